This is an optimization exercise on Yosys and OpenROAD, whose aim is small area, not a production implementation. Function was checked by simulation only, so behaviour that the tests miss may differ from the original. The runs stand in the order in which they began. Some may have run side by side, so a run need not build on the results above it, and the first need not be the original design. Some runs may be left out. An edit can pass the tests and still lose a function that they never use. The flow treats the clock pin as an ideal source, which a real chip does not have. Power is estimated from default activity; no workload was simulated.

$ cat flow/design.v
`timescale 1ns / 1ps
module fulladder( input logic a, b, cin, output logic s, cout );
    assign s = a ^ b ^ cin;
    assign cout = (a&b) | (a&cin) | (b&cin);
endmodule
`timescale 1ns / 1ps
module mux2( input logic s, input logic [3:0] in1, in0, output logic [3:0] y );
    assign y = s ? in1 : in0;
endmodule
`timescale 1ns / 1ps
module ALU( input logic [3:0] a, b, input logic [1:0] s, output logic [3:0] Res );
    logic [3:0] op1, op2, op3, op4, cout1, cout2, cout3;
    fulladder additionop1( a[0], b[0], 0, op2[0], cout2[0] );
    fulladder additionop2( a[1], b[1], cout2[0], op2[1], cout2[1] );
    fulladder additionop3( a[2], b[2], cout2[1], op2[2], cout2[2] );
    fulladder additionop4( a[3], b[3], cout2[2], op2[3], cout2[3] );
    fulladder subtraction1( a[0], ~b[0], 1, op3[0], cout3[0] );
    fulladder subtraction2( a[1], ~b[1], cout3[0], op3[1], cout3[1] );
    fulladder subtraction3( a[2], ~b[2], cout3[1], op3[2], cout3[2] );
    fulladder subtraction4( a[3], ~b[3], cout3[2], op3[3], cout3[3] );
    always_comb
        begin
            case( s )
            0: Res = 0;
            1: Res = op2;
            2: Res = op3;
            3: Res = 0;
            endcase
        end
endmodule
`timescale 1ns / 1ps
module RF(input logic clk, wr_en, rst, input logic [2:0] rda1, rda2, wra, input logic [3:0] wrd, output logic [3:0] rdd1 ,rdd2);
    logic [3:0] registerData [7:0];
    logic loadCounter;
    always_ff @( posedge clk or posedge rst )
    begin
        if ( rst )
        begin
          registerData[0]  <= 0;
          registerData[1]  <= 0;
          registerData[2]  <= 0;
          registerData[3]  <= 0;
          registerData[4]  <= 0;
          registerData[5]  <= 0;
          registerData[6]  <= 0;
          registerData[7]  <= 0;
          loadCounter <= 0;
          rdd1 <= 0;
          rdd2 <= 0;
        end
        else
        begin
            if ( wr_en )
                registerData[wra] <= wrd;
            rdd1 <= registerData[rda1];
            rdd2 <= registerData[rda2]; 
        end
    end
endmodule
`timescale 1ns / 1ps
module Data_memory(input logic D_rd, D_wr, clk, reset, input logic [3:0] D_addr, W_data, output logic [3:0] R_data); 
    logic [3:0] data [15:0];
    always_ff @( posedge clk or posedge reset )
    begin
        if ( reset )
        begin
          data[0]  <= 4'h0;
          data[1]  <= 4'h1;
          data[2]  <= 4'h2;
          data[3]  <= 4'h3;
          data[4]  <= 4'h4;
          data[5]  <= 4'h5;
          data[6]  <= 4'h6;
          data[7]  <= 4'h7;
          data[8]  <= 4'h8;
          data[9]  <= 4'h9;
          data[10] <= 4'hA;
          data[11] <= 4'hB;
          data[12] <= 4'hC;
          data[13] <= 4'hD;
          data[14] <= 4'hE;
          data[15] <= 4'hF;
          R_data <= 0;
        end
        else
        begin
            if ( D_wr )
                data[D_addr] <= W_data;
            else if ( D_rd )
                R_data <= data[D_addr];
        end
    end
endmodule
`timescale 1ns / 1ps
module PC(input logic clk, leftBtnDebounce, rst, output logic [2:0] q);
    always_ff @( posedge clk, posedge rst )
    if ( rst )
    begin
        q <= 0;
    end      
    else if ( leftBtnDebounce )
    begin
        q <= q + 1;
    end
endmodule
`timescale 1ns / 1ps
module IR(input logic clk, leftBtnBounce, rst, switchEn, input logic[11:0] d1, d0, output logic [11:0] q);
    always_ff @(posedge clk or posedge rst) 
      if (rst)
        begin
        q <= 0; 
        end
      else
         begin
         if (leftBtnBounce)
         begin
         case( switchEn )
            1: q <= d1;
            0: q <= d0;
        endcase
         end
      end
endmodule
`timescale 1ns / 1ps
module Instruction_Memory( input logic [2:0] rda, output logic [11:0] rdd);
        always_comb
        case ( rda )
        0: rdd = 12'b000_00_001_0010;  
        1: rdd = 12'b000_00_000_0110;  
        2: rdd = 12'b101_010_000_001;  
        3: rdd = 12'b101_011_001_010;  
        4: rdd = 12'b110_100_000_011;  
        5: rdd = 12'b001_00_001_0101;  
        6: rdd = 12'b000_00_110_0101;  
        7: rdd = 12'b101_111_001_110;  
        endcase
endmodule 
`timescale 1ns / 1ps
module Controller(input logic switchEn, clk, reset, leftBtnDebounce, rightBtnDebounce, input logic [11:0] instructions, 
output logic D_rd, D_wr, isExternal,
output logic [1:0] ALUSel, output logic wr_en, output logic [3:0] D_addr, 
output logic [2:0] RF_addr1, RF_addr2, 
RF_waddr ); 
    logic loadCounter;
    always_ff @( posedge clk, posedge reset )
    if ( reset )
    begin
        ALUSel <= 0;
        D_rd <= 0;
        D_wr <= 0;
        isExternal <= 0; 
        wr_en <= 0; 
        D_addr <= 0;
        RF_addr1 <= 0;
        RF_addr2 <= 0;
        RF_waddr <= 0;
        loadCounter <= 0;   
    end
    else 
    begin
        if( (leftBtnDebounce & ~switchEn) | (rightBtnDebounce & switchEn) )
        begin           
            case( instructions[11:9] )
            3'b000:
            begin               
                ALUSel <= 0;
                D_rd <= 1;
                D_wr <= 0;
                isExternal <= 1; 
                wr_en <= 1;
                D_addr <= instructions[3:0];
                RF_waddr <= instructions[6:4];
                case ( loadCounter )
                0:
                begin
                RF_addr1 <= instructions[6:4];
                loadCounter <= 1;
                end
                1:
                begin
                RF_addr2 <= instructions[6:4];
                loadCounter <= 0;
                end
                endcase                 
            end
            3'b001:
            begin                
                ALUSel <= 0;
                D_rd <= 0;
                D_wr <= 1;
                isExternal <= 0; 
                wr_en <= 0; 
                D_addr <= instructions[3:0];
                RF_addr1 <= instructions[6:4];
                loadCounter <= 1;
            end
            3'b101:
            begin
                ALUSel <= 2'b01;
                D_rd <= 0;
                D_wr <= 0;
                isExternal <= 0; 
                wr_en <= 1;
                RF_addr1 <= instructions[2:0];
                RF_addr2 <= instructions[5:3];
                RF_waddr <= instructions[8:6];
            end    
            3'b110:
            begin
                ALUSel <= 2'b10;
                D_rd <= 0;
                D_wr <= 0;
                isExternal <= 0; 
                wr_en <= 1;
                RF_addr1 <= instructions[2:0];
                RF_addr2 <= instructions[5:3];
                RF_waddr <= instructions[8:6]; 
            end
            endcase 
         end
    end
endmodule 
`timescale 1ns / 1ps
module Control_Unit( input logic clk, reset, leftBtnDebounce, rightBtnDebounce, switchEn, input logic [11:0] switch, output logic [3:0] D_addr, 
output logic D_rd, D_wr, output logic [2:0] RF_addr1, RF_addr2, 
RF_waddr, output logic [1:0] ALUSel, output logic isExternal, output logic wr_en);
    logic [2:0] PC_out;
    logic loadCounter, IR_ld;
    logic [11:0] IM_ins, instructions;
    logic [2:0] PC_index;  
    assign IR_ld = 1;
    PC pc( clk, leftBtnDebounce, reset, PC_index );        
    Instruction_Memory ROM( PC_index, IM_ins );
    IR ins_reg( clk, IR_ld , reset, switchEn, switch, IM_ins, instructions );
    Controller controller( switchEn, clk, reset, leftBtnDebounce, rightBtnDebounce, instructions,
    D_rd, D_wr, isExternal, ALUSel, wr_en, D_addr, RF_addr1, RF_addr2, RF_waddr );
endmodule
`timescale 1ns / 1ps
module SevenSegmentDisplay(
    input clk, rst,
    input [3:0] in3, in2, in1, in0,
    output [6:0]seg, output logic dp,
    output [3:0] an
    );
    localparam N = 6;
    logic [N-1:0] count;
    always@ (posedge clk or posedge rst)
        if (rst)
            count <= {N{1'b0}};
        else
            count <= count + 1;
    logic [4:0]digit_val;
    logic [3:0]digit_en;
    always@ (*)
     begin
     digit_en = 4'b1111;
     digit_val = in0;
      case(count[N-1:N-2])
       2'b00 :   
        begin
         digit_val = {1'b0, in0};
         digit_en = 4'b1110;
        end
       2'b01:   
        begin
         digit_val = {1'b0, in1};
         digit_en = 4'b1101;
        end
       2'b10:   
        begin
         digit_val = {1'b0, in2};
         digit_en = 4'b1011;
        end
       2'b11:   
        begin
         digit_val = {1'b0, in3};
         digit_en = 4'b0111;
        end
      endcase
     end
    logic [6:0] sseg_LEDs; 
    always @(*)
     begin 
      sseg_LEDs = 7'b1111111;  
      case( digit_val)
       5'd0 : sseg_LEDs = 7'b1000000;  
       5'd1 : sseg_LEDs = 7'b1111001;  
       5'd2 : sseg_LEDs = 7'b0100100;  
       5'd3 : sseg_LEDs = 7'b0110000;  
       5'd4 : sseg_LEDs = 7'b0011001;  
       5'd5 : sseg_LEDs = 7'b0010010;  
       5'd6 : sseg_LEDs = 7'b0000010;  
       5'd7 : sseg_LEDs = 7'b1111000;  
       5'd8 : sseg_LEDs = 7'b0000000;  
       5'd9 : sseg_LEDs = 7'b0010000;  
       5'd10: sseg_LEDs = 7'b0001000;  
       5'd11: sseg_LEDs = 7'b0000011;  
       5'd12: sseg_LEDs = 7'b1000110;  
       5'd13: sseg_LEDs = 7'b0100001;  
       5'd14: sseg_LEDs = 7'b0000110;  
       5'd15: sseg_LEDs = 7'b0001110;  
       5'd16: sseg_LEDs = 7'b0110111;  
       default : sseg_LEDs = 7'b0111111;  
      endcase
    end
    assign an = digit_en;
    assign seg = sseg_LEDs; 
    assign dp = 1'b1;  
endmodule
module debouncer(input logic clk, input logic rst, input logic btnL,output logic pulse);
    logic [7:0] timer;
    typedef enum logic [1:0]{S0,S1,S2,S3} states;
    states state, nextState;
    logic gotInput;
    always_ff@(posedge clk or posedge rst)
        if (rst)
            state <= S0;
        else
            state <= nextState;
    always_ff@(posedge clk)
        begin    
            if(gotInput)
                timer <= 8'd200;
            else
                timer <= timer - 1;
        end
    always_comb
        case(state)
            S0: if(btnL) 
                begin  
                    nextState = S1;    
                    gotInput = 1;
                end
                else begin nextState = S0; gotInput = 0; end
            S1: begin nextState = S2; gotInput = 0; end
            S2: begin nextState = S3; gotInput = 0; end
            S3: begin if(timer == 0) nextState = S0; else nextState = S3; gotInput = 0; end
            default: begin nextState = S0; gotInput = 0; end
            endcase
    assign pulse = ( state == S1 );
endmodule
module datapathmodule( input logic [3:0] EXTDATA, input logic [2:0] AddrSrc1, AddrSrc2, AddrDest, input logic isExternal, clk, pushButn, rst, input logic [1:0] ALUSel, output [6:0]seg, output logic dp,
    output [3:0] an, output logic [3:0] rdd1);
    logic [3:0] data, rdd2, Res;
    logic pulse; 
    mux2 writeDataSelect( isExternal, EXTDATA, Res, data );
    debouncer bounce( clk, rst, pushButn, pulse );
    RF registerfile( clk, pulse, rst, AddrSrc1, AddrSrc2, AddrDest, data, rdd1, rdd2 );
    ALU aluxd( rdd1, rdd2, ALUSel, Res ); 
    SevenSegmentDisplay display( clk, rst, rdd1, rdd2, 0, Res, seg, dp, an );    
endmodule
`timescale 1ns / 1ps
module Simple_Processor(input logic clk, reset, leftBtn, rightBtn, switchEn, input logic [11:0] switch, output logic [6:0] seg, output logic dp, output logic [3:0] an);
    logic [3:0] D_addr, DataMemRead, rdd1;
    logic [2:0] RF_addr1, RF_addr2, RF_waddr;
    logic [1:0] ALUSel; 
    logic D_rd, D_wr, isExternal, wr_en, leftBtnDebounce, rightBtnDebounce;
    debouncer intstruc_mem_bounce( clk, reset, leftBtn, leftBtnDebounce );
    debouncer switch_bounce( clk, reset, rightBtn, rightBtnDebounce );
    Control_Unit controlUnit( clk, reset, leftBtnDebounce, rightBtnDebounce, switchEn, switch, D_addr, D_rd,D_wr,RF_addr1, RF_addr2, RF_waddr, ALUSel, isExternal, wr_en );    
    Data_memory dataMemory( D_rd, D_wr, clk, reset, D_addr, rdd1 , DataMemRead );                                                                                            
    datapathmodule datapath( DataMemRead, RF_addr1, RF_addr2, RF_waddr, isExternal, clk, wr_en, reset, ALUSel, seg, dp, an, rdd1);
endmodule
$ cat flow/run.sh
#!/bin/bash
# synth_recipe.tcl (not shown) runs the flow's synth.tcl, then flattens the netlist and writes it again
# the make line also repeats each setting of config.mk as NAME=value (left out here)
make -C /OpenROAD-flow-scripts/flow DESIGN_CONFIG=/design/flow/config.mk WORK_HOME=/design/flow/orfs CLKGATE_MAP_FILE= SYNTH_SCRIPT=/design/flow/synth_recipe.tcl finish
$ cat flow/config.mk
export PLATFORM = sky130hd
export DESIGN_NAME = Simple_Processor
export DESIGN_NICKNAME = Simple_Processor
export VERILOG_FILES = /design/flow/design.v
export SDC_FILE = /design/flow/constraint.sdc
export NUM_CORES = 4
export LEC_CHECK = 0
export CAP_MARGIN = 20
export CORE_MARGIN = 2
export CORE_UTILIZATION = 40
export SLEW_MARGIN = 20
$ cat flow/constraint.sdc
create_clock -name core_clock -period 10.0 [get_ports {clk}]
set_input_delay 2.0000 -clock core_clock [delete_from_list [all_inputs] [get_ports {clk}]]
set_output_delay 2.0000 -clock core_clock [all_outputs]
set_load 0.01 [all_outputs]
==> results.py, run 1 <==
metrics = {
    "run_status": {
        "outcome": "complete, no violations",
    },
    "clock_network": {
        "cts-root-buf": "clkbuf_16",
        "path_clk_slew_ns": 0.07,
        "clk_path_buf_depth": 2,
        "hold_buffers": 0,
        "cts_sinks": 178,
        "cts-resized-gates": 0,
        "clkLatencyLatePin_ns": 0.44,
        "post_cts_buffers": 0,
        "cts_buffers": 17,
        "cts_max_level": 4,
        "cts_tree": "built",
    },
    "yosys": {
        "synth_cell_types": 67,
        "syn_inst": 854,
        "yosys.area.top_type": "dfrtp_1",
        "avgSynthCellArea_um2": 10.57,
        "synth_seq_cells": 178,
        "yosys-top-cells-count": "dfrtp_1, nand2_1, mux2_2",
        "yosys.cell_count.top_type": "dfrtp_1",
        "syn_area_mm2": 0.009030,
        "synth_nets": 896,
        "ys_seq_area_share_pct": 48.44,
        "yosys_warnings": 14,
        "synth_flop_cell": "dfrtp_1",
        "synth-edff-count": 0,
        "netlist.area_leader.share_pct": 33.81,
        "synthTopCellsByArea": "dfrtp_1, mux2_2, dfstp_2, dfxtp_1, nand2_1",
        "synthArstFlopShare_pct": 86.52,
    },
    "die": {
        "io_pins": 29,
        "die_w_um": 154.3,
        "initial_utilization_pct": 41.12,
        "dieArea_mm2": 0.02379,
        "rows": 54,
        "die_h_um": 154.3,
        "coreArea_mm2": 0.02196,
    },
    "global_route": {
        "grt_pass1_vias": 6140,
        "grt_max_degree": 79,
        "antenna_found_initial": 0,
        "overflow": 0,
        "grt_pass1_wl_um": 33150,
        "grt_usage_pct": 17.75,
    },
    "finish": {
        "num-nets-final": 906,
        "diodes": 0,
        "final_area_mm2": 0.01013,
        "layout-drive-gt1-share_pct": 19.73,
        "area_growth_pct": 12.14,
    },
    "sta": {
        "tns_ns": 0,
        "slew_headroom_pct": 33.11,
        "skew_ns": 0.008660,
        "rsz0062_at_grt": "no",
        "setup_viol": 0,
        "finalCritPeriodShare_pct": 61.43,
        "report.final.slew_viol_count": 0,
        "fin_crit_ns": 6.143,
        "tightest_slew_ns": 1.003,
        "fmaxAchievable_mhz": 162.8,
        "final_hold_viol_count": 0,
    },
    "place": {
        "place_area_mm2": 0.009504,
        "dp_hpwl_um": 13470,
        "gp_congestion": 0.8407,
        "port_buffers": 27,
    },
    "power": {
        "ir_drop_uv": 116.0,
        "powerDensity_mw_per_mm2": 169.4,
        "p_leak_nw": 4.277,
    },
    "route": {
        "first_iter_violations": 514,
        "route.detailed.drc": 0,
        "first_pass_iters": 5,
        "vias_per_cell": 5.397,
        "wl_per_cell_um": 17.04,
        "routed_wl_um": 19710,
        "drtAntennaViolNets": 0,
        "vias": 6244,
    },
    "job": {
        "maxCapViolations": 0,
    },
    "critical_path": {
        "critPathRequiredTime_ns": 8.00,
        "critPathLaunchType": "flop",
        "cp-end-kind": "output pin",
        "worst-path-max-fanout": 12,
        "crit_arrival_ns": 4.14,
        "path_class": "reg2out",
    },
    "hold_path": {
        "hp-class": "reg2reg",
    },
}
-- per-stage QoR --
step	power, mW	setup WS, ns	cells	util (%)	hold slack, ns
floorplan	0.9879	3.903	854	-	0.4128
global placement	1.059	4.138	1124	43.28	0.4310
detailed placement	1.063	4.039	1124	43.28	0.4378
CTS	1.728	3.580	1156	45.97	0.4544
global route	1.805	3.570	1157	46.11	0.4736
finish	1.715	3.857	1157	46.11	0.4456
-- cell families after synthesis --
group	Yosys count	synth area share [%]
xor gates and xnor gates	25	2.757
and+or+nand+nor	269	14.27
buffers and inverters	74	3.339
AOI/OAI and AO/OA	151	10.03
other	1	0.04153
adders and majority gates	25	3.797
muxes	131	17.32
DFF	178	48.44
-- final cells by class --
class,count,area (um^2)
Inverter,34,132.6
Multi-Input combinational cell,602,4359
Clock inverter,13,125.1
Tap cell,280,350.3
Sequential cell,178,4374
Clock buffer,19,464.2
Fill cell,2021,11830
Timing Repair Buffer,31,320.3
-- cell usage in the layout (no fill, tap or decap), types with 12 or more instances in the layout --
cell type        instances
a21oi_1                 42
clkbuf_16               18
clkdlybuf4s50_1         27
dfrtp_1                122
dfstp_2                 32
dfxtp_1                 24
ha_1                    21
inv_1                   32
mux2_2                  89
mux2i_1                 31
nand2_1                 93
nand2b_1                15
nand3_1                 20
nor2_1                  69
nor2b_1                 12
nor3_1                  12
o21ai_0                 56
xnor2_1                 18
-- metal layers --
layer	wire [um]	global-route usage, %	share of wire (%)	vias to the layer above
met3	761	3.362	3.9	19
met1	9520	25.17	48	3080
li1	-	-	-	3013
met4	196	4.762	0.99	0
met5	0	0	0	-
met2	9234	28.12	47	132
-- worst max-delay path, cell delays in order, from the launching register on --
cell	delay [ns]
dfrtp_1	0.58
inv_1	0.22
ha_1	0.26
fa_1	0.42
inv_1	0.09
fa_1	0.18
xor3_1	0.25
nor4b_1	0.41
o31ai_2	0.25
or3_1	0.39
o211ai_1	0.11
clkdlybuf4s50_1	0.56
-- state kept, by name, indices dropped and copies added, names as in the netlist --
signal and cells:
controlUnit.controller.ALUSel 2, controlUnit.controller.D_addr 4, controlUnit.controller.D_rd 1, controlUnit.controller.D_wr 1
controlUnit.controller.RF_addr1 3, controlUnit.controller.RF_addr2 3, controlUnit.controller.RF_waddr 3, controlUnit.controller.loadCounter 1
controlUnit.controller.wr_en 1, controlUnit.ins_reg.q 12, controlUnit.pc.q 3, dataMemory.R_data 4
dataMemory.data 64, datapath.bounce.state 2, datapath.bounce.timer 8, datapath.display.count 6
datapath.registerfile.rdd1 4, datapath.registerfile.rdd2 4, datapath.registerfile.registerData 32, intstruc_mem_bounce.state 2
intstruc_mem_bounce.timer 8, switch_bounce.state 2, switch_bounce.timer 8
-- worst paths after layout --
path	start	end	depth (start not counted)	slack (ns)
max	datapath.registerfile.rdd1[0]$_DFF_PP0_	seg[1]	11	3.86
min	datapath.bounce.timer[0]$_SDFF_PP0_	datapath.bounce.timer[0]$_SDFF_PP0_	1	0.45
max reg2reg	datapath.registerfile.rdd1[0]$_DFF_PP0_	datapath.registerfile.registerData[3][3]$_DFFE_PP0P_	9	6.97
min reg2reg	datapath.bounce.timer[0]$_SDFF_PP0_	datapath.bounce.timer[0]$_SDFF_PP0_	1	0.45
max in group asynchronous	reset	dataMemory.data[15][1]$_DFFE_PP1P_	4	6.78
min in group asynchronous	reset	dataMemory.data[4][3]$_DFFE_PP0P_	2	2.05
-- where the power goes --
part	switching, mW	internal, mW	leakage [nW]
logic	0.118	0.102	1.88
clock network	0.297	0.367	0.274
registers	0.0618	0.770	2.12
==> inputs of run 2 (changes only) <==
==> flow/design.v (replaced) <==
`timescale 1ns / 1ps
module debouncer(input logic clk, input logic rst, input logic btn, output logic pulse);
    logic b;
    logic [7:0] t;
    logic last;
    assign last = (t & 8'hf5) == 8'h00;
    assign pulse = b & ((t & 8'h7b) == 8'h00);
    always_ff @(posedge clk)
        b <= ~rst & (b ? ~last : btn);
    always_ff @(posedge clk)
        t <= b ? {t[6:0], t[7] ^ t[2]} : 8'h04;
endmodule
module Simple_Processor(input logic clk, reset, leftBtn, rightBtn, switchEn, input logic [11:0] switch, output logic [6:0] seg, output logic dp, output logic [3:0] an);
    logic pL, pR, pW;
    logic [2:0] PC;
    logic [11:0] IR, rom;
    logic w;
    logic [1:0] e;
    logic lc;
    logic [3:0] D_addr;
    logic [2:0] a1, a2, wa;
    logic [3:0] dm [15:0];
    logic [3:0] R_data;
    logic [3:0] rf [7:0];
    logic [3:0] rdd1, rdd2, Res, wd;
    logic [5:0] count;
    logic ld, st, exec;
    debouncer dbL(clk, reset, leftBtn, pL);
    debouncer dbR(clk, reset, rightBtn, pR);
    debouncer dbW(clk, reset, w, pW);
    localparam logic [95:0] ROMV = {12'hBCE, 12'h065, 12'h215, 12'hD03,
                                    12'hACA, 12'hA81, 12'h006, 12'h012};
    assign rom = ROMV[PC*12 +: 12];
    always_ff @(posedge clk)
        if (reset) PC <= 3'd0;
        else if (pL) PC <= PC + 3'd1;
    always_ff @(posedge clk)
        IR <= switchEn ? switch : rom;
    assign exec = switchEn ? pR : pL;
    assign ld = w & (e == 2'b00);
    assign st = (e == 2'b11);
    always_ff @(posedge clk)
        if (reset) begin
            w <= 1'b0; e <= 2'b00; lc <= 1'b0; a1 <= 3'd0; a2 <= 3'd0;
        end else if (exec)
            case (IR[11:9])
                3'b000: begin
                    w <= 1'b1; e <= 2'b00; lc <= ~lc;
                    if (lc) a2 <= IR[6:4]; else a1 <= IR[6:4];
                end
                3'b001: begin
                    w <= 1'b0; e <= 2'b11; lc <= 1'b1; a1 <= IR[6:4];
                end
                3'b101: begin
                    w <= 1'b1; e <= 2'b01; a1 <= IR[2:0]; a2 <= IR[5:3];
                end
                3'b110: begin
                    w <= 1'b1; e <= 2'b10; a1 <= IR[2:0]; a2 <= IR[5:3];
                end
                default: ;
            endcase
    always_ff @(posedge clk)
        if (exec && IR[11:10] == 2'b00) D_addr <= IR[3:0];
    always_ff @(posedge clk)
        if (exec)
            case (IR[11:9])
                3'b000: wa <= IR[6:4];
                3'b101, 3'b110: wa <= IR[8:6];
                default: ;
            endcase
    logic [3:0] rwd;
    assign wd = ld ? R_data : Res;
    assign rwd = wd & {4{~reset}};
    always_ff @(posedge clk)
        for (int i = 0; i < 16; i++)
            if (reset | (st & (D_addr == i)))
                dm[i] <= (rdd1 & {4{~reset}}) | (4'(i) & {4{reset}});
    always_ff @(posedge clk)
        for (int i = 0; i < 8; i++)
            if (reset | (pW & (wa == i)))
                rf[i] <= rwd;
    always_ff @(posedge clk)
        if (reset | ld) R_data <= dm[D_addr] & {4{~reset}};
    always_ff @(posedge clk) begin
        rdd1 <= rf[a1];
        rdd2 <= rf[a2];
    end
    always_comb
        case (e)
            2'b01: Res = rdd1 + rdd2;
            2'b10: Res = rdd1 - rdd2;
            default: Res = 4'd0;
        endcase
    always_ff @(posedge clk)
        if (reset) count <= 6'd0;
        else count <= count + 6'd1;
    logic [3:0] dv;
    always_comb
        case (count[5:4])
            2'b00: begin dv = Res;  an = 4'b1110; end
            2'b01: begin dv = 4'd0; an = 4'b1101; end
            2'b10: begin dv = rdd2; an = 4'b1011; end
            default: begin dv = rdd1; an = 4'b0111; end
        endcase
    always_comb
        case (dv)
            4'd0 : seg = 7'b1000000;
            4'd1 : seg = 7'b1111001;
            4'd2 : seg = 7'b0100100;
            4'd3 : seg = 7'b0110000;
            4'd4 : seg = 7'b0011001;
            4'd5 : seg = 7'b0010010;
            4'd6 : seg = 7'b0000010;
            4'd7 : seg = 7'b1111000;
            4'd8 : seg = 7'b0000000;
            4'd9 : seg = 7'b0010000;
            4'd10: seg = 7'b0001000;
            4'd11: seg = 7'b0000011;
            4'd12: seg = 7'b1000110;
            4'd13: seg = 7'b0100001;
            4'd14: seg = 7'b0000110;
            default: seg = 7'b0001110;
        endcase
    assign dp = 1'b1;
endmodule
--- a/flow/config.mk
+++ b/flow/config.mk
@@ -5,6 +5,7 @@
 export SDC_FILE = /design/flow/constraint.sdc
 export NUM_CORES = 4
 export LEC_CHECK = 0
+export ABC_AREA = 1
 export CAP_MARGIN = 20
 export CORE_MARGIN = 2
 export CORE_UTILIZATION = 40
==> run 2 against run 1 <==
  * Non-clock buffer count down 2
  * Combinational power decreased by 21%
  * Die area decreased by 15%
  * Sequential power rose by 1%
  * Register-to-register slack improved by 0.28 ns
  * Critical path depth rose by 3
  * Fmax rose by 12%
  * Core utilization rose by 0.58 points
  * Worst hold slack worse by 0.019 ns
  * Power decreased by 2.3%
  * Sequential cell count is 5 lower
  * Clock power down 0.6%
==> results.py, run 2 <==
metrics = {
    "yosys": {
        "synth_nets": 864,
        "synth_cell_types": 43,
        "synth_seq_cells": 173,
        "yosys_warnings": 4,
        "syn_inst": 826,
        "yosys.area.top_type": "edfxtp_1",
        "syn_area_mm2": 0.007669,
        "synth_flop_cell": "edfxtp_1",
        "synthTopCellsByArea": "edfxtp_1, dfxtp_1, nand2_1, inv_1, nor2_1",
        "netlist.area_leader.share_pct": 41.90,
        "yosys-top-cells-count": "nand2_1, inv_1, edfxtp_1",
        "ys_seq_area_share_pct": 59.13,
        "synth-edff-count": 107,
        "synthArstFlopShare_pct": 0,
        "yosys.cell_count.top_type": "nand2_1",
        "avgSynthCellArea_um2": 9.284,
    },
    "critical_path": {
        "cpPeakStageDelay_ns": 0.52,
        "slowest_stage": "clkdlybuf4s50_1",
        "worstPathCellList": "inv_1 > ha_1 > inv_1 > o21ai_0 > fa_1 > nor3_1 > nor3_2 > inv_1 > ha_1 > inv_1 > o21ai_0 > nand3_1 > nand2_1 > clkdlybuf4s50_1",
        "crit_path_frequent_cell": "inv_1",
        "reg2reg_from": "rdd2[0]$_DFF_P_",
        "cp-end-kind": "output pin",
        "reg2reg_slack_ns": 7.25,
        "rr_worst_depth": 12,
        "path_class": "reg2out",
        "critPathRequiredTime_ns": 8.00,
        "critPathBufInv": 5,
        "cp_top_family": "adder cells",
        "crit_arrival_ns": 3.48,
        "worst-path-max-fanout": 5,
        "critPathLaunchType": "flop",
        "timing.rr.end": "rf[5][3]$_DFFE_PP_",
    },
    "finish": {
        "largest_reg_flops": 64,
        "layout_common_cells": "nand2_1, inv_1, edfxtp_1",
        "final_area_mm2": 0.008763,
        "largestRegisters": "dm (64), rf (32), IR (12)",
        "regMostFlops": "dm",
        "diodes": 0,
        "area_growth_pct": 14.28,
        "layout-drive-gt1-share_pct": 5.747,
        "num-nets-final": 895,
        "final_common_cell": "nand2_1",
    },
    "sta": {
        "setup_viol": 0,
        "tightest_slew_ns": 1.066,
        "finalCritPeriodShare_pct": 54.82,
        "tns_ns": 0,
        "fmaxAchievable_mhz": 182.4,
        "slew_headroom_pct": 27.99,
        "rsz0062_at_grt": "no",
        "report.final.slew_viol_count": 0,
        "skew_ns": 0.008440,
        "fin_crit_ns": 5.482,
        "final_hold_viol_count": 0,
    },
    "global_route": {
        "overflow": 0,
        "grt_usage_pct": 16.51,
        "antenna_found_initial": 0,
        "grt_pass1_wl_um": 26110,
        "grt_pass1_vias": 5333,
        "grt_max_degree": 41,
    },
    "clock_network": {
        "cts_sinks": 173,
        "cts-resized-gates": 0,
        "cts_buffers": 17,
        "clk_path_buf_depth": 2,
        "cts-root-buf": "clkbuf_16",
        "hold_buffers": 0,
        "clkLatencyLatePin_ns": 0.43,
        "cts_max_level": 4,
        "post_cts_buffers": 0,
        "path_clk_slew_ns": 0.07,
        "cts_tree": "built",
    },
    "route": {
        "route.detailed.drc": 0,
        "vias_per_cell": 5.034,
        "routed_wl_um": 15790,
        "first_pass_iters": 5,
        "wl_per_cell_um": 14.31,
        "first_iter_violations": 375,
        "drtAntennaViolNets": 0,
        "vias": 5558,
    },
    "power": {
        "ir_drop_uv": 114.5,
        "p_leak_nw": 3.655,
        "powerDensity_mw_per_mm2": 191.3,
    },
    "die": {
        "die_h_um": 142.5,
        "dieArea_mm2": 0.02029,
        "io_pins": 29,
        "rows": 50,
        "coreArea_mm2": 0.01877,
        "initial_utilization_pct": 40.86,
        "die_w_um": 142.5,
    },
    "place": {
        "place_area_mm2": 0.008144,
        "dp_hpwl_um": 11570,
        "gp_congestion": 0.9077,
        "port_buffers": 27,
    },
    "hold_path": {
        "whs_path_depth": 2,
        "min_from": "dbR.t[5]$_SDFF_PN0_",
        "hp-class": "reg2reg",
        "hold_end": "dbR.t[6]$_SDFF_PN0_",
    },
    "run_status": {
        "outcome": "complete, no violations",
    },
    "job": {
        "maxCapViolations": 0,
    },
}
==> run 2: cells by family after synthesis <==
group	share of synthesized area [%]
simple gates	19.74
flops	59.13
buf+inv	7.603
compound gates	9.725
fa+ha+maj	3.524
xor+xnor	0.2285
other cells	0.04890
==> run 2: worst max-delay path by stage <==
stage / start / endpoint / slack (ns) / depth (start not counted)
2_1_floorplan: rdd2[0]$_DFF_P_ / seg[3] / 5.67 / 13
3_3_place_gp: rdd2[0]$_DFF_P_ / seg[3] / 5.00 / 12
3_5_place_dp: rdd2[0]$_DFF_P_ / seg[3] / 4.96 / 14
4_1_cts: rdd2[0]$_DFF_P_ / seg[3] / 4.49 / 14
5_1_grt: rdd2[0]$_DFF_P_ / seg[3] / 4.25 / 14
6_report: rdd2[0]$_DFF_P_ / seg[3] / 4.52 / 14
==> run 2: metal layers <==
metal	wire length (um)	share of wire, %	GRT usage, %
met1	7713	49	22.32
met2	7213	46	25.91
met3	587	3.7	3.735
met4	279	1.8	6.357
met5	0	0	0
==> run 2: layout make-up <==
class	count	area (um^2)
clock buffers	21	525.5
clock inverters	11	86.33
fillers	1792	10000
inverters	128	480.5
multi-input cells	508	2559
flip-flops and latches	173	4534
well taps	234	292.8
repair buffers	29	285.3
==> run 2: per-stage QoR <==
step / hold slack, ns / std cells / utilization, % / worst slack (ns) / power (mW)
3_3_place_gp: 0.4128 / 1072 / 43.39 / 5.004 / 1.029
4_1_cts: 0.4257 / 1104 / 46.65 / 4.495 / 1.689
5_1_grt: 0.4503 / 1104 / 46.69 / 4.247 / 1.751
2_1_floorplan: 0.4003 / 826 / - / 5.672 / 0.9723
3_5_place_dp: 0.4176 / 1072 / 43.39 / 4.957 / 1.032
6_report: 0.4264 / 1104 / 46.69 / 4.518 / 1.676
==> run 2: tightest hold or removal path, delay by kind of cell, from the launching register on <==
family	cells	cell delay (ns)
simple gates	1	0.05
buf+inv	1	0.03
flops	1	0.31
==> run 2: report_power, final <==
group / leakage, nW / internal, mW / switching [mW] / total [mW]
clock network: 0.308 / 0.383 / 0.277 / 0.660
registers: 1.60 / 0.819 / 0.0251 / 0.844
logic: 1.75 / 0.0589 / 0.113 / 0.172
==> inputs of run 3 (changes only) <==
--- a/flow/config.mk
+++ b/flow/config.mk
@@ -8,5 +8,6 @@
 export ABC_AREA = 1
 export CAP_MARGIN = 20
 export CORE_MARGIN = 2
-export CORE_UTILIZATION = 40
+export CORE_UTILIZATION = 60
+export CTS_BUF_LIST = sky130_fd_sc_hd__clkbuf_8
 export SLEW_MARGIN = 20
==> run 3 against run 2 <==
  * Clock power decreased by 25%
  * Critical path type unchanged
  * Global-route usage increased by 8.0 points
  * Power decreased by 9.8%
  * Design area down 3.0%
  * Area after synthesis stayed put
  * Sequential share of layout area up 1.6 points
  * Via count rose by 1.3%
  * Cell count down 5.6%
  * Critical path depth unchanged
  * Worst setup slack got worse by 0.043 ns
  * Count of clock-buffer cells in the layout down 2
  * Worst hold slack better by 0.0020 ns
==> results.py, run 3 <==
metrics = {
    "run_status": {
        "outcome": "complete, no violations",
    },
    "global_route": {
        "grt_max_degree": 33,
        "grt_usage_pct": 24.49,
        "grt_pass1_wl_um": 25260,
        "antenna_found_initial": 0,
        "overflow": 0,
        "grt_pass1_vias": 5285,
    },
    "critical_path": {
        "worstPathCellList": "inv_1 > ha_1 > inv_1 > o21ai_0 > fa_1 > nor3_1 > nor3_2 > inv_1 > ha_1 > nand2_1 > o21ai_0 > nand3_1 > nand2_1 > clkdlybuf4s50_1",
        "worst-path-max-fanout": 5,
        "rr_worst_depth": 11,
        "critPathLaunchType": "flop",
        "cp_top_family": "adder cells",
        "path_class": "reg2out",
        "timing.rr.end": "rf[1][3]$_DFFE_PP_",
        "crit_path_frequent_cell": "inv_1",
        "reg2reg_slack_ns": 7.44,
        "critPathBufInv": 4,
        "slowest_stage": "clkdlybuf4s50_1",
        "reg2reg_from": "rdd2[0]$_DFF_P_",
        "critPathRequiredTime_ns": 8.00,
        "crit_arrival_ns": 3.52,
        "cp-end-kind": "output pin",
        "cpPeakStageDelay_ns": 0.52,
    },
    "place": {
        "port_buffers": 27,
        "place_area_mm2": 0.008082,
        "dp.cells": 1010,
        "gp_congestion": 0.9341,
        "dp_hpwl_um": 11490,
        "pre_cts_slack_ns": 4.974,
    },
    "sta": {
        "report.final.slew_viol_count": 0,
        "rsz0062_at_grt": "no",
        "fmaxAchievable_mhz": 181.0,
        "setup_viol": 0,
        "fin_crit_ns": 5.525,
        "fin_ws_ns": 4.475,
        "tns_ns": 0,
        "timing.hold.ws_ns": 0.4285,
        "slew_headroom_pct": 28.06,
        "finalCritPeriodShare_pct": 55.25,
        "skew_ns": 0.01039,
        "final_hold_viol_count": 0,
        "tightest_slew_ns": 1.065,
    },
    "route": {
        "first_iter_violations": 405,
        "wl_per_cell_um": 14.97,
        "drtAntennaViolNets": 0,
        "route.detailed.drc": 0,
        "vias": 5629,
        "wl_met2_um": 7418,
        "vias_per_cell": 5.402,
        "routed_wl_um": 15600,
        "first_pass_iters": 5,
        "wl_met3_um": 758,
        "top_layer_used": "met4",
        "wl_met1_um": 7056,
    },
    "power": {
        "finalPower_mw": 1.511,
        "p_leak_nw": 3.561,
        "pwr-share-seq_pct": 55.8,
        "powerDensity_mw_per_mm2": 177.9,
        "switchingPower_mw": 0.3769,
        "pwr-share-clk_pct": 32.8,
        "p_int_mw": 1.134,
        "swShare_pct": 24.94,
        "power_frac_comb_pct": 11.4,
        "ir_drop_uv": 130.2,
    },
    "finish": {
        "largestRegisters": "dm (64), rf (32), IR (12)",
        "diodes": 0,
        "largest_reg_flops": 64,
        "nFillCells": 1004,
        "layout.cells.non_filler": 1042,
        "final_common_cell": "nand2_1",
        "regMostFlops": "dm",
        "num-nets-final": 895,
        "area_growth_pct": 10.80,
        "final_area_mm2": 0.008497,
        "utilization_pct": 67.61,
        "layout_common_cells": "nand2_1, inv_1, edfxtp_1",
        "layout-drive-gt1-share_pct": 5.402,
    },
    "hold_path": {
        "hp-class": "reg2reg",
        "whs_path_depth": 2,
        "min_from": "dbR.t[3]$_SDFF_PN0_",
        "hold_end": "dbR.t[4]$_SDFF_PN0_",
    },
    "die": {
        "io_pins": 29,
        "die_h_um": 117.1,
        "die_w_um": 117.1,
        "rows": 41,
        "dieArea_mm2": 0.01370,
        "coreArea_mm2": 0.01257,
        "initial_utilization_pct": 61.02,
    },
    "yosys": {
        "yosys-top-cells-count": "nand2_1, inv_1, edfxtp_1",
        "syn_inst": 826,
        "synth-edff-count": 107,
        "synth_nets": 864,
        "synth_seq_cells": 173,
        "synth_cell_types": 43,
        "ys_seq_area_share_pct": 59.13,
        "yosys_warnings": 4,
        "yosys.area.top_type": "edfxtp_1",
        "synth_flop_cell": "edfxtp_1",
        "syn_area_mm2": 0.007669,
        "avgSynthCellArea_um2": 9.284,
        "netlist.area_leader.share_pct": 41.90,
        "yosys.cell_count.top_type": "nand2_1",
        "synthTopCellsByArea": "edfxtp_1, dfxtp_1, nand2_1, inv_1, nor2_1",
        "synthArstFlopShare_pct": 0,
    },
    "job": {
        "maxCapViolations": 0,
    },
    "clock_network": {
        "clk_path_buf_depth": 2,
        "cts_tree": "built",
        "hold_buffers": 0,
        "cts_sinks": 173,
        "cts-resized-gates": 0,
        "post_cts_buffers": 0,
        "clkLatencyLatePin_ns": 0.45,
        "cts-root-buf": "clkbuf_8",
        "path_clk_slew_ns": 0.08,
        "cts_buffers": 17,
        "cts_max_level": 4,
    },
}
==> run 3: cell types whose count changed in the layout (fill, tap and decap cells not counted), moves of 3 or more <==
cell | previous run | this run
clkbuf_8 | 0 | 19
bufinv_16 | 0 | 3
clkbuf_16 | 21 | 0
clkinv_1 | 1 | 4
==> run 3: cell type report <==
cell class	instances	area, um^2	share of cell area (%)
Inverter	128	480.5	5.655
Tap cell	172	215.2	2.533
Timing Repair Buffer	29	285.3	3.357
Clock inverter	13	146.4	1.723
Sequential cell	173	4534	53.36
Clock buffer	19	261.5	3.078
Multi-Input combinational cell	508	2574	30.29
==> run 3: cell families (layout without fill, tap and decap cells) <==
family / after synthesis / count (layout) / synth area share (%)
and+or+nand+nor: 359 / 359 / 19.74
adders and majority gates: 21 / 21 / 3.524
xor gates and xnor gates: 2 / 2 / 0.2285
AOI/OAI and AO/OA: 125 / 125 / 9.725
other: 1 / 1 / 0.04890
DFF: 173 / 173 / 59.13
buffers and inverters: 145 / 189 / 7.603
==> run 3: worst max path at each step <==
stage | startpoint | to | slack (ns) | cells past startpoint
floorplan | rdd2[0]$_DFF_P_ | seg[3] | 5.67 | 13
finish | rdd2[0]$_DFF_P_ | seg[3] | 4.48 | 14
global route | rdd2[0]$_DFF_P_ | seg[3] | 4.20 | 14
global placement | rdd2[0]$_DFF_P_ | seg[3] | 5.03 | 14
detailed placement | rdd2[0]$_DFF_P_ | seg[3] | 4.97 | 14
CTS | rdd2[0]$_DFF_P_ | seg[3] | 4.47 | 14
==> run 3: power by group through the flow <==
stage / clock [mW] / combinational (mW) / sequential [mW]
after floorplan: 0 / 0.123 / 0.850
after global placement: 0 / 0.167 / 0.859
after detailed placement: 0 / 0.171 / 0.860
after CTS: 0.501 / 0.172 / 0.844
after global routing: 0.526 / 0.199 / 0.850
final: 0.495 / 0.172 / 0.844
==> run 3: worst reg2reg max path: stages, from the launching register on <==
cell      delay, ns
dfxtp_1        0.39
inv_1          0.06
ha_1           0.27
inv_1          0.04
o21ai_0        0.27
inv_1          0.08
ha_1           0.28
nand3b_1       0.08
nand2_1        0.07
nand3_1        0.11
nand3_1        0.09
a21oi_1        0.53
==> run 3: layer usage <==
metal,vias to the layer above,global-route usage [%]
met5,-,0
met4,0,10.98
met3,30,4.428
met2,179,40.73
met1,2604,31.59
li1,2816,-
==> inputs of run 4 (changes only) <==
--- a/flow/config.mk
+++ b/flow/config.mk
@@ -9,5 +9,5 @@
 export CAP_MARGIN = 20
 export CORE_MARGIN = 2
 export CORE_UTILIZATION = 60
-export CTS_BUF_LIST = sky130_fd_sc_hd__clkbuf_8
+export CTS_BUF_LIST = sky130_fd_sc_hd__clkbuf_4 sky130_fd_sc_hd__clkbuf_8
 export SLEW_MARGIN = 20
==> run 4 against run 3 <==
  * Still clean on timing, DRC and antenna
  * Global-route usage about the same
  * Fmax about the same
  * Core utilization increased by 0.060 points
  * Register-to-register slack about the same
  * Via count increased by 0.11%
  * Highest routed layer unchanged
==> results.py, run 4 <==
metrics = {
    "critical_path": {
        "critPathRequiredTime_ns": 8.00,
        "cp-end-kind": "output pin",
        "crit_path_start": "rdd2[0]$_DFF_P_",
        "path_class": "reg2out",
        "reg2reg_from": "rdd2[0]$_DFF_P_",
        "worst-path-max-fanout": 5,
        "critPathLaunchType": "flop",
        "rr_worst_depth": 11,
        "crit_arrival_ns": 3.52,
    },
    "route": {
        "first_iter_violations": 522,
        "route.detailed.drc": 0,
        "vias_per_cell": 5.408,
        "wl_per_cell_um": 15.01,
        "vias": 5635,
        "first_pass_iters": 5,
        "drtAntennaViolNets": 0,
        "routed_wl_um": 15650,
    },
    "clock_network": {
        "path_clk_slew_ns": 0.08,
        "cts_sinks": 173,
        "cts-resized-gates": 0,
        "cts_max_level": 4,
        "cts_buffers": 17,
        "cts-root-buf": "clkbuf_8",
        "hold_buffers": 0,
        "post_cts_buffers": 0,
        "clk_path_buf_depth": 2,
        "clkLatencyLatePin_ns": 0.45,
        "cts_tree": "built",
    },
    "place": {
        "pre_cts_slack_ns": 4.974,
        "dp_hpwl_um": 11490,
        "port_buffers": 27,
        "gp_congestion": 0.9341,
    },
    "hold_path": {
        "min_from": "dbR.t[3]$_SDFF_PN0_",
        "whs_path_depth": 2,
        "hp-class": "reg2reg",
    },
    "sta": {
        "report.final.slew_viol_count": 0,
        "tns_ns": 0,
        "slew_headroom_pct": 27.03,
        "final_hold_viol_count": 0,
        "rsz0062_at_grt": "no",
        "setup_viol": 0,
        "skew_ns": 0.01082,
        "tightest_slew_ns": 1.080,
        "finalCritPeriodShare_pct": 55.19,
        "fmaxAchievable_mhz": 181.2,
        "fin_ws_ns": 4.481,
        "fin_crit_ns": 5.519,
    },
    "power": {
        "ir_drop_uv": 130.3,
        "powerDensity_mw_per_mm2": 178.5,
        "p_leak_nw": 3.560,
    },
    "die": {
        "die_w_um": 117.1,
        "io_pins": 29,
        "dieArea_mm2": 0.01370,
        "die_h_um": 117.1,
        "coreArea_mm2": 0.01257,
        "initial_utilization_pct": 61.02,
        "rows": 41,
    },
    "yosys": {
        "syn_inst": 826,
        "synth_nets": 864,
        "netlist.area_leader.share_pct": 41.90,
        "synth_seq_cells": 173,
        "syn_area_mm2": 0.007669,
        "synth_cell_types": 43,
        "synth-edff-count": 107,
        "yosys_warnings": 4,
        "avgSynthCellArea_um2": 9.284,
        "yosys.area.top_type": "edfxtp_1",
        "ys_seq_area_share_pct": 59.13,
        "yosys-top-cells-count": "nand2_1, inv_1, edfxtp_1",
        "yosys.cell_count.top_type": "nand2_1",
        "synthTopCellsByArea": "edfxtp_1, dfxtp_1, nand2_1, inv_1, nor2_1",
        "synth_flop_cell": "edfxtp_1",
        "synthArstFlopShare_pct": 0,
    },
    "finish": {
        "layout-drive-gt1-share_pct": 5.632,
        "final_common_cell": "nand2_1",
        "largestRegisters": "dm (64), rf (32), IR (12)",
        "area_growth_pct": 10.90,
        "diodes": 0,
        "layout_common_cells": "nand2_1, inv_1, edfxtp_1",
        "nFillCells": 999,
        "regMostFlops": "dm",
        "largest_reg_flops": 64,
        "num-nets-final": 895,
    },
    "global_route": {
        "overflow": 0,
        "grt_pass1_wl_um": 25290,
        "grt_usage_pct": 24.51,
        "grt_max_degree": 33,
        "grt_pass1_vias": 5294,
        "antenna_found_initial": 0,
    },
    "job": {
        "maxCapViolations": 0,
    },
    "run_status": {
        "outcome": "complete, no violations",
    },
}
-- run 4: cell counts after synthesis --
No cell type changed its count.
-- run 4: final cells by class --
type / count / area [um^2] / area share (%)
clock inverter: 11 / 138.9 / 1.633
clock buffer: 21 / 276.5 / 3.251
timing repair buffer: 29 / 285.3 / 3.354
sequential: 173 / 4534 / 53.32
multi-input combinational: 508 / 2574 / 30.26
tap: 172 / 215.2 / 2.531
inverter: 128 / 480.5 / 5.650
-- run 4: through the flow --
| stage | area (um^2) | hold slack (ns) | util (%) | total power, mW | instances |
|---|---|---|---|---|---|
| floorplan | 7669 | 0.4003 | - | 0.9723 | 826 |
| global placement | 8066 | 0.4127 | 64.18 | 1.026 | 1010 |
| detailed placement | 8082 | 0.4153 | 64.30 | 1.031 | 1010 |
| CTS | 8497 | 0.4263 | 67.61 | 1.525 | 1042 |
| global route | 8504 | 0.4498 | 67.67 | 1.583 | 1042 |
| finish | 8504 | 0.4289 | 67.67 | 1.518 | 1042 |
-- run 4: logic make-up (layout without fill, tap and decap cells) --
| logic type | count (synthesis) | after routing | share of synthesized area (%) |
|---|---|---|---|
| simple gates | 359 | 359 | 19.74 |
| flops | 173 | 173 | 59.13 |
| other cells | 1 | 1 | 0.04890 |
| buf+inv | 145 | 189 | 7.603 |
| fa+ha+maj | 21 | 21 | 3.524 |
| compound gates | 125 | 125 | 9.725 |
| xor+xnor | 2 | 2 | 0.2285 |
-- run 4: metal layers --
layer,vias to the layer above,share of wire (%),global-route usage (%)
met5,-,0,0
met1,2597,45,31.61
met3,31,5.8,4.428
met4,0,2.4,10.98
li1,2819,-,-
met2,188,47,40.77
-- run 4: final timing paths --
path         slack, ns                  end
max reg2reg       7.43   rf[1][3]$_DFFE_PP_
min               0.43  dbR.t[4]$_SDFF_PN0_
max               4.48               seg[3]
min reg2reg       0.43  dbR.t[4]$_SDFF_PN0_
-- run 4: where the power goes --
group	internal (mW)	switching, mW	total [mW]
Combinational	0.0592	0.113	0.172
Sequential	0.818	0.0258	0.844
Clock	0.264	0.237	0.502
Total	1.14	0.376	1.52
-- run 4: critical path: stages (launching register included) --
cell	delay, ns
dfxtp_1	0.38
inv_1	0.06
ha_1	0.27
inv_1	0.04
o21ai_0	0.27
fa_1	0.49
nor3_1	0.26
nor3_2	0.12
inv_1	0.13
ha_1	0.20
nand2_1	0.09
o21ai_0	0.08
nand3_1	0.09
nand2_1	0.08
clkdlybuf4s50_1	0.52
==> inputs of run 5 (changes only) <==
==> flow/flow/run.sh (new file) <==
#!/bin/bash
# Own layout flow: the standard synthesis, then the combinational logic
# (not the registers, which keep their cells and names) is mapped again with
# an area-oriented ABC script, then the standard layout steps run on that
# netlist, with the smallest buffer on the ports. Each tool's output is kept
# in a log file of its own in the work folder.
set -euo pipefail
W=$PWD
F=$W/flow
R=$W/orfs/results/${FLOW_PLATFORM:-sky130hd}/Simple_Processor/base
LIB=$FLOW_HOME/platforms/sky130hd/lib/sky130_fd_sc_hd__tt_025C_1v80.lib
YOSYS=${YOSYS_EXE:-$(command -v yosys || echo /OpenROAD-flow-scripts/tools/install/yosys/bin/yosys)}

bash standard.sh synth > $W/flow_synth.log 2>&1

# cells the platform does not allow
DU=""
for c in $(sed -n '/DONT_USE_CELLS += /,/^$/p' $FLOW_HOME/platforms/sky130hd/config.mk | tr -d '\\' | grep -o 'sky130[a-z0-9_]*'); do
  DU="$DU -dont_use $c"
done

cp $R/1_2_yosys.v $W/standard_1_2_yosys.v
cat > $W/remap.ys <<Y
read_liberty -ignore_miss_func $LIB
delete sky130_fd_sc_hd__df* sky130_fd_sc_hd__edf* sky130_fd_sc_hd__sdf* sky130_fd_sc_hd__sedf* sky130_fd_sc_hd__dlx* sky130_fd_sc_hd__dlr* sky130_fd_sc_hd__lpflow_inputisolatch_1
read_liberty -lib -ignore_redef $LIB
read_verilog $W/standard_1_2_yosys.v
hierarchy -top $FLOW_TOP
flatten
opt -purge
read_liberty -lib -ignore_redef $LIB
abc -script $F/remap.abc -liberty $LIB $DU
opt_clean -purge
setundef -zero
splitnets
opt_clean -purge
hilomap -singleton -hicell sky130_fd_sc_hd__conb_1 HI -locell sky130_fd_sc_hd__conb_1 LO
insbuf -buf sky130_fd_sc_hd__buf_4 A X
check -assert -mapped
stat -liberty $LIB
write_verilog -noattr -nohex -nodec $W/remapped.v
Y
$YOSYS -s $W/remap.ys > $W/flow_remap.log 2>&1
cp $W/remapped.v $R/1_2_yosys.v
touch $R/1_2_yosys.v

bash standard.sh finish "BUFFER_PORTS_ARGS=-buffer_cell sky130_fd_sc_hd__buf_1" > $W/flow_finish.log 2>&1
==> flow/flow/remap.abc (new file) <==
strash; &get -n; &dch; &nf -R 1000 -p; &put; strash; &get -n; &dch; &nf -R 1000 -p; &put; strash; &get -n; &dch; &nf -R 1000 -p; &put
==> flow/standard.sh (new file) <==
#!/bin/bash
# synth_recipe.tcl (not shown) runs the flow's synth.tcl, then flattens the netlist and writes it again
# the make line also repeats each setting of config.mk as NAME=value (left out here)
make -C /OpenROAD-flow-scripts/flow DESIGN_CONFIG=/design/flow/config.mk WORK_HOME=/design/flow/orfs CLKGATE_MAP_FILE= SYNTH_SCRIPT=/design/flow/synth_recipe.tcl "${@:-finish}"
--- a/flow/config.mk
+++ b/flow/config.mk
@@ -9,5 +9,5 @@
 export CAP_MARGIN = 20
 export CORE_MARGIN = 2
 export CORE_UTILIZATION = 60
-export CTS_BUF_LIST = sky130_fd_sc_hd__clkbuf_4 sky130_fd_sc_hd__clkbuf_8
+export CTS_BUF_LIST = sky130_fd_sc_hd__clkbuf_8
 export SLEW_MARGIN = 20
removed: flow/run.sh
==> run 5 against run 4 <==
  * Global-route usage fell by 0.19 points
  * Worst hold slack improved by 0.025 ns
  * Clock skew barely moved
  * Critical path depth fell by 1
  * Sequential cell count did not move
  * Critical path type unchanged
  * Still clean on timing, DRC and antenna
  * Non-clock buffer count fell by 1
  * Sequential power rose by 4.1%
  * Routed wire length fell by 7.5%
  * Worst setup slack improved by 0.12 ns
  * Power rose by 0.63%
  * Design area fell by 11%
==> results.py, run 5 <==
metrics = {
    "global_route": {
        "grt_max_degree": 64,
        "grt_usage_pct": 24.33,
        "grt_pass1_wl_um": 23280,
        "antenna_found_initial": 0,
        "grt_pass1_vias": 4478,
        "overflow": 0,
    },
    "power": {
        "p_leak_nw": 2.696,
        "ir_drop_uv": 185.2,
        "powerDensity_mw_per_mm2": 202.0,
        "finalPower_mw": 1.527,
    },
    "die": {
        "initial_utilization_pct": 61.30,
        "die_h_um": 111.8,
        "die_w_um": 111.8,
        "coreArea_mm2": 0.01137,
        "dieArea_mm2": 0.01249,
        "io_pins": 29,
        "rows": 39,
    },
    "sta": {
        "slew_headroom_pct": 29.97,
        "tns_ns": 0,
        "setup_viol": 0,
        "fmaxAchievable_mhz": 185.2,
        "final_hold_viol_count": 0,
        "finalCritPeriodShare_pct": 54.00,
        "report.final.slew_viol_count": 0,
        "tightest_slew_ns": 1.050,
        "skew_ns": 0.01035,
        "timing.hold.ws_ns": 0.4538,
        "fin_crit_ns": 5.400,
        "rsz0062_at_grt": "no",
    },
    "clock_network": {
        "cts_tree": "built",
        "cts_max_level": 4,
        "cts_buffers": 17,
        "post_cts_buffers": 0,
        "clkLatencyLatePin_ns": 0.45,
        "hold_buffers": 0,
        "cts-root-buf": "clkbuf_8",
        "clk_path_buf_depth": 2,
        "path_clk_slew_ns": 0.08,
        "cts_sinks": 173,
        "cts-resized-gates": 0,
    },
    "place": {
        "gp_congestion": 0.9289,
        "dp_hpwl_um": 10380,
        "place_area_mm2": 0.007168,
        "dp.cells": 725,
        "port_buffers": 27,
    },
    "critical_path": {
        "reg2reg_slack_ns": 6.50,
        "critPathRequiredTime_ns": 8.00,
        "path_class": "reg2out",
        "cpPeakStageDelay_ns": 0.40,
        "worstPathCellList": "nand2b_1 > nand2_1 > xor2_1 > maj3_1 > maj3_1 > xnor2_1 > nand2_1 > o21ai_0 > o21ai_0 > o221ai_1 > o21ai_0 > nand2_1 > buf_1",
        "cp_top_family": "compound AO/OA/AOI/OAI gates",
        "critPathLaunchType": "flop",
        "critPathBufInv": 1,
        "cp-end-kind": "output pin",
        "worst-path-max-fanout": 8,
        "slowest_stage": "dfxtp_1",
        "crit_arrival_ns": 3.40,
    },
    "route": {
        "first_pass_iters": 5,
        "first_iter_violations": 491,
        "vias": 4694,
        "route.detailed.drc": 0,
        "routed_wl_um": 14470,
        "wl_per_cell_um": 19.11,
        "vias_per_cell": 6.201,
        "drtAntennaViolNets": 0,
    },
    "yosys": {
        "syn_inst": 566,
        "syn_area_mm2": 0.006969,
        "avgSynthCellArea_um2": 12.31,
        "yosys_warnings": 4,
        "synth_nets": 583,
    },
    "hold_path": {
        "hp-class": "reg2reg",
    },
    "finish": {
        "largest_reg_flops": 64,
        "regMostFlops": "dm",
        "layout.cells.non_filler": 757,
        "final_area_mm2": 0.007561,
        "layout_common_cells": "edfxtp_1, dfxtp_1, nor2_1",
        "nFillCells": 882,
        "num-nets-final": 618,
        "layout-drive-gt1-share_pct": 5.049,
        "area_growth_pct": 8.492,
        "multi_input_area_mm2": 0.002307,
        "diodes": 0,
        "final_common_cell": "edfxtp_1",
        "largestRegisters": "dm (64), rf (32), IR (12)",
        "regArea_mm2": 0.004534,
    },
    "run_status": {
        "outcome": "complete, no violations",
    },
    "job": {
        "maxCapViolations": 0,
    },
}
[run 5: power by group]
part	internal [mW]	switching, mW
clock	0.240	0.230
sequential	0.835	0.0437
combinational	0.0687	0.110
[run 5: area by class of cell]
cell class / instances / area share, %
tap: 143 / 2.366
multi-input combinational: 371 / 30.51
clock buffer: 20 / 3.641
timing repair buffer: 28 / 1.456
clock inverter: 12 / 1.556
inverter: 10 / 0.4964
sequential: 173 / 59.97
[run 5: final timing paths]
kind | from | endpoint | cells after the start
setup / recovery | e[0]$_SDFFE_PP0P_ | seg[3] | 13
hold / removal | dbL.t[6]$_SDFF_PN0_ | dbL.t[7]$_SDFF_PN0_ | 1
setup reg to reg | dbL.t[6]$_SDFF_PN0_ | a1[1]$_SDFFE_PP0P_ | 8
hold reg to reg | dbL.t[6]$_SDFF_PN0_ | dbL.t[7]$_SDFF_PN0_ | 1
[run 5: through the flow]
step,setup WS [ns],utilization [%]
floorplan,5.400,-
global placement,5.172,63.05
detailed placement,5.067,63.05
CTS,4.567,66.50
global route,4.359,66.50
finish,4.600,66.50
[run 5: per-layer routing]
layer  wire length (um)  global-route usage (%)
met4                388                   9.877
met5                  0                       0
met1               6371                   32.47
met3                792                   5.171
met2               6916                   39.23
==> inputs of run 6 (changes only) <==
--- a/flow/flow/run.sh
+++ b/flow/flow/run.sh
@@ -44,4 +44,6 @@
 cp $W/remapped.v $R/1_2_yosys.v
 touch $R/1_2_yosys.v
 
-bash standard.sh finish "BUFFER_PORTS_ARGS=-buffer_cell sky130_fd_sc_hd__buf_1" > $W/flow_finish.log 2>&1
+# layout settings for the standard steps (make variables)
+source $F/params.sh
+bash standard.sh finish "${FINISH_ARGS[@]}" > $W/flow_finish.log 2>&1
==> flow/flow/params.sh (new file) <==
FINISH_ARGS=(
  "BUFFER_PORTS_ARGS=-buffer_cell sky130_fd_sc_hd__buf_1"
  "CTS_ARGS=-sink_clustering_enable -repair_clock_nets -dont_use_dummy_load -buf_list sky130_fd_sc_hd__clkbuf_8"
)
==> run 6 against run 5 <==
  * Clock power is 27% lower
  * Critical endpoint unchanged
  * Still clean on timing, DRC and antenna
  * Critical path depth stayed put
  * Design area is 2.1% lower
  * Largest cell class unchanged
  * Worst setup slack better by 0.0028 ns
  * Combinational power hardly changed
  * Sequential cell count stayed put
  * Cell count is 2.0% lower
  * Largest power group unchanged
  * Area after synthesis stayed put
  * Sequential power hardly changed
==> results.py, run 6 <==
metrics = {
    "route": {
        "wl_met2_um": 6887,
        "vias_per_cell": 6.292,
        "vias": 4669,
        "drtAntennaViolNets": 0,
        "wl_met3_um": 768,
        "wl_per_cell_um": 19.44,
        "first_pass_iters": 6,
        "routed_wl_um": 14420,
        "route.detailed.drc": 0,
        "first_iter_violations": 509,
        "wl_met1_um": 6408,
        "top_layer_used": "met4",
    },
    "finish": {
        "regMostFlops": "dm",
        "largest_reg_flops": 64,
        "layout-drive-gt1-share_pct": 3.172,
        "final_common_cell": "edfxtp_1",
        "layout.cells.non_filler": 742,
        "layout_common_cells": "edfxtp_1, dfxtp_1, nor2_1",
        "num-nets-final": 618,
        "largestRegisters": "dm (64), rf (32), IR (12)",
        "diodes": 0,
        "area_growth_pct": 6.212,
        "utilization_pct": 65.10,
        "nFillCells": 898,
        "final_area_mm2": 0.007402,
    },
    "die": {
        "io_pins": 29,
        "coreArea_mm2": 0.01137,
        "dieArea_mm2": 0.01249,
        "die_w_um": 111.8,
        "die_h_um": 111.8,
        "initial_utilization_pct": 61.30,
        "rows": 39,
    },
    "critical_path": {
        "cp_top_family": "compound AO/OA/AOI/OAI gates",
        "timing.rr.end": "a1[1]$_SDFFE_PP0P_",
        "slowest_stage": "dfxtp_1",
        "cpPeakStageDelay_ns": 0.40,
        "worst-path-max-fanout": 8,
        "cp-end-kind": "output pin",
        "worstPathCellList": "nand2b_1 > nand2_1 > xor2_1 > maj3_1 > maj3_1 > xnor2_1 > nand2_1 > o21ai_0 > o21ai_0 > o221ai_1 > o21ai_0 > nand2_1 > buf_1",
        "reg2reg_from": "dbL.t[6]$_SDFF_PN0_",
        "path_class": "reg2out",
        "reg2reg_slack_ns": 6.51,
        "critPathLaunchType": "flop",
        "rr_worst_depth": 8,
        "critPathBufInv": 1,
        "critPathRequiredTime_ns": 8.00,
        "crit_arrival_ns": 3.40,
    },
    "global_route": {
        "overflow": 0,
        "grt_max_degree": 64,
        "antenna_found_initial": 0,
        "grt_pass1_wl_um": 23070,
        "grt_usage_pct": 24.13,
        "grt_pass1_vias": 4478,
    },
    "power": {
        "ir_drop_uv": 150.9,
        "p_leak_nw": 2.600,
        "powerDensity_mw_per_mm2": 189.6,
        "finalPower_mw": 1.403,
    },
    "yosys": {
        "syn_inst": 566,
        "synth_nets": 583,
        "syn_area_mm2": 0.006969,
        "yosys_warnings": 4,
        "avgSynthCellArea_um2": 12.31,
    },
    "clock_network": {
        "cts_tree": "built",
        "cts-root-buf": "clkbuf_8",
        "post_cts_buffers": 0,
        "cts_buffers": 17,
        "path_clk_slew_ns": 0.07,
        "clk_path_buf_depth": 2,
        "cts_sinks": 173,
        "cts-resized-gates": 0,
        "clkLatencyLatePin_ns": 0.44,
        "hold_buffers": 0,
        "cts_max_level": 4,
    },
    "sta": {
        "fin_crit_ns": 5.397,
        "skew_ns": 0.02894,
        "fmaxAchievable_mhz": 185.3,
        "slew_headroom_pct": 28.85,
        "timing.hold.ws_ns": 0.4520,
        "finalCritPeriodShare_pct": 53.97,
        "tns_ns": 0,
        "final_hold_viol_count": 0,
        "fin_ws_ns": 4.603,
        "setup_viol": 0,
        "tightest_slew_ns": 1.067,
        "report.final.slew_viol_count": 0,
        "rsz0062_at_grt": "no",
    },
    "place": {
        "port_buffers": 27,
        "pre_cts_slack_ns": 5.067,
        "dp.cells": 725,
        "gp_congestion": 0.9289,
        "dp_hpwl_um": 10380,
        "place_area_mm2": 0.007168,
    },
    "hold_path": {
        "hold_end": "dbL.t[7]$_SDFF_PN0_",
        "hp-class": "reg2reg",
        "min_from": "dbL.t[6]$_SDFF_PN0_",
        "whs_path_depth": 1,
    },
    "run_status": {
        "outcome": "complete, no violations",
    },
    "job": {
        "maxCapViolations": 0,
    },
}
-- run 6: report_power, final --
| part | switching, mW | internal, mW |
|---|---|---|
| sequential | 0.0435 | 0.836 |
| combinational | 0.111 | 0.0687 |
| clock | 0.195 | 0.150 |
-- run 6: worst max-delay path by stage --
stage,slack (ns),start,cells past startpoint,endpoint
2_1_floorplan,5.40,e[0]$_SDFFE_PP0P_,12,seg[0]
3_3_place_gp,5.17,e[0]$_SDFFE_PP0P_,13,seg[3]
3_5_place_dp,5.07,e[0]$_SDFFE_PP0P_,13,seg[3]
4_1_cts,4.57,e[0]$_SDFFE_PP0P_,13,seg[3]
5_1_grt,4.37,e[0]$_SDFFE_PP0P_,12,seg[0]
6_report,4.60,e[0]$_SDFFE_PP0P_,13,seg[3]
-- run 6: metal layers --
metal / vias to the layer above / GRT usage, %
met5: - / 0
met3: 36 / 5.226
li1: 2243 / -
met4: 0 / 10.37
met1: 2220 / 32.04
met2: 170 / 38.75
-- run 6: final cells by class --
class                           instances  area [um^2]  area share (%)
Clock buffer                           17        234.0           3.161
Inverter                               10        37.54          0.5071
Multi-Input combinational cell        371         2307           31.17
Sequential cell                       173         4534           61.26
Tap cell                              143        178.9           2.417
Timing Repair Buffer                   28        110.1           1.487
==> inputs of run 7 (changes only) <==
--- a/flow/design.v
+++ b/flow/design.v
@@ -1,14 +1,16 @@
 `timescale 1ns / 1ps
 module debouncer(input logic clk, input logic rst, input logic btn, output logic pulse);
+    localparam logic [7:0] POL = 8'haa;
     logic b;
-    logic [7:0] t;
+    logic [7:0] u, t;
     logic last;
+    assign t = u ^ POL;
     assign last = (t & 8'hf5) == 8'h00;
     assign pulse = b & ((t & 8'h7b) == 8'h00);
     always_ff @(posedge clk)
         b <= ~rst & (b ? ~last : btn);
     always_ff @(posedge clk)
-        t <= b ? {t[6:0], t[7] ^ t[2]} : 8'h04;
+        u <= (b ? {t[6:0], t[7] ^ t[2]} : 8'h04) ^ POL;
 endmodule
 module Simple_Processor(input logic clk, reset, leftBtn, rightBtn, switchEn, input logic [11:0] switch, output logic [6:0] seg, output logic dp, output logic [3:0] an);
     logic pL, pR, pW;
@@ -69,7 +71,7 @@
                 default: ;
             endcase
     logic [3:0] rwd;
-    assign wd = ld ? R_data : Res;
+    assign wd = Res | (R_data & {4{ld}});
     assign rwd = wd & {4{~reset}};
     always_ff @(posedge clk)
         for (int i = 0; i < 16; i++)
@@ -85,12 +87,9 @@
         rdd1 <= rf[a1];
         rdd2 <= rf[a2];
     end
-    always_comb
-        case (e)
-            2'b01: Res = rdd1 + rdd2;
-            2'b10: Res = rdd1 - rdd2;
-            default: Res = 4'd0;
-        endcase
+    logic [3:0] sum;
+    assign sum = rdd1 + (rdd2 ^ {4{e[1]}}) + {3'b000, e[1]};
+    assign Res = sum & {4{e[0] ^ e[1]}};
     always_ff @(posedge clk)
         if (reset) count <= 6'd0;
         else count <= count + 6'd1;
==> run 7 against run 6 <==
  * Area after synthesis fell by 0.29%
  * Non-clock buffer count did not move
  * Clock skew fell by 0.0026 ns
  * Clock power rose by 1%
  * Fmax fell by 8.0%
  * Combinational power fell by 25%
  * Critical path depth fell by 6
  * Design area fell by 0.27%
  * Routed wire length rose by 0.93%
  * Power fell by 4.0%
  * Cell count rose by 0.40%
  * Worst hold slack got worse by 0.066 ns
==> results.py, run 7 <==
metrics = {
    "critical_path": {
        "path_class": "reg2out",
        "slowest_stage": "and2_0",
        "worstPathCellList": "and2_0 > nor3_1 > a222oi_1 > clkinv_1 > or3_1 > o221ai_1 > buf_1",
        "worst-path-max-fanout": 18,
        "crit_arrival_ns": 3.86,
        "cp-end-kind": "output pin",
        "critPathRequiredTime_ns": 8.00,
        "cp_top_family": "simple AND/OR/NAND/NOR gates",
        "critPathLaunchType": "flop",
        "cpPeakStageDelay_ns": 0.84,
        "critPathBufInv": 2,
    },
    "sta": {
        "slew_headroom_pct": 33.78,
        "tightest_slew_ns": 0.9927,
        "fin_ws_ns": 4.135,
        "fmaxAchievable_mhz": 170.5,
        "finalCritPeriodShare_pct": 58.65,
        "final_hold_viol_count": 0,
        "skew_ns": 0.02636,
        "fin_crit_ns": 5.865,
        "timing.hold.ws_ns": 0.3864,
        "setup_viol": 0,
        "report.final.slew_viol_count": 0,
        "tns_ns": 0,
        "rsz0062_at_grt": "no",
    },
    "clock_network": {
        "clk_path_buf_depth": 2,
        "path_clk_slew_ns": 0.07,
        "cts_buffers": 17,
        "cts-root-buf": "clkbuf_8",
        "cts_max_level": 4,
        "cts_tree": "built",
        "cts_sinks": 173,
        "cts-resized-gates": 0,
        "clkLatencyLatePin_ns": 0.45,
        "hold_buffers": 0,
        "post_cts_buffers": 0,
    },
    "yosys": {
        "syn_area_mm2": 0.006949,
        "synth_nets": 586,
        "avgSynthCellArea_um2": 12.21,
        "syn_inst": 569,
        "yosys_warnings": 4,
    },
    "power": {
        "powerDensity_mw_per_mm2": 182.4,
        "ir_drop_uv": 139.5,
        "p_leak_nw": 2.607,
        "finalPower_mw": 1.347,
    },
    "route": {
        "route.detailed.drc": 0,
        "drtAntennaViolNets": 0,
        "vias": 4710,
        "first_iter_violations": 468,
        "routed_wl_um": 14560,
        "wl_per_cell_um": 19.54,
        "vias_per_cell": 6.322,
        "first_pass_iters": 5,
    },
    "finish": {
        "layout.cells.non_filler": 745,
        "utilization_pct": 64.93,
        "layout-drive-gt1-share_pct": 3.156,
        "final_area_mm2": 0.007382,
        "num-nets-final": 621,
        "area_growth_pct": 6.230,
        "final_common_cell": "edfxtp_1",
        "layout_common_cells": "edfxtp_1, dfxtp_1, nand2_1",
        "regMostFlops": "dm",
        "diodes": 0,
        "largestRegisters": "dm (64), rf (32), IR (12)",
        "largest_reg_flops": 64,
    },
    "place": {
        "dp.cells": 728,
        "gp_congestion": 0.9336,
        "dp_hpwl_um": 10370,
        "place_area_mm2": 0.007148,
        "port_buffers": 27,
        "pre_cts_slack_ns": 4.675,
    },
    "global_route": {
        "grt_pass1_vias": 4557,
        "grt_max_degree": 64,
        "overflow": 0,
        "grt_pass1_wl_um": 23710,
        "grt_usage_pct": 24.69,
        "antenna_found_initial": 0,
    },
    "die": {
        "dieArea_mm2": 0.01246,
        "die_w_um": 111.6,
        "die_h_um": 111.6,
        "coreArea_mm2": 0.01137,
        "rows": 39,
        "io_pins": 29,
        "initial_utilization_pct": 61.12,
    },
    "job": {
        "maxCapViolations": 0,
    },
    "hold_path": {
        "hp-class": "reg2reg",
    },
    "run_status": {
        "outcome": "complete, no violations",
    },
}
## run 7: worst register-to-register path: stages (launching register included)
cell and delay (ns):
dfxtp_1 0.32, nor3_1 0.18, nand2_1 0.11, o32ai_1 0.68, nor3b_1 0.74, a31oi_1 0.21
a21oi_1 0.42, nor2_1 0.08, a211oi_1 0.23
## run 7: layout make-up
cell class | instances | area [um^2]
repair buffers | 28 | 110.1
flip-flops and latches | 173 | 4534
multi-input cells | 372 | 2280
fillers | 878 | 3988
clock buffers | 17 | 234.0
well taps | 143 | 178.9
inverters | 12 | 45.04
## run 7: layer usage
| metal | GRT usage [%] | vias to the layer above | wire [um] |
|---|---|---|---|
| li1 | - | 2252 | - |
| met1 | 34.55 | 2235 | 6567 |
| met2 | 38.46 | 198 | 6793 |
| met3 | 5.389 | 25 | 952 |
| met4 | 9.218 | 0 | 244 |
| met5 | 0 | - | 0 |
## run 7: final timing paths
check | slack [ns] | start | cells past startpoint | endpoint
max | 4.14 | e[1]$_SDFFE_PP0P_ | 7 | seg[3]
min | 0.39 | dbL.u[6]$_SDFF_PN0_ | 1 | dbL.u[7]$_DFF_P_
max reg2reg | 6.95 | dbR.u[4]$_SDFF_PN0_ | 8 | a1[2]$_SDFFE_PP0P_
min reg2reg | 0.39 | dbL.u[6]$_SDFF_PN0_ | 1 | dbL.u[7]$_DFF_P_
## run 7: report_power, final
group	switching (mW)	total (mW)	internal [mW]
combinational	0.0827	0.135	0.0518
clock	0.199	0.349	0.150
sequential	0.0395	0.863	0.824
==> inputs of run 8 (changes only) <==
==> flow/flow/params.sh (replaced) <==
FINISH_ARGS=(
  "BUFFER_PORTS_ARGS=-buffer_cell sky130_fd_sc_hd__buf_1"
  "CTS_ARGS=-sink_clustering_enable -repair_clock_nets -dont_use_dummy_load -buf_list sky130_fd_sc_hd__clkbuf_8"
  "POST_CTS_TCL=$F/post_cts.tcl"
)
==> flow/flow/post_cts.tcl (new file) <==
proc my_clk_worst_slew {} {
  set w 0
  foreach p [get_pins -hierarchical */CLK] {
    set s [get_property $p slew_max]
    if {$s > $w} { set w $s }
  }
  return $w
}
proc my_level_cmp {a b} {
  set la [lindex [split [get_name $a] _] 1]
  set lb [lindex [split [get_name $b] _] 1]
  return [expr {$la - $lb}]
}
set my_limit 0.115
set my_sizes {sky130_fd_sc_hd__clkbuf_2 sky130_fd_sc_hd__clkbuf_4 sky130_fd_sc_hd__clkbuf_8}
estimate_parasitics -placement
puts "post_cts: worst clock-pin slew before [my_clk_worst_slew]"
# leaf buffers first, then the buffers nearer the root
set my_insts [lsort -decreasing -command my_level_cmp [get_cells clkbuf_*]]
foreach inst $my_insts {
  set orig [get_property $inst ref_name]
  set oi [lsearch $my_sizes $orig]
  if {$oi < 0} { continue }
  for {set i 0} {$i < $oi} {incr i} {
    set cand [lindex $my_sizes $i]
    replace_cell $inst $cand
    estimate_parasitics -placement
    if {[my_clk_worst_slew] <= $my_limit} {
      puts "post_cts: [get_name $inst] $orig -> $cand"
      break
    }
    replace_cell $inst $orig
    estimate_parasitics -placement
  }
}
puts "post_cts: worst clock-pin slew after [my_clk_worst_slew]"
==> run 8 against run 7 <==
  * Fmax decreased by 1.9%
  * Power shrank 4.4%
  * First-iteration DRC count fell by 5.3%
  * Highest routed layer unchanged
==> results.py, run 8 <==
metrics = {
    "global_route": {
        "grt_max_degree": 64,
        "grt_pass1_vias": 4549,
        "grt_usage_pct": 24.73,
        "overflow": 0,
        "grt_pass1_wl_um": 23750,
        "antenna_found_initial": 0,
    },
    "finish": {
        "multi_input_area_mm2": 0.002280,
        "regMostFlops": "dm",
        "area_growth_pct": 5.149,
        "nFillCells": 889,
        "num-nets-final": 621,
        "largestRegisters": "dm (64), rf (32), IR (12)",
        "final_common_cell": "edfxtp_1",
        "regArea_mm2": 0.004534,
        "largest_reg_flops": 64,
        "layout-drive-gt1-share_pct": 3.156,
        "layout_common_cells": "edfxtp_1, dfxtp_1, nand2_1",
        "diodes": 0,
    },
    "run_status": {
        "outcome": "complete, no violations",
    },
    "critical_path": {
        "worstPathCellList": "and2_0 > nor3_1 > a222oi_1 > clkinv_1 > or3_1 > o221ai_1 > buf_1",
        "slowest_stage": "and2_0",
        "critPathRequiredTime_ns": 8.00,
        "cpPeakStageDelay_ns": 0.82,
        "cp-end-kind": "output pin",
        "path_class": "reg2out",
        "crit_arrival_ns": 3.98,
        "worst-path-max-fanout": 18,
        "critPathLaunchType": "flop",
    },
    "clock_network": {
        "clkLatencyLatePin_ns": 0.56,
        "cts_tree": "built",
        "path_clk_slew_ns": 0.09,
        "cts_sinks": 173,
    },
    "die": {
        "dieArea_mm2": 0.01246,
        "initial_utilization_pct": 61.12,
        "rows": 39,
        "io_pins": 29,
        "coreArea_mm2": 0.01137,
        "die_w_um": 111.6,
        "die_h_um": 111.6,
    },
    "yosys": {
        "avgSynthCellArea_um2": 12.21,
        "synth_nets": 586,
        "syn_inst": 569,
        "yosys_warnings": 4,
        "syn_area_mm2": 0.006949,
    },
    "route": {
        "vias_per_cell": 6.325,
        "vias": 4712,
        "route.detailed.drc": 0,
        "wl_per_cell_um": 19.61,
        "first_iter_violations": 443,
        "routed_wl_um": 14610,
        "first_pass_iters": 5,
        "drtAntennaViolNets": 0,
    },
    "sta": {
        "tightest_slew_ns": 0.9747,
        "report.final.slew_viol_count": 0,
        "slew_headroom_pct": 34.98,
        "fmaxAchievable_mhz": 167.2,
        "rsz0062_at_grt": "no",
        "setup_viol": 0,
        "skew_ns": 0.03648,
        "finalCritPeriodShare_pct": 59.81,
        "tns_ns": 0,
        "fin_crit_ns": 5.981,
        "timing.hold.ws_ns": 0.3831,
        "final_hold_viol_count": 0,
    },
    "place": {
        "dp_hpwl_um": 10370,
        "port_buffers": 27,
        "gp_congestion": 0.9336,
    },
    "job": {
        "maxCapViolations": 0,
    },
    "power": {
        "ir_drop_uv": 135.2,
        "powerDensity_mw_per_mm2": 176.2,
        "p_leak_nw": 2.576,
    },
    "hold_path": {
        "hp-class": "reg2reg",
    },
}
## run 8: report_power, final
group / total, mW / internal, mW / switching [mW] / leakage, nW
sequential: 0.863 / 0.823 / 0.0395 / 1.60
clock: 0.290 / 0.0986 / 0.192 / 0.0912
combinational: 0.135 / 0.0519 / 0.0830 / 0.880
## run 8: worst paths after layout
kind	start	to	slack, ns	cells past startpoint
worst max-delay path	e[1]$_SDFFE_PP0P_	seg[3]	4.02	7
worst max register to register	dbL.b$_DFF_P_	a1[2]$_SDFFE_PP0P_	6.84	8
worst min register to register	dbL.u[1]$_DFF_P_	dbL.u[2]$_SDFF_PN1_	0.38	1
worst min-delay path	dbL.u[1]$_DFF_P_	dbL.u[2]$_SDFF_PN1_	0.38	1
## run 8: worst max-delay path, delay by kind of cell, from the launching register on
kind | cells | cell delay, ns
AOI/OAI and AO/OA | 2 | 0.89
buffers and inverters | 2 | 0.53
and+or+nand+nor | 3 | 1.48
DFF | 1 | 0.53
## run 8: metrics by stage
step,worst slack [ns],utilization [%],cells,power (mW),instance area [um^2]
finish,4.019,64.27,745,1.288,7307
global route,3.763,64.27,745,1.343,7307
detailed placement,4.675,62.87,728,1.011,7148
global placement,4.781,62.87,728,1.007,7148
floorplan,5.086,-,569,0.9641,6949
## run 8: layer usage
metal / global-route usage, % / routed length [um] / vias to the layer above / part of all wire [%]
met5: 0 / 0 / - / 0
met4: 8.971 / 236 / 0 / 1.6
met3: 5.716 / 966 / 20 / 6.6
met2: 38.46 / 6782 / 216 / 46
met1: 34.55 / 6621 / 2223 / 45
li1: - / - / 2253 / -
## run 8: area by class of cell
cell class | count | share of cell area, %
Tap cell | 143 | 2.449
Sequential cell | 173 | 62.05
Multi-Input combinational cell | 372 | 31.20
Inverter | 12 | 0.6164
Clock buffer | 17 | 2.175
Timing Repair Buffer | 28 | 1.507
==> inputs of run 9 (changes only) <==
--- a/flow/design.v
+++ b/flow/design.v
@@ -5,8 +5,8 @@
     logic [7:0] u, t;
     logic last;
     assign t = u ^ POL;
-    assign last = (t & 8'hf5) == 8'h00;
-    assign pulse = b & ((t & 8'h7b) == 8'h00);
+    assign last = (t & 8'hf5) == 8'h00;    
+    assign pulse = b & ((t & 8'hf3) == 8'h00);
     always_ff @(posedge clk)
         b <= ~rst & (b ? ~last : btn);
     always_ff @(posedge clk)
--- a/flow/flow/run.sh
+++ b/flow/flow/run.sh
@@ -20,7 +20,11 @@
 done
 
 cp $R/1_2_yosys.v $W/standard_1_2_yosys.v
-cat > $W/remap.ys <<Y
+
+# remap_one SCRIPT TAG: map the standard netlist's logic again with one ABC
+# script; writes $W/remapped_TAG.v and its log.
+remap_one() {
+  cat > $W/remap_$2.ys <<Y
 read_liberty -ignore_miss_func $LIB
 delete sky130_fd_sc_hd__df* sky130_fd_sc_hd__edf* sky130_fd_sc_hd__sdf* sky130_fd_sc_hd__sedf* sky130_fd_sc_hd__dlx* sky130_fd_sc_hd__dlr* sky130_fd_sc_hd__lpflow_inputisolatch_1
 read_liberty -lib -ignore_redef $LIB
@@ -29,20 +33,41 @@
 flatten
 opt -purge
 read_liberty -lib -ignore_redef $LIB
-abc -script $F/remap.abc -liberty $LIB $DU
+abc -script $1 -liberty $LIB $DU
 opt_clean -purge
 setundef -zero
 splitnets
 opt_clean -purge
 hilomap -singleton -hicell sky130_fd_sc_hd__conb_1 HI -locell sky130_fd_sc_hd__conb_1 LO
-insbuf -buf sky130_fd_sc_hd__buf_4 A X
+insbuf -buf sky130_fd_sc_hd__buf_1 A X
 check -assert -mapped
 stat -liberty $LIB
-write_verilog -noattr -nohex -nodec $W/remapped.v
+write_verilog -noattr -nohex -nodec $W/remapped_$2.v
 Y
-$YOSYS -s $W/remap.ys > $W/flow_remap.log 2>&1
-cp $W/remapped.v $R/1_2_yosys.v
-touch $R/1_2_yosys.v
+  $YOSYS -s $W/remap_$2.ys > $W/flow_remap_$2.log 2>&1
+}
+
+# try each script, keep the smallest netlist (the standard one if none works)
+best=""
+best_area=""
+for scr in $F/remap*.abc; do
+  tag=$(basename $scr .abc)
+  if remap_one $scr $tag; then
+    area=$(grep "Chip area" $W/flow_remap_$tag.log | tail -1 | awk '{print $NF}' || true)
+    echo "$tag $area" >> $W/flow_remap_summary.log
+    if [[ -n "$area" ]] && { [[ -z "$best_area" ]] || awk "BEGIN{exit !($area < $best_area)}"; }; then
+      best=$tag
+      best_area=$area
+    fi
+  else
+    echo "$tag failed" >> $W/flow_remap_summary.log
+  fi
+done
+echo "chosen: ${best:-standard}" >> $W/flow_remap_summary.log
+if [[ -n "$best" ]]; then
+  cp $W/remapped_$best.v $R/1_2_yosys.v
+  touch $R/1_2_yosys.v
+fi
 
 # layout settings for the standard steps (make variables)
 source $F/params.sh
==> flow/flow/remap1.abc (new file) <==
strash; &get -n; &dch; &nf -R 1000 -p; &put; strash; &get -n; &dch; &nf -R 1000 -p; &put; strash; &get -n; &dch; &nf -R 1000 -p; &put
==> flow/flow/remap2.abc (new file) <==
strash; &get -n; &dch; &nf -R 1000 -p; &put; strash; &get -n; &dch; &nf -R 1000 -p; &put; strash; &get -n; &dch; &nf -R 1000 -p; &put; strash; &get -n; &dch; &nf -R 1000 -p; &put
==> flow/flow/remap3.abc (new file) <==
strash; &get -n; &dch -f; &nf -R 1000 -p -F 10 -A 10; &put; strash; &get -n; &dch -f; &nf -R 1000 -p -F 10 -A 10; &put; strash; &get -n; &dch -f; &nf -R 1000 -p -F 10 -A 10; &put
==> flow/flow/remap4.abc (new file) <==
strash; dch; if -K 4; mfs2 -W 10; strash; &get -n; &dch; &nf -R 1000 -p; &put; strash; &get -n; &dch; &nf -R 1000 -p; &put
==> flow/flow/remap5.abc (new file) <==
&get -n; &st; &dc2; &dch -f; &nf -R 1000 -p; &put
removed: flow/flow/remap.abc
==> run 9 against run 8 <==
  * Still clean
  * Routed wire length is 0.23% lower
  * Global-route usage is 0.68 points higher
  * Register-to-register slack better by 0.67 ns
==> results.py, run 9 <==
metrics = {
    "run_status": {
        "outcome": "complete, no violations",
    },
    "global_route": {
        "grt_usage_pct": 25.41,
        "overflow": 0,
        "antenna_found_initial": 0,
        "grt_pass1_vias": 4680,
        "grt_max_degree": 64,
        "grt_pass1_wl_um": 24120,
    },
    "sta": {
        "final_hold_viol_count": 0,
        "skew_ns": 0.03983,
        "tightest_slew_ns": 1.017,
        "tns_ns": 0,
        "fin_crit_ns": 5.701,
        "report.final.slew_viol_count": 0,
        "slew_headroom_pct": 32.17,
        "finalCritPeriodShare_pct": 57.01,
        "fmaxAchievable_mhz": 175.4,
        "rsz0062_at_grt": "no",
        "setup_viol": 0,
    },
    "finish": {
        "diodes": 0,
        "final_common_cell": "edfxtp_1",
        "largestRegisters": "dm (64), rf (32), IR (12)",
        "layout-drive-gt1-share_pct": 3.268,
        "layout_common_cells": "edfxtp_1, dfxtp_1, nand2_1",
        "largest_reg_flops": 64,
        "regMostFlops": "dm",
        "area_growth_pct": 5.851,
        "num-nets-final": 631,
    },
    "critical_path": {
        "timing.rr.end": "a2[2]$_SDFFE_PP0P_",
        "reg2reg_from": "dbR.b$_DFF_P_",
        "rr_worst_depth": 7,
        "cp-end-kind": "output pin",
        "reg2reg_slack_ns": 7.51,
        "critPathRequiredTime_ns": 8.00,
        "critPathLaunchType": "flop",
        "worst-path-max-fanout": 17,
        "crit_arrival_ns": 3.70,
        "path_class": "reg2out",
    },
    "route": {
        "vias_per_cell": 6.254,
        "vias": 4722,
        "wl_per_cell_um": 19.30,
        "route.detailed.drc": 0,
        "first_pass_iters": 7,
        "first_iter_violations": 485,
        "drtAntennaViolNets": 0,
        "routed_wl_um": 14570,
    },
    "place": {
        "port_buffers": 27,
        "gp_congestion": 0.9313,
        "dp_hpwl_um": 10540,
    },
    "power": {
        "finalPower_mw": 1.289,
        "p_leak_nw": 2.602,
        "ir_drop_uv": 135.9,
        "powerDensity_mw_per_mm2": 176.8,
    },
    "yosys": {
        "yosys_warnings": 4,
        "synth_nets": 596,
        "syn_inst": 579,
        "avgSynthCellArea_um2": 11.89,
        "syn_area_mm2": 0.006885,
    },
    "die": {
        "rows": 39,
        "die_h_um": 111.1,
        "dieArea_mm2": 0.01235,
        "coreArea_mm2": 0.01132,
        "io_pins": 29,
        "initial_utilization_pct": 60.82,
        "die_w_um": 111.1,
    },
    "clock_network": {
        "cts_tree": "built",
        "clkLatencyLatePin_ns": 0.58,
        "path_clk_slew_ns": 0.10,
        "cts_sinks": 173,
    },
    "hold_path": {
        "whs_path_depth": 1,
        "hold_end": "dbR.u[1]$_DFF_P_",
        "min_from": "dbR.u[0]$_SDFF_PN0_",
        "hp-class": "reg2reg",
    },
    "job": {
        "maxCapViolations": 0,
    },
}
==> run 9: power by group <==
| part | internal, mW | switching (mW) | total (mW) |
|---|---|---|---|
| logic | 0.0507 | 0.0863 | 0.137 |
| clock network | 0.0944 | 0.196 | 0.291 |
| registers | 0.823 | 0.0374 | 0.861 |
| total | 0.968 | 0.320 | 1.29 |
==> run 9: worst max path at each step <==
stage / startpoint / end / slack, ns
3_5_place_dp: e[1]$_SDFFE_PP0P_ / seg[3] / 4.91
2_1_floorplan: e[1]$_SDFFE_PP0P_ / seg[3] / 5.55
5_1_grt: e[1]$_SDFFE_PP0P_ / seg[3] / 3.79
6_report: e[1]$_SDFFE_PP0P_ / seg[3] / 4.30
3_3_place_gp: e[1]$_SDFFE_PP0P_ / seg[3] / 5.11
==> run 9: per-layer routing <==
metal	vias to the layer above	GRT usage, %	part of all wire, %
met2	183	41.06	48
met1	2239	32.33	43
met4	0	11.93	3.4
met3	45	6.616	6.0
met5	-	0	0
li1	2255	-	-
==> run 9: worst max-delay path, cell delays in order, from the launching register on <==
cell and delay (ns):
dfxtp_1 0.47, and2_0 0.84, nor2_1 0.22, nand2_1 0.14, nor2_1 0.05, a221oi_1 0.66, nand2_1 0.19, a21oi_1 0.18
nor2_1 0.07, o21ai_0 0.15, buf_1 0.16
==> run 9: cell type report <==
type	count	area, um^2
tap	143	178.9
timing repair buffer	28	110.1
inverter	10	37.54
sequential	173	4534
fill	872	4033
multi-input combinational	384	2275
clock buffer	17	152.6
==> run 9: through the flow <==
step	cell area (um^2)	hold WS [ns]	setup WS [ns]	util, %	cells
2_1_floorplan	6885	0.3660	5.550	-	579
3_3_place_gp	7129	0.3748	5.113	62.98	738
3_5_place_dp	7129	0.3728	4.913	62.98	738
5_1_grt	7288	0.3713	3.788	64.38	755
6_report	7288	0.3622	4.299	64.38	755
==> inputs of run 10 (changes only) <==
--- a/flow/config.mk
+++ b/flow/config.mk
@@ -8,6 +8,6 @@
 export ABC_AREA = 1
 export CAP_MARGIN = 20
 export CORE_MARGIN = 2
-export CORE_UTILIZATION = 60
+export CORE_UTILIZATION = 75
 export CTS_BUF_LIST = sky130_fd_sc_hd__clkbuf_8
 export SLEW_MARGIN = 20
==> run 10 against run 9 <==
  * Design area shrank 0.58%
  * Sequential power is essentially flat
  * Register-to-register slack lost 0.14 ns
  * Worst setup slack lost 0.15 ns
  * Fmax shrank 2.6%
  * Count of clock-buffer cells in the layout is the same
  * First-iteration DRC count grew 18%
  * Via count grew 4.4%
  * Critical path type unchanged
  * Largest cell class unchanged
==> results.py, run 10 <==
metrics = {
    "sta": {
        "fin_ws_ns": 4.149,
        "tns_ns": 0,
        "setup_viol": 0,
        "rsz0062_at_grt": "no",
        "tightest_slew_ns": 1.212,
        "report.final.slew_viol_count": 0,
        "fmaxAchievable_mhz": 170.9,
        "final_hold_viol_count": 0,
        "skew_ns": 0.04896,
        "fin_crit_ns": 5.851,
        "slew_headroom_pct": 18.47,
        "finalCritPeriodShare_pct": 58.51,
    },
    "place": {
        "pre_cts_slack_ns": 4.892,
        "gp_congestion": 0.9854,
        "dp_hpwl_um": 10290,
        "dp.cells": 703,
        "place_area_mm2": 0.007086,
        "port_buffers": 27,
    },
    "finish": {
        "utilization_pct": 82.28,
        "largestRegisters": "dm (64), rf (32), IR (12)",
        "area_growth_pct": 5.234,
        "num-nets-final": 631,
        "layout-drive-gt1-share_pct": 3.105,
        "layout.cells.non_filler": 720,
        "final_area_mm2": 0.007246,
        "layout_common_cells": "edfxtp_1, dfxtp_1, nand2_1",
        "final_common_cell": "edfxtp_1",
        "largest_reg_flops": 64,
        "diodes": 0,
        "regMostFlops": "dm",
    },
    "critical_path": {
        "path_class": "reg2out",
        "cp-end-kind": "output pin",
        "critPathLaunchType": "flop",
        "crit_arrival_ns": 3.85,
        "critPathRequiredTime_ns": 8.00,
        "rr_worst_depth": 6,
        "worst-path-max-fanout": 17,
    },
    "yosys": {
        "synth_nets": 596,
        "syn_area_mm2": 0.006885,
        "yosys_warnings": 4,
        "avgSynthCellArea_um2": 11.89,
        "syn_inst": 579,
    },
    "job": {
        "maxCapViolations": 0,
    },
    "power": {
        "powerDensity_mw_per_mm2": 178.9,
        "ir_drop_uv": 134.1,
        "p_leak_nw": 2.606,
    },
    "route": {
        "vias_per_cell": 6.849,
        "route.detailed.drc": 0,
        "first_iter_violations": 573,
        "drtAntennaViolNets": 0,
        "routed_wl_um": 14630,
        "first_pass_iters": 6,
        "wl_per_cell_um": 20.32,
        "vias": 4931,
    },
    "die": {
        "die_h_um": 99.82,
        "rows": 34,
        "coreArea_mm2": 0.008806,
        "io_pins": 29,
        "dieArea_mm2": 0.009963,
        "die_w_um": 99.82,
        "initial_utilization_pct": 78.19,
    },
    "clock_network": {
        "clkLatencyLatePin_ns": 0.56,
        "cts_tree": "built",
        "path_clk_slew_ns": 0.10,
        "cts_sinks": 173,
    },
    "global_route": {
        "grt_max_degree": 64,
        "grt_pass1_wl_um": 23730,
        "overflow": 0,
        "grt_usage_pct": 31.54,
        "grt_pass1_vias": 4686,
        "antenna_found_initial": 0,
    },
    "hold_path": {
        "hp-class": "reg2reg",
        "whs_path_depth": 1,
    },
    "run_status": {
        "outcome": "complete, no violations",
    },
}
-- run 10: per-layer routing --
| metal | share of wire, % | GRT usage (%) |
|---|---|---|
| met1 | 40 | 42.90 |
| met2 | 48 | 50.36 |
| met3 | 10 | 7.730 |
| met4 | 1.9 | 11.80 |
| met5 | 0 | 0 |
-- run 10: final timing paths --
kind / start / end / slack (ns)
worst min register to register: dbR.u[3]$_DFF_P_ / dbR.u[4]$_SDFF_PN0_ / 0.39
worst min-delay path: dbR.u[3]$_DFF_P_ / dbR.u[4]$_SDFF_PN0_ / 0.39
worst max register to register: D_addr[3]$_DFFE_PP_ / R_data[0]$_DFFE_PP_ / 7.37
worst max-delay path: e[1]$_SDFFE_PP0P_ / seg[3] / 4.15
-- run 10: power breakdown --
part	internal [mW]	switching (mW)	total, mW
Clock	0.0990	0.195	0.294
Combinational	0.0507	0.0887	0.139
Sequential	0.823	0.0391	0.863
Total	0.973	0.323	1.30
-- run 10: critical path, stage by stage (launching register included) --
cell and delay [ns]:
dfxtp_1 0.48, and2_0 0.88, nor2_1 0.25, nand2_1 0.16
nor2_1 0.05, a221oi_1 0.67, nand2_1 0.21, a21oi_1 0.19
nor2_1 0.07, o21ai_0 0.17, buf_1 0.17
-- run 10: layout make-up --
type	count	area (um^2)
inverter	10	37.54
multi-input combinational	384	2268
clock buffer	17	160.2
fill	505	1560
timing repair buffer	28	110.1
tap	108	135.1
sequential	173	4534
-- run 10: metrics by stage --
| stage | hold slack, ns | total power, mW |
|---|---|---|
| after floorplan | 0.3660 | 0.9621 |
| after global placement | 0.3713 | 1.003 |
| after detailed placement | 0.3792 | 1.013 |
| after global routing | 0.4099 | 1.341 |
| final | 0.3895 | 1.296 |
==> inputs of run 11 (changes only) <==
==> flow/flow/remap2.abc (replaced) <==
strash; &get -n; &dch -x; &nf -R 1000 -p -C 32; &put; strash; &get -n; &dch -x; &nf -R 1000 -p -C 32; &put; strash; &get -n; &dch -x; &nf -R 1000 -p -C 32; &put; strash; &get -n; &dch -x; &nf -R 1000 -p -C 32; &put; strash; &get -n; &dch -x; &nf -R 1000 -p -C 32; &put
==> flow/flow/remap3.abc (replaced) <==
strash; &get -n; &dch; &nf -R 1000 -p -C 32; &put; strash; &get -n; &dch; &nf -R 1000 -p -C 32; &put; strash; &get -n; &dch; &nf -R 1000 -p -C 32; &put; strash; &get -n; &dch; &nf -R 1000 -p -C 32; &put; strash; &get -n; &dch; &nf -R 1000 -p -C 32; &put
==> flow/flow/remap4.abc (replaced) <==
strash; &get -n; &dch -x; &nf -R 1000 -p -C 32; &put; strash; &get -n; &dch -x; &nf -R 1000 -p -C 32; &put; strash; &get -n; &dch -x; &nf -R 1000 -p -C 32; &put
==> flow/flow/remap5.abc (replaced) <==
strash; &get -n; &dch -x; &nf -R 1000 -p -C 32; &put; strash; &get -n; &dch -x; &nf -R 1000 -p -C 32; &put; strash; &get -n; &dc2; &put; strash; &get -n; &dch -x; &nf -R 1000 -p -C 32; &put; strash; &get -n; &dch -x; &nf -R 1000 -p -C 32; &put; strash; &get -n; &dch -x; &nf -R 1000 -p -C 32; &put
==> flow/flow/remap6.abc (new file) <==
strash; &get -n; &dc2; &put; strash; &get -n; &dch -x; &nf -R 1000 -p -C 32; &put; strash; &get -n; &dch -x; &nf -R 1000 -p -C 32; &put; strash; &get -n; &dch -x; &nf -R 1000 -p -C 32; &put; strash; &get -n; &dch -x; &nf -R 1000 -p -C 32; &put; strash; &get -n; &dch -x; &nf -R 1000 -p -C 32; &put
--- a/flow/config.mk
+++ b/flow/config.mk
@@ -8,6 +8,6 @@
 export ABC_AREA = 1
 export CAP_MARGIN = 20
 export CORE_MARGIN = 2
-export CORE_UTILIZATION = 75
+export CORE_UTILIZATION = 60
 export CTS_BUF_LIST = sky130_fd_sc_hd__clkbuf_8
 export SLEW_MARGIN = 20
==> run 11 against run 10 <==
  * Sequential share of layout area up 0.36 points
  * Non-clock buffer count up 1
  * Core utilization down 16 points
  * Sequential power up 0.6%
  * Largest cell class unchanged
==> results.py, run 11 <==
metrics = {
    "clock_network": {
        "cts_sinks": 173,
        "cts_tree": "built",
        "clkLatencyLatePin_ns": 0.43,
        "path_clk_slew_ns": 0.11,
    },
    "route": {
        "first_iter_violations": 650,
        "wl_per_cell_um": 19.43,
        "vias_per_cell": 6.431,
        "routed_wl_um": 14300,
        "drtAntennaViolNets": 0,
        "route.detailed.drc": 0,
        "first_pass_iters": 7,
        "vias": 4733,
    },
    "critical_path": {
        "slowest_stage": "and2_0",
        "reg2reg_slack_ns": 6.74,
        "worstSetupPathDepth": 10,
        "worstPathCellList": "and2_0 > nor2_1 > nand2_1 > nor2_1 > a221oi_1 > nand2b_1 > a21oi_1 > nor2b_1 > a21oi_1 > buf_1",
        "critPathLaunchType": "flop",
        "cp_top_family": "simple AND/OR/NAND/NOR gates",
        "path_class": "reg2out",
        "timing.rr.end": "a1[0]$_SDFFE_PP0P_",
        "worst-path-max-fanout": 17,
        "crit_arrival_ns": 3.80,
        "cp-endpoint": "seg[1]",
        "cp-end-kind": "output pin",
        "cpPeakStageDelay_ns": 0.81,
        "reg2reg_from": "dbL.u[6]$_SDFF_PN0_",
        "critPathRequiredTime_ns": 8.00,
        "rr_worst_depth": 9,
        "critPathBufInv": 1,
        "crit_path_start": "e[1]$_SDFFE_PP0P_",
    },
    "place": {
        "dp_hpwl_um": 10260,
        "port_buffers": 27,
        "gp_congestion": 0.9468,
    },
    "sta": {
        "final_hold_viol_count": 0,
        "slew_headroom_pct": 34.65,
        "report.final.slew_viol_count": 0,
        "fmaxAchievable_mhz": 172.5,
        "skew_ns": 0.03554,
        "finalCritPeriodShare_pct": 57.97,
        "fin_crit_ns": 5.797,
        "setup_viol": 0,
        "tns_ns": 0,
        "rsz0062_at_grt": "no",
        "tightest_slew_ns": 0.9700,
    },
    "power": {
        "pwr-share-seq_pct": 67.1,
        "power_frac_comb_pct": 10.6,
        "finalPower_mw": 1.294,
        "p_leak_nw": 2.554,
        "swShare_pct": 24.73,
        "switchingPower_mw": 0.3200,
        "pwr-share-clk_pct": 22.4,
        "ir_drop_uv": 126.8,
        "powerDensity_mw_per_mm2": 179.6,
        "p_int_mw": 0.9742,
    },
    "finish": {
        "largestRegisters": "dm (64), rf (32), IR (12)",
        "num-nets-final": 615,
        "diodes": 0,
        "regMostFlops": "dm",
        "largest_reg_flops": 64,
        "final_common_cell": "edfxtp_1",
        "layout-drive-gt1-share_pct": 3.356,
        "area_growth_pct": 5.885,
        "utilization_pct": 65.88,
        "layout_common_cells": "edfxtp_1, nand2_1, dfxtp_1",
        "nFillCells": 855,
    },
    "global_route": {
        "grt_usage_pct": 24.09,
        "antenna_found_initial": 0,
        "grt_pass1_wl_um": 22940,
        "grt_max_degree": 64,
        "overflow": 0,
        "grt_pass1_vias": 4365,
    },
    "yosys": {
        "syn_inst": 562,
        "avgSynthCellArea_um2": 12.11,
        "yosys_warnings": 4,
        "synth_nets": 579,
        "syn_area_mm2": 0.006804,
    },
    "die": {
        "die_w_um": 110.5,
        "coreArea_mm2": 0.01094,
        "io_pins": 29,
        "die_h_um": 110.5,
        "rows": 38,
        "dieArea_mm2": 0.01221,
        "initial_utilization_pct": 62.22,
    },
    "hold_path": {
        "whs_path_depth": 1,
        "hp-class": "reg2reg",
    },
    "run_status": {
        "outcome": "complete, no violations",
    },
    "job": {
        "maxCapViolations": 0,
    },
}
[run 11: through the flow]
stage / setup slack (ns) / hold WS [ns] / area [um^2] / std cells
2_1_floorplan: 5.471 / 0.3646 / 6804 / 562
3_3_place_gp: 4.990 / 0.3695 / 7052 / 719
3_5_place_dp: 4.732 / 0.3741 / 7052 / 719
5_1_grt: 3.826 / 0.4041 / 7204 / 736
6_report: 4.203 / 0.3896 / 7204 / 736
[run 11: area by class of cell]
type | instances | area [um^2] | area share, %
Clock buffer | 17 | 152.6 | 2.119
Inverter | 5 | 18.77 | 0.2605
Multi-Input combinational cell | 372 | 2206 | 30.62
Sequential cell | 173 | 4534 | 62.94
Tap cell | 140 | 175.2 | 2.431
Timing Repair Buffer | 29 | 117.6 | 1.633
[run 11: how the worst min path moves through the flow]
stage | slack [ns] | startpoint | to
floorplan | 0.36 | dbL.u[1]$_DFF_P_ | dbL.u[2]$_SDFF_PN1_
global placement | 0.37 | dbR.u[3]$_DFF_P_ | dbR.u[4]$_SDFF_PN0_
detailed placement | 0.37 | dbL.u[4]$_SDFF_PN0_ | dbL.u[5]$_DFF_P_
global route | 0.40 | dbL.u[4]$_SDFF_PN0_ | dbL.u[5]$_DFF_P_
finish | 0.39 | dbR.u[3]$_DFF_P_ | dbR.u[4]$_SDFF_PN0_
[run 11: power groups by stage]
stage | sequential (mW) | clock, mW | combinational [mW]
2_1_floorplan | 0.867 | 0 | 0.0996
3_3_place_gp | 0.882 | 0 | 0.132
3_5_place_dp | 0.884 | 0 | 0.136
5_1_grt | 0.875 | 0.325 | 0.153
6_report | 0.868 | 0.289 | 0.137
[run 11: worst reg2reg max path: stages (launching register included)]
cell      delay (ns)
dfxtp_1         0.32
nor3_1          0.18
nand3_1         0.12
or2_0           0.30
o22ai_1         0.44
nor3b_1         0.83
a21oi_1         0.22
a21oi_1         0.43
nor2_1          0.07
a311oi_1        0.26
[run 11: metal layers]
layer | global-route usage (%) | routed length (um) | vias up
li1 | - | - | 2225
met1 | 33.83 | 6484 | 2264
met2 | 36.77 | 6560 | 219
met3 | 5.982 | 899 | 25
met4 | 8.917 | 354 | 0
met5 | 0 | 0 | -
==> inputs of run 12 (changes only) <==
--- a/flow/flow/post_cts.tcl
+++ b/flow/flow/post_cts.tcl
@@ -11,7 +11,7 @@
   set lb [lindex [split [get_name $b] _] 1]
   return [expr {$la - $lb}]
 }
-set my_limit 0.115
+set my_limit 0.106
 set my_sizes {sky130_fd_sc_hd__clkbuf_2 sky130_fd_sc_hd__clkbuf_4 sky130_fd_sc_hd__clkbuf_8}
 estimate_parasitics -placement
 puts "post_cts: worst clock-pin slew before [my_clk_worst_slew]"
==> run 12 against run 11 <==
  * Still clean
  * Synthesized cell count did not move
  * Critical path depth did not move
  * Power rose by 1.3%
  * Clock skew fell by 0.0053 ns
  * Routed wire length fell by 0.34%
  * Die area did not move
  * Global-route usage barely moved
  * Count of clock-buffer cells in the layout did not move
  * Critical path type unchanged
  * Critical endpoint unchanged
==> results.py, run 12 <==
metrics = {
    "hold_path": {
        "hp-class": "reg2reg",
        "hold_end": "dbR.u[4]$_SDFF_PN0_",
        "whs_path_depth": 1,
        "min_from": "dbR.u[3]$_DFF_P_",
    },
    "critical_path": {
        "reg2reg_slack_ns": 6.73,
        "worst-path-max-fanout": 17,
        "timing.rr.end": "a1[2]$_SDFFE_PP0P_",
        "cp_top_family": "simple AND/OR/NAND/NOR gates",
        "critPathBufInv": 1,
        "cpPeakStageDelay_ns": 0.81,
        "critPathLaunchType": "flop",
        "reg2reg_from": "dbL.u[6]$_SDFF_PN0_",
        "rr_worst_depth": 9,
        "crit_arrival_ns": 3.85,
        "worstPathCellList": "and2_0 > nor2_1 > nand2_1 > nor2_1 > a221oi_1 > nand2b_1 > a21oi_1 > nor2b_1 > a21oi_1 > buf_1",
        "slowest_stage": "and2_0",
        "path_class": "reg2out",
        "critPathRequiredTime_ns": 8.00,
        "cp-end-kind": "output pin",
    },
    "yosys": {
        "synth_nets": 579,
        "syn_area_mm2": 0.006804,
        "syn_inst": 562,
        "avgSynthCellArea_um2": 12.11,
        "yosys_warnings": 4,
    },
    "sta": {
        "tns_ns": 0,
        "report.final.slew_viol_count": 0,
        "final_hold_viol_count": 0,
        "slew_headroom_pct": 34.36,
        "rsz0062_at_grt": "no",
        "fin_crit_ns": 5.850,
        "fmaxAchievable_mhz": 170.9,
        "skew_ns": 0.03028,
        "tightest_slew_ns": 0.9743,
        "setup_viol": 0,
        "finalCritPeriodShare_pct": 58.50,
    },
    "finish": {
        "layout-drive-gt1-share_pct": 3.356,
        "diodes": 0,
        "largestRegisters": "dm (64), rf (32), IR (12)",
        "final_common_cell": "edfxtp_1",
        "largest_reg_flops": 64,
        "area_growth_pct": 6.252,
        "layout.cells.non_filler": 736,
        "layout_common_cells": "edfxtp_1, nand2_1, dfxtp_1",
        "nFillCells": 854,
        "regMostFlops": "dm",
        "num-nets-final": 615,
    },
    "power": {
        "swShare_pct": 24.57,
        "p_int_mw": 0.9890,
        "switchingPower_mw": 0.3222,
        "pwr-share-seq_pct": 66.2,
        "powerDensity_mw_per_mm2": 181.4,
        "pwr-share-clk_pct": 23.4,
        "p_leak_nw": 2.564,
        "power_frac_comb_pct": 10.4,
        "ir_drop_uv": 128.8,
    },
    "route": {
        "first_pass_iters": 7,
        "first_iter_violations": 779,
        "routed_wl_um": 14250,
        "vias": 4719,
        "drtAntennaViolNets": 0,
        "route.detailed.drc": 0,
        "wl_per_cell_um": 19.36,
        "vias_per_cell": 6.412,
    },
    "run_status": {
        "outcome": "complete, no violations",
    },
    "place": {
        "port_buffers": 27,
        "gp_congestion": 0.9468,
        "dp_hpwl_um": 10260,
        "dp.cells": 719,
    },
    "die": {
        "initial_utilization_pct": 62.22,
        "dieArea_mm2": 0.01221,
        "io_pins": 29,
        "rows": 38,
        "coreArea_mm2": 0.01094,
        "die_h_um": 110.5,
        "die_w_um": 110.5,
    },
    "global_route": {
        "overflow": 0,
        "grt_max_degree": 64,
        "grt_usage_pct": 24.06,
        "antenna_found_initial": 0,
        "grt_pass1_vias": 4398,
        "grt_pass1_wl_um": 22890,
    },
    "clock_network": {
        "cts_sinks": 173,
        "cts_tree": "built",
        "clkLatencyLatePin_ns": 0.54,
        "path_clk_slew_ns": 0.09,
    },
    "job": {
        "maxCapViolations": 0,
    },
}
-- run 12: layout make-up --
type | instances | area [um^2] | share of cell area, %
sequential | 173 | 4534 | 62.72
inverter | 5 | 18.77 | 0.2596
tap | 140 | 175.2 | 2.423
clock buffer | 17 | 177.7 | 2.458
timing repair buffer | 29 | 117.6 | 1.627
multi-input combinational | 372 | 2206 | 30.51
-- run 12: power by group through the flow --
stage | Sequential (mW) | Clock, mW | Combinational, mW
global route | 0.875 | 0.343 | 0.153
detailed placement | 0.884 | 0 | 0.136
floorplan | 0.867 | 0 | 0.0996
global placement | 0.882 | 0 | 0.132
finish | 0.868 | 0.307 | 0.137
-- run 12: metal layers --
layer	vias up	track usage, %	share of wire, %
met5	-	0	0
met4	0	9.667	2.2
met3	28	6.422	7.3
met2	227	36.48	46
met1	2239	33.38	44
li1	2225	-	-
-- run 12: how the worst max path moves through the flow --
stage              to  slack (ns)         startpoint  depth (start not counted)
2_1_floorplan  seg[1]        5.47  e[1]$_SDFFE_PP0P_                         10
3_3_place_gp   seg[1]        4.99  e[1]$_SDFFE_PP0P_                         10
3_5_place_dp   seg[1]        4.73  e[1]$_SDFFE_PP0P_                         10
5_1_grt        seg[3]        3.73  e[1]$_SDFFE_PP0P_                         10
6_report       seg[1]        4.15  e[1]$_SDFFE_PP0P_                         10
-- run 12: metrics by stage --
stage | power, mW | setup slack [ns] | instance area, um^2 | hold WS, ns | utilization, %
finish | 1.311 | 4.150 | 7229 | 0.3898 | 66.11
global route | 1.371 | 3.725 | 7229 | 0.4045 | 66.11
detailed placement | 1.019 | 4.732 | 7052 | 0.3741 | 64.49
global placement | 1.014 | 4.990 | 7052 | 0.3695 | 64.49
floorplan | 0.9670 | 5.471 | 6804 | 0.3646 | -
==> inputs of run 13 (changes only) <==
--- a/flow/flow/post_cts.tcl
+++ b/flow/flow/post_cts.tcl
@@ -11,7 +11,7 @@
   set lb [lindex [split [get_name $b] _] 1]
   return [expr {$la - $lb}]
 }
-set my_limit 0.106
+set my_limit 0.110
 set my_sizes {sky130_fd_sc_hd__clkbuf_2 sky130_fd_sc_hd__clkbuf_4 sky130_fd_sc_hd__clkbuf_8}
 estimate_parasitics -placement
 puts "post_cts: worst clock-pin slew before [my_clk_worst_slew]"
==> run 13 against run 12 <==
  * Sequential power barely moved
  * Worst setup slack improved by 0.00070 ns
  * Non-clock buffer count did not move
  * Critical path depth did not move
  * Sequential share of layout area rose by 0.11 points
  * Worst hold slack barely moved
  * Area after synthesis did not move
  * Synthesized cell count did not move
  * Routed wire length rose by 0.37%
  * Critical endpoint unchanged
  * Highest routed layer unchanged
==> results.py, run 13 <==
metrics = {
    "run_status": {
        "outcome": "complete, no violations",
    },
    "critical_path": {
        "cp-end-kind": "output pin",
        "slowest_stage": "and2_0",
        "worstPathCellList": "and2_0 > nor2_1 > nand2_1 > nor2_1 > a221oi_1 > nand2b_1 > a21oi_1 > nor2b_1 > a21oi_1 > buf_1",
        "worst-path-max-fanout": 17,
        "path_class": "reg2out",
        "cpPeakStageDelay_ns": 0.82,
        "crit_arrival_ns": 3.85,
        "rr_worst_depth": 9,
        "critPathRequiredTime_ns": 8.00,
        "critPathLaunchType": "flop",
    },
    "route": {
        "wl_met3_um": 1024,
        "wl_per_cell_um": 19.43,
        "drtAntennaViolNets": 0,
        "wl_met2_um": 6582,
        "route.detailed.drc": 0,
        "top_layer_used": "met4",
        "vias_per_cell": 6.452,
        "first_pass_iters": 7,
        "wl_met1_um": 6349,
        "vias": 4749,
        "first_iter_violations": 743,
        "routed_wl_um": 14300,
    },
    "sta": {
        "fmaxAchievable_mhz": 171.0,
        "slew_headroom_pct": 34.47,
        "finalCritPeriodShare_pct": 58.49,
        "timing.hold.ws_ns": 0.3898,
        "final_hold_viol_count": 0,
        "rsz0062_at_grt": "no",
        "tns_ns": 0,
        "setup_viol": 0,
        "tightest_slew_ns": 0.9727,
        "report.final.slew_viol_count": 0,
        "skew_ns": 0.03879,
        "fin_crit_ns": 5.849,
    },
    "place": {
        "dp.cells": 719,
        "gp_congestion": 0.9468,
        "dp_hpwl_um": 10260,
        "port_buffers": 27,
    },
    "global_route": {
        "grt_usage_pct": 24.09,
        "grt_max_degree": 64,
        "overflow": 0,
        "antenna_found_initial": 0,
        "grt_pass1_vias": 4391,
        "grt_pass1_wl_um": 22920,
    },
    "power": {
        "p_leak_nw": 2.559,
        "ir_drop_uv": 128.7,
        "powerDensity_mw_per_mm2": 180.4,
    },
    "finish": {
        "regMostFlops": "dm",
        "largestRegisters": "dm (64), rf (32), IR (12)",
        "largest_reg_flops": 64,
        "layout.cells.non_filler": 736,
        "layout_common_cells": "edfxtp_1, nand2_1, dfxtp_1",
        "final_common_cell": "edfxtp_1",
        "area_growth_pct": 6.068,
        "layout-drive-gt1-share_pct": 3.356,
        "diodes": 0,
        "nFillCells": 856,
        "num-nets-final": 615,
    },
    "die": {
        "die_h_um": 110.5,
        "initial_utilization_pct": 62.22,
        "io_pins": 29,
        "coreArea_mm2": 0.01094,
        "rows": 38,
        "dieArea_mm2": 0.01221,
        "die_w_um": 110.5,
    },
    "clock_network": {
        "clkLatencyLatePin_ns": 0.54,
        "path_clk_slew_ns": 0.09,
        "cts_sinks": 173,
        "cts_tree": "built",
    },
    "yosys": {
        "syn_inst": 562,
        "synth_nets": 579,
        "avgSynthCellArea_um2": 12.11,
        "yosys_warnings": 4,
        "syn_area_mm2": 0.006804,
    },
    "hold_path": {
        "hp-class": "reg2reg",
        "whs_path_depth": 1,
    },
    "job": {
        "maxCapViolations": 0,
    },
}
==> run 13: area by class of cell <==
type	count	area [um^2]	area share (%)
flip-flops and latches	173	4534	62.83
multi-input cells	372	2206	30.57
well taps	140	175.2	2.427
clock buffers	17	165.2	2.288
repair buffers	29	117.6	1.630
inverters	5	18.77	0.2601
==> run 13: worst paths after layout <==
path / start / to / slack (ns)
max: e[1]$_SDFFE_PP0P_ / seg[1] / 4.15
min: dbR.u[3]$_DFF_P_ / dbR.u[4]$_SDFF_PN0_ / 0.39
max reg2reg: dbL.u[6]$_SDFF_PN0_ / a1[2]$_SDFFE_PP0P_ / 6.72
min reg2reg: dbR.u[3]$_DFF_P_ / dbR.u[4]$_SDFF_PN0_ / 0.39
==> run 13: through the flow <==
step	setup WS [ns]	util (%)	cell area [um^2]	power (mW)
3_5_place_dp	4.732	64.49	7052	1.019
3_3_place_gp	4.990	64.49	7052	1.014
5_1_grt	3.735	66.00	7217	1.362
6_report	4.151	66.00	7217	1.302
2_1_floorplan	5.471	-	6804	0.9670
==> run 13: power breakdown <==
part / switching, mW / internal (mW)
clock network: 0.194 / 0.103
logic: 0.0860 / 0.0509
registers: 0.0411 / 0.827
==> run 13: critical path: cells and delay by family (launching register included) <==
family,cells,cell delay (ns)
simple gates,6,1.63
buf+inv,1,0.18
flops,1,0.52
compound gates,3,1.01
==> run 13: routing by layer <==
metal	GRT usage [%]	up-vias
met4	9.667	0
met3	6.422	32
met5	0	-
li1	-	2220
met2	36.40	232
met1	33.53	2265
==> inputs of run 14 (changes only) <==
==> flow/flow/remap7.abc (new file) <==
strash; &get -n; &deepsyn -T 60; &put; strash; &get -n; &dch -x; &nf -R 1000 -p -C 32; &put; strash; &get -n; &dch -x; &nf -R 1000 -p -C 32; &put; strash; &get -n; &dch -x; &nf -R 1000 -p -C 32; &put; strash; &get -n; &dch -x; &nf -R 1000 -p -C 32; &put; strash; &get -n; &dch -x; &nf -R 1000 -p -C 32; &put
==> run 14 against run 13 <==
  * Count of clock-buffer cells in the layout is the same
  * Via count shrank 2.5%
  * Global-route usage up 1.3 points
  * Largest cell class unchanged
  * Highest routed layer unchanged
  * Power increased by 6.0%
  * Sequential power up 2.3%
  * Still clean on timing, DRC and antenna
  * First-iteration DRC count is 19% higher
  * Core utilization decreased by 0.19 points
==> results.py, run 14 <==
metrics = {
    "die": {
        "coreArea_mm2": 0.01094,
        "die_h_um": 110.2,
        "initial_utilization_pct": 61.91,
        "dieArea_mm2": 0.01215,
        "io_pins": 29,
        "rows": 38,
        "die_w_um": 110.2,
    },
    "route": {
        "wl_per_cell_um": 19.94,
        "vias_per_cell": 6.398,
        "first_iter_violations": 885,
        "drtAntennaViolNets": 0,
        "first_pass_iters": 6,
        "route.detailed.drc": 0,
        "routed_wl_um": 14440,
        "vias": 4632,
    },
    "place": {
        "port_buffers": 27,
        "place_area_mm2": 0.007018,
        "pre_cts_slack_ns": 4.481,
        "gp_congestion": 0.9504,
        "dp_hpwl_um": 10200,
    },
    "sta": {
        "report.final.slew_viol_count": 0,
        "skew_ns": 0.03627,
        "fin_ws_ns": 3.905,
        "final_hold_viol_count": 0,
        "slew_headroom_pct": 35.27,
        "fin_crit_ns": 6.095,
        "tightest_slew_ns": 0.9704,
        "finalCritPeriodShare_pct": 60.95,
        "setup_viol": 0,
        "fmaxAchievable_mhz": 164.1,
        "tns_ns": 0,
        "rsz0062_at_grt": "no",
    },
    "critical_path": {
        "reg2reg_from": "dbL.b$_DFF_P_",
        "crit_path_start": "e[1]$_SDFFE_PP0P_",
        "slowest_stage": "and2_0",
        "path_class": "reg2out",
        "critPathRequiredTime_ns": 8.00,
        "worst-path-max-fanout": 17,
        "cpPeakStageDelay_ns": 0.81,
        "crit_path_frequent_cell": "nor2_1",
        "crit_arrival_ns": 4.09,
        "cp-end-kind": "output pin",
        "critPathLaunchType": "flop",
        "worstPathCellList": "and2_0 > nor2_1 > nand2_1 > nor2_1 > a221oi_1 > xnor2_1 > o21a_1 > nand2b_1 > o21ai_0 > nor3_1 > o2bb2ai_1 > buf_1",
    },
    "finish": {
        "layout_common_cells": "edfxtp_1, dfxtp_1, nand2_1",
        "largestRegisters": "dm (64), rf (32), IR (12)",
        "num-nets-final": 603,
        "largest_reg_flops": 64,
        "final_common_cell": "edfxtp_1",
        "final_area_mm2": 0.007196,
        "area_growth_pct": 6.283,
        "regMostFlops": "dm",
        "nFillCells": 841,
        "layout-drive-gt1-share_pct": 3.425,
        "diodes": 0,
    },
    "hold_path": {
        "hp-class": "reg2reg",
        "min_from": "dbL.u[3]$_DFF_P_",
    },
    "power": {
        "power_frac_comb_pct": 13.2,
        "ir_drop_uv": 115.9,
        "swShare_pct": 25.96,
        "pwr-share-seq_pct": 64.3,
        "pwr-share-clk_pct": 22.5,
        "powerDensity_mw_per_mm2": 191.8,
        "p_int_mw": 1.022,
        "p_leak_nw": 2.537,
        "switchingPower_mw": 0.3582,
    },
    "yosys": {
        "yosys_warnings": 4,
        "avgSynthCellArea_um2": 12.31,
        "synth_nets": 567,
        "syn_area_mm2": 0.006770,
        "syn_inst": 550,
    },
    "global_route": {
        "antenna_found_initial": 0,
        "grt_pass1_wl_um": 22420,
        "grt_usage_pct": 25.43,
        "overflow": 0,
        "grt_pass1_vias": 4257,
        "grt_max_degree": 64,
    },
    "job": {
        "maxCapViolations": 0,
    },
    "clock_network": {
        "clkLatencyLatePin_ns": 0.45,
        "path_clk_slew_ns": 0.09,
        "cts_sinks": 173,
        "cts_tree": "built",
    },
    "run_status": {
        "outcome": "complete, no violations",
    },
}
[run 14: cell types whose count changed in the layout (fill, tap and decap cells not counted), sizes merged, moves of 4 or more]
| cell | change |
|---|---|
| clkinv | +8 |
| nor2b | -4 |
| nand2 | -11 |
| a31o | +4 |
| nand4 | -5 |
| nor2 | -6 |
| o21ai | -7 |
[run 14: layout make-up]
| type | count | area (um^2) | area share, % |
|---|---|---|---|
| clock buffers | 17 | 177.7 | 2.469 |
| inverters | 13 | 48.80 | 0.6781 |
| multi-input cells | 352 | 2142 | 29.77 |
| flip-flops and latches | 173 | 4534 | 63.02 |
| well taps | 140 | 175.2 | 2.434 |
| repair buffers | 29 | 117.6 | 1.635 |
[run 14: critical path: cells and delay by family (launching register included)]
| family | cells | cell delay [ns] |
|---|---|---|
| buf+inv | 1 | 0.17 |
| compound gates | 4 | 1.20 |
| flops | 1 | 0.49 |
| xor+xnor | 1 | 0.18 |
| simple gates | 6 | 1.63 |
[run 14: per-layer routing]
| metal | GRT usage, % | routed length [um] |
|---|---|---|
| met2 | 39.96 | 6816 |
| met3 | 6.408 | 1002 |
| met5 | 0 | 0 |
| met1 | 34.37 | 6344 |
| met4 | 9.732 | 274 |
[run 14: final timing paths]
kind                         endpoint  slack, ns  cells after the start
setup / recovery               seg[2]       3.91                     12
hold / removal    dbL.u[4]$_SDFF_PN0_       0.39                      1
setup reg to reg   a1[0]$_SDFFE_PP0P_       7.18                      9
hold reg to reg   dbL.u[4]$_SDFF_PN0_       0.39                      1
[run 14: through the flow]
| stage | cells | utilization (%) | power, mW | hold WS, ns |
|---|---|---|---|---|
| 2_1_floorplan | 550 | - | 1.019 | 0.3660 |
| 3_3_place_gp | 707 | 64.18 | 1.075 | 0.3697 |
| 3_5_place_dp | 707 | 64.18 | 1.082 | 0.3766 |
| 5_1_grt | 724 | 65.80 | 1.439 | 0.4098 |
| 6_report | 724 | 65.80 | 1.380 | 0.3875 |
[run 14: power groups by stage]
| stage | Sequential [mW] | Clock (mW) | Combinational (mW) |
|---|---|---|---|
| after global routing | 0.894 | 0.345 | 0.201 |
| after detailed placement | 0.902 | 0 | 0.180 |
| final | 0.888 | 0.310 | 0.182 |
| after floorplan | 0.884 | 0 | 0.135 |
| after global placement | 0.899 | 0 | 0.176 |

what the ideal ports hide:
The results above use ideal ports. As a check the final layouts listed here were re-extracted and re-timed, cells and wires unchanged. Step 1 (the two cells are an assumption about what drives the block):
set clk [get_ports {clk}]
set_driving_cell -lib_cell sky130_fd_sc_hd__clkbuf_16 $clk
set_driving_cell -lib_cell sky130_fd_sc_hd__buf_2 [delete_from_list [all_inputs] $clk]
Step 2 also shifts input and output timing later by t, the mid clock arrival at the registers, as if the neighbouring blocks saw the same clock. a / b / c = ideal / step 1 / step 2; a / b = the first two.
| run | t (ns) | setup slack, ns | worst setup path at the end | cell pins on the clock port's net |
|---|---|---|---|---|
| run 1 | 0.475 | 3.857 / 3.817 / 4.292 | register to output | 1 |
| run 2 | 0.466 | 4.518 / 4.475 / 4.941 | register to output | 1 |
| run 3 | 0.483 | 4.475 / 4.439 / 4.923 | register to output | 1 |
| run 4 | 0.481 | 4.481 / 4.444 / 4.926 | register to output | 1 |
| run 5 | 0.476 | 4.600 / 4.563 / 5.039 | register to output | 1 |
| run 6 | 0.468 | 4.603 / 4.563 / 5.031 | register to output | 1 |
| run 7 | 0.476 | 4.135 / 4.100 / 4.576 | register to output | 1 |
| run 8 | 0.574 | 4.019 / 3.985 / 4.559 | register to output | 1 |
| run 9 | 0.587 | 4.299 / 4.268 / 4.855 | register to output | 1 |
| run 10 | 0.570 | 4.149 / 4.115 / 4.685 | register to output | 1 |
| run 11 | 0.446 | 4.203 / 4.167 / 4.613 | register to output | 1 |
| run 12 | 0.561 | 4.150 / 4.116 / 4.678 | register to output | 1 |
| run 13 | 0.558 | 4.151 / 4.117 / 4.675 | register to output | 1 |
| run 14 | 0.463 | 3.905 / 3.872 / 4.335 | register to output | 1 |
After both steps setup and hold are still met in every run listed.
